Source: an optimization exercise on an open RTL-to-GDS flow (aim: small area, a short achievable clock period and few clock cycles). Production flows keep margins and buffers that such runs may drop.
RTL that was checked went through simulation tests only; none was proved equivalent to the original.
The runs stand in the order in which they began. Some may have run side by side, so a run need not build on the results above it, and the first need not be the original design.
Some runs may be left out. An edit can pass the tests and still lose a function that they never use.
The RTL of run 3 was laid out without a check of its function.
Power and IR drop assume default switching activity.

`flow/run.sh`:
```
#!/bin/bash
# synth_recipe.tcl (not shown) runs the flow's synth.tcl, then flattens the netlist and writes it again
# the make line also repeats each setting of config.mk as NAME=value (left out here)
make -C /OpenROAD-flow-scripts/flow DESIGN_CONFIG=/design/flow/config.mk WORK_HOME=/design/flow/orfs CLKGATE_MAP_FILE= SYNTH_SCRIPT=/design/flow/synth_recipe.tcl finish
```
`flow/config.mk`:
```
export PLATFORM = sky130hd
export DESIGN_NAME = top_CPU
export DESIGN_NICKNAME = top_CPU
export VERILOG_FILES = /design/flow/design.v
export SDC_FILE = /design/flow/constraint.sdc
export NUM_CORES = 4
export LEC_CHECK = 0
export CAP_MARGIN = 20
export CORE_MARGIN = 2
export CORE_UTILIZATION = 30
export PLACE_DENSITY = 0.45
export SLEW_MARGIN = 20
```
`flow/constraint.sdc`:
```
create_clock -name core_clock -period 11.0 [get_ports {clk}]
set_input_delay 2.2000 -clock core_clock [delete_from_list [all_inputs] [get_ports {clk}]]
set_output_delay 2.2000 -clock core_clock [all_outputs]
set_load 0.01 [all_outputs]
```
`flow/design.v`:
```
`timescale 1ns / 1ps
module ALU(
    input [2:0] ALUOp,
    input [31:0] A,
    input [31:0] B,
    output reg [31:0] result,
    output zero,     
    output sign     
    );
    assign zero = (result == 0) ? 1 : 0;
    assign sign = result[31];
    always @(ALUOp or A or B) begin
        case(ALUOp)
            3'b000: result = A + B;
            3'b001: result = A - B;
            3'b010: result = B << A;
            3'b011: result = A | B;
            3'b100: result = A & B;
            3'b101: result = (A < B) ? 1 : 0;  
            3'b110: begin                      
                        if((A[31] == B[31]) && (A < B)) result = 1;
                        else if(A[31]==1 && B[31]==0) result = 1;
                        else result = 0;
                    end
            3'b111: result = A ^ B;
        endcase
    end
endmodule
`timescale 1ns / 1ps
module ImmediateExtend(
    input [15:0] original,
    input ExtSel,     
    output reg [31:0] extended
    );
    always @(*) begin
        extended[15:0] = original;     
        if(ExtSel == 0) begin    
            extended[31:16] = 0;
        end
        else begin    
            if(original[15] == 0) extended[31:16] = 0;
            else extended[31:16] = 16'hFFFF;
        end
    end
endmodule
`timescale 1ns / 1ps
module Mux2_32bits(
    input choice,
    input [31:0] in0,
    input [31:0] in1,
    output [31:0] out
    );
    assign out = (choice==0) ? in0 : in1;
endmodule
`timescale 1ns / 1ps
module Mux4_32bits(
    input [1:0] choice,
    input [31:0] in0,
    input [31:0] in1,
    input [31:0] in2,
    input [31:0] in3,
    output reg [31:0] out
    );
    always @(choice or in0 or in1 or in2 or in3) begin
        case(choice)
            2'b00: out = in0;
            2'b01: out = in1;
            2'b10: out = in2;
            2'b11: out = in3;
            default: out = 0;
        endcase
    end
endmodule
`timescale 1ns / 1ps
module Mux4_5bits(
    input [1:0] choice,
    input [4:0] in0, in1, in2, in3,
    output reg [4:0] out
    );
    always @(*) begin
        case(choice)
            0: out = in0;
            1: out = in1;
            2: out = in2;
            default: out = in3;
        endcase
    end
endmodule
`timescale 1ns / 1ps
module DFF_32bits(
    input clk,
    input Reset,
    input [31:0] in,
    output reg [31:0] out
    );
    always @(posedge clk ) begin
          out <= in;
    end
endmodule
`timescale 1ns / 1ps
module RegisterFile(
    input clk,
    input Reset,
    input WE,     
    input [4:0] ReadReg1,
    input [4:0] ReadReg2,
    input [4:0] WriteReg,
    input [31:0] WriteData,
    output [31:0] ReadData1,
    output [31:0] ReadData2
    );
    reg [31:0] file [1:31];
    integer i;
    assign ReadData1 = (ReadReg1 == 0) ? 0 : file[ReadReg1];
    assign ReadData2 = (ReadReg2 == 0) ? 0 : file[ReadReg2];
    always @(posedge clk or negedge Reset) begin
        if(Reset == 0) begin
            for(i = 1; i <= 31; i=i+1) begin
                file[i] <= 0;
            end
        end
        else if(WE == 1 && WriteReg != 0)
            file[WriteReg] <= WriteData;
    end
endmodule
`timescale 1ns / 1ps
module PC(
    input clk,
    input Reset,
    input PCWre,
    input [31:0] nextIAddr,
    output reg [31:0] currentIAddr
    );
    always @(posedge clk or negedge Reset) begin
        if(Reset == 0) currentIAddr <= 0;
        else begin
            if(PCWre == 1) currentIAddr <= nextIAddr;
            else currentIAddr <= currentIAddr;
        end
    end
endmodule
`timescale 1ns / 1ps
module IR(
    input clk,
    input IRWre,
    input [31:0] insIn,
    output reg [31:0] insOut
    );
    always @(posedge clk) begin
        if(IRWre==1) insOut <= insIn;
        else insOut <= insOut;
    end
endmodule
`timescale 1ns / 1ps
module ControlUnit(
    input clk, rst,
    input zero, sign,
    input [5:0] opcode,
    output reg PCWre, ALUSrcA, ALUSrcB, DBDataSrc, RegWre, WrRegDSrc, mWR, IRWre, ExtSel,
    output reg [1:0] PCSrc,
    output reg [1:0] RegDst,
    output reg [2:0] ALUOp,
    output reg halted
    );
    reg [2:0] state;
    wire op_branch = (opcode==6'b110100 || opcode==6'b110101 || opcode==6'b110110);
    wire op_mem    = (opcode==6'b110000 || opcode==6'b110001);
    wire op_jump   = (opcode==6'b111000 || opcode==6'b111001 || opcode==6'b111010);
    wire op_halt   = (opcode==6'b111111);
    wire op_alu    = (opcode==6'b000000 || opcode==6'b000001 || opcode==6'b000010 || opcode==6'b010000 || opcode==6'b010001 ||
                      opcode==6'b010010 || opcode==6'b010011 || opcode==6'b011000 || opcode==6'b100110 || opcode==6'b100111);
    always @(posedge clk or negedge rst) begin
        if(rst==0) begin
            state <= 3'b000;
            halted <= 0;
        end
        else begin
            case(state)
                3'b000: state <= 3'b001;
                3'b001: begin
                        if(op_branch) state <= 3'b101;
                        else if(op_mem) state <= 3'b010;
                        else if(op_jump) state <= 3'b000;
                        else if(op_halt) begin
                            state <= 3'b001;
                            halted <= 1;
                        end
                        else state <= 3'b110;
                    end
                3'b110: state <= 3'b111;
                3'b010: state <= 3'b011;
                3'b011: begin
                        if(opcode==6'b110001) state <= 3'b100;
                        else state <= 3'b000;
                    end
                default: state <= 3'b000;
            endcase
        end
    end
    always @(*) begin
        case(opcode)
            6'b000000: {ALUSrcA, ALUSrcB, DBDataSrc, WrRegDSrc, ExtSel, PCSrc, RegDst, ALUOp} = 12'b00010_00_10_000;  
            6'b000001: {ALUSrcA, ALUSrcB, DBDataSrc, WrRegDSrc, ExtSel, PCSrc, RegDst, ALUOp} = 12'b00010_00_10_001;  
            6'b000010: {ALUSrcA, ALUSrcB, DBDataSrc, WrRegDSrc, ExtSel, PCSrc, RegDst, ALUOp} = 12'b01011_00_01_000;  
            6'b010000: {ALUSrcA, ALUSrcB, DBDataSrc, WrRegDSrc, ExtSel, PCSrc, RegDst, ALUOp} = 12'b00010_00_10_100;  
            6'b010001: {ALUSrcA, ALUSrcB, DBDataSrc, WrRegDSrc, ExtSel, PCSrc, RegDst, ALUOp} = 12'b01010_00_01_100;  
            6'b010010: {ALUSrcA, ALUSrcB, DBDataSrc, WrRegDSrc, ExtSel, PCSrc, RegDst, ALUOp} = 12'b01010_00_01_011;  
            6'b010011: {ALUSrcA, ALUSrcB, DBDataSrc, WrRegDSrc, ExtSel, PCSrc, RegDst, ALUOp} = 12'b01010_00_01_111;  
            6'b011000: {ALUSrcA, ALUSrcB, DBDataSrc, WrRegDSrc, ExtSel, PCSrc, RegDst, ALUOp} = 12'b10010_00_10_010;  
            6'b100110: {ALUSrcA, ALUSrcB, DBDataSrc, WrRegDSrc, ExtSel, PCSrc, RegDst, ALUOp} = 12'b01011_00_01_110;  
            6'b100111: {ALUSrcA, ALUSrcB, DBDataSrc, WrRegDSrc, ExtSel, PCSrc, RegDst, ALUOp} = 12'b00010_00_10_110;  
            6'b110000: {ALUSrcA, ALUSrcB, DBDataSrc, WrRegDSrc, ExtSel, PCSrc, RegDst, ALUOp} = 12'b01011_00_00_000;  
            6'b110001: {ALUSrcA, ALUSrcB, DBDataSrc, WrRegDSrc, ExtSel, PCSrc, RegDst, ALUOp} = 12'b01111_00_01_000;  
            6'b110100: {ALUSrcA, ALUSrcB, DBDataSrc, WrRegDSrc, ExtSel, PCSrc, RegDst, ALUOp} = {5'b00011, (zero==1) ? 2'b01 : 2'b00, 5'b00_001};  
            6'b110101: {ALUSrcA, ALUSrcB, DBDataSrc, WrRegDSrc, ExtSel, PCSrc, RegDst, ALUOp} = {5'b00011, (zero==0) ? 2'b01 : 2'b00, 5'b00_001};  
            6'b110110: {ALUSrcA, ALUSrcB, DBDataSrc, WrRegDSrc, ExtSel, PCSrc, RegDst, ALUOp} = {5'b00011, (sign==1) ? 2'b01 : 2'b00, 5'b00_000};  
            6'b111000: {ALUSrcA, ALUSrcB, DBDataSrc, WrRegDSrc, ExtSel, PCSrc, RegDst, ALUOp} = 12'b00010_11_00_000;  
            6'b111001: {ALUSrcA, ALUSrcB, DBDataSrc, WrRegDSrc, ExtSel, PCSrc, RegDst, ALUOp} = 12'b00010_10_00_000;  
            6'b111010: {ALUSrcA, ALUSrcB, DBDataSrc, WrRegDSrc, ExtSel, PCSrc, RegDst, ALUOp} = 12'b00000_11_00_000;  
            default:   {ALUSrcA, ALUSrcB, DBDataSrc, WrRegDSrc, ExtSel, PCSrc, RegDst, ALUOp} = 12'b00010_00_00_000;  
        endcase
    end
    always @(*) begin
        IRWre = (state == 3'b000);
        mWR   = (state == 3'b011) && (opcode == 6'b110000);
        RegWre = (state == 3'b111 && op_alu)
              || (state == 3'b100)
              || (state == 3'b001 && opcode == 6'b111010);
        case(state)
            3'b111, 3'b101, 3'b100: PCWre = 1;
            3'b011: PCWre = (opcode==6'b110000);
            3'b001: PCWre = op_jump;
            default: PCWre = 0;
        endcase
    end
endmodule
`timescale 1ns / 1ps
module top_CPU(
    input clk,
    input Reset,
    output [31:0] imem_addr,
    input  [31:0] imem_data,
    output [31:0] dmem_addr,
    output [31:0] dmem_wdata,
    output dmem_we,
    input  [31:0] dmem_rdata,
    output halted
    );
    wire [31:0] currentIAddr, nextIAddr;
    wire [31:0] bincode;
    wire [31:0] ALU_inA, ALU_inB, ALU_result;
    wire [31:0] ReadData1, ReadData2;
    wire [5:0] opcode;
    wire [4:0] rs, rt, rd;
    wire ALU_zero, ALU_sign;
    wire [15:0] immediate;
    wire [31:0] extended;
    wire [31:0] ADR_out, BDR_out, ALUoutDR_out, DataBus_before, DataBus;
    assign opcode = bincode[31:26];
    assign rs = bincode[25:21];
    assign rt = bincode[20:16];
    assign rd = bincode[15:11];
    assign immediate = bincode[15:0];
    wire PCWre, ALUSrcA, ALUSrcB, DBDataSrc, RegWre, WrRegDSrc, mWR, IRWre, ExtSel;
    wire [1:0] PCSrc;
    wire [1:0] RegDst;
    wire [2:0] ALUOp;
    wire [4:0] WriteReg;
    wire [31:0] WriteData;
    assign imem_addr = currentIAddr;
    assign dmem_addr = ALUoutDR_out;
    assign dmem_wdata = BDR_out;
    assign dmem_we = mWR;
    ControlUnit ControlUnit(
        .clk(clk), .rst(Reset),
        .zero(ALU_zero), .sign(ALU_sign),
        .opcode(opcode),
        .PCWre(PCWre), .ALUSrcA(ALUSrcA), .ALUSrcB(ALUSrcB), .DBDataSrc(DBDataSrc), .RegWre(RegWre), .WrRegDSrc(WrRegDSrc), .mWR(mWR), .IRWre(IRWre), .ExtSel(ExtSel),
        .PCSrc(PCSrc),
        .RegDst(RegDst),
        .ALUOp(ALUOp),
        .halted(halted)
    );
    PC PC(
        .clk(clk), .Reset(Reset), .PCWre(PCWre), .nextIAddr(nextIAddr),
        .currentIAddr(currentIAddr)
    );
    RegisterFile RegisterFile(
        .clk(clk), .Reset(Reset), .WE(RegWre),
        .ReadReg1(rs), .ReadReg2(rt), .WriteReg(WriteReg), .WriteData(WriteData),
        .ReadData1(ReadData1), .ReadData2(ReadData2)
    );
    ALU ALU(
        .ALUOp(ALUOp), .A(ALU_inA), .B(ALU_inB),
        .result(ALU_result), .zero(ALU_zero), .sign(ALU_sign)
    );
    ImmediateExtend ImmediateExtend(
        .original(immediate), .ExtSel(ExtSel),
        .extended(extended)
    );
    IR IR(
        .clk(clk), .IRWre(IRWre), .insIn(imem_data),
        .insOut(bincode)
    );
    DFF_32bits ADR(
        .clk(clk), .Reset(Reset), .in(ReadData1),
        .out(ADR_out)
    );
    DFF_32bits BDR(
        .clk(clk), .Reset(Reset), .in(ReadData2),
        .out(BDR_out)
    );
    DFF_32bits ALUoutDR(
        .clk(clk), .Reset(Reset), .in(ALU_result),
        .out(ALUoutDR_out)
    );
    DFF_32bits DBDR(
        .clk(clk), .Reset(Reset), .in(DataBus_before),
        .out(DataBus)
    );
    Mux4_32bits Mux_nextIAddr(
        .choice(PCSrc), .in0(currentIAddr+4), .in1(currentIAddr+4+(extended<<2)), .in2(ReadData1), .in3({currentIAddr[31:28], bincode[25:0], 2'b00}),
        .out(nextIAddr)
    );
    Mux4_5bits Mux_WriteReg(
        .choice(RegDst), .in0(5'd31), .in1(rt), .in2(rd), .in3(5'd0),
        .out(WriteReg)
    );
    Mux2_32bits Mux_WriteData(
        .choice(WrRegDSrc), .in0(currentIAddr+4), .in1(DataBus),
        .out(WriteData)
    );
    Mux2_32bits Mux_ALU_inA(
        .choice(ALUSrcA), .in0(ADR_out), .in1({27'd0, immediate[10:6]}),
        .out(ALU_inA)
    );
    Mux2_32bits Mux_ALU_inB(
        .choice(ALUSrcB), .in0(BDR_out), .in1(extended),
        .out(ALU_inB)
    );
    Mux2_32bits Mux_DBDR(
        .choice(DBDataSrc), .in0(ALU_result), .in1(dmem_rdata),
        .out(DataBus_before)
    );
endmodule
```
==> results.rst, run 1 <==
.. list-table::
   :header-rows: 1

   * - Metric
     - Value
   * - Status
     - complete, no violations
   * - Post-layout total power
     - 17600 uW
   * - GPL Wtd Cong
     - 0.976
   * - Type of the worst setup path
     - flop to flop
   * - Top area cells in the synthesized netlist
     - sky130_fd_sc_hd__dfrtp_1 41%, sky130_fd_sc_hd__o21ai_0 8.9%, sky130_fd_sc_hd__nand2_1 7.8%
   * - H-tree lvl count
     - 4
   * - Final number of max-transition violations
     - 0
   * - Average routed wire per standard cell
     - 38.0 um
   * - Clock slew at the register clock pins of the worst setup and hold paths
     - 0.06 ns
   * - Master cell of the clock root buffer
     - sky130_fd_sc_hd__clkbuf_16
   * - Kind of capture point of the worst setup path
     - flop
   * - Final worst hold slack
     - 0.507 ns
   * - Global-route wire length before repair
     - 515 mm
   * - I/O pin count
     - 164
   * - Synth-to-Final Area Change
     - 16.6%
   * - Number of vias after detailed routing
     - 63719
   * - Final period util
     - 0.865
   * - CP max-delay cell
     - sky130_fd_sc_hd__edfxtp_1
   * - Commonest cells in the netlist
     - 1318 x sky130_fd_sc_hd__nand2_1, 1117 x sky130_fd_sc_hd__o21ai_0, 1028 x sky130_fd_sc_hd__dfrtp_1, 572 x sky130_fd_sc_hd__clkbuf_1, 333 x sky130_fd_sc_hd__a22oi_1
   * - Number of antenna violations at the first check in global routing
     - 27
   * - Max Cap Violations
     - 0
   * - Sequential area share after synthesis
     - 0.463
   * - Hold Violations, Final
     - 0
   * - Standby leakage power
     - 0.0303 uW
   * - Hold crit path type
     - flop to flop
   * - Count of synthesis-stage warnings from yosys
     - 10
   * - Total negative setup slack
     - 0 ns
   * - Total DRC errors in the routed layout
     - 0
   * - Most numerous cell in the Yosys netlist
     - sky130_fd_sc_hd__nand2_1
   * - Count of antenna-violating nets left after detailed routing
     - 0
   * - Data required time at the worst endpoint
     - 11.71 ns
   * - Non-filler instance count after layout
     - 10005
   * - FF+latch count, synth
     - 1188
   * - Worst vdd ir
     - 175 uV
   * - Maximum cell stage delay along the critical path
     - 0.86 ns
   * - Maximum frequency from static timing analysis
     - 0.105 GHz
   * - Worst slack at placement
     - 1.79 ns
   * - Async set or reset register ratio after synthesis
     - 0.865
   * - All-Layer GR Usage
     - 0.343
   * - Die Y
     - 463 um
   * - Unrepaired setup endpoints after global routing
     - no
   * - EDFF count, synth
     - 32
   * - Largest area contributor in the netlist
     - sky130_fd_sc_hd__dfrtp_1
   * - Port Buffers
     - 163
   * - Worst-Skew Late Latency
     - 0.84 ns
   * - Cell Chain, Critical Path
     - nor3b_2 > o21ai_4 > nand2_2 > a21oi_1 > inv_1 > ha_1 > nor2_1 > o221ai_1 > a211oi_1 > o21ai_0 > buf_4 > o21a_1 > a21oi_1 > a211oi_1 > or2_2 > a211oi_1 > o22ai_1 > nor4b_1 > and3_1 > o21a_1 > buf_4 > a221oi_1 > a221oi_1
   * - Worst Tran Pin Value
     - 1.35 ns
   * - Number of global-route vias before repair
     - 59791
   * - Number of buffers on the longest clock path
     - 3
   * - Detailed placement HPWL
     - 238 mm
   * - Arrival time reported for the critical path endpoint
     - 10.22 ns
   * - Worst-path fanout max
     - 35
   * - Die Width
     - 463 um
   * - # Post-CTS Setup Buffers
     - 0
   * - Critical Path Start Type
     - flop
   * - Number of sinks handled by clock tree synthesis
     - 1188
   * - Crit-path leading delay family
     - compound AO/OA/AOI/OAI gates
   * - Effective utilization at floorplan
     - 0.302
   * - Fin Clk Skew
     - 0.0336 ns
   * - Final worst path period need
     - 9.51 ns
   * - Total buffers and inverters traversed by the critical path
     - 3
   * - Iteration count of the initial detailed-routing pass
     - 11
   * - Cell count after placement
     - 9720
   * - Total CTS buffers
     - 144
   * - Share of cells above drive strength 1
     - 0.103
   * - Vias per std cell
     - 6.37
   * - CTS tree
     - done
   * - DRC violation total after the first TritonRoute iteration
     - 9798
   * - Maximum number of pins on one net before global-route repair
     - 159
   * - Remaining global-route overflow
     - 0
   * - Final net count
     - 7256
   * - Count of final setup violators
     - 0
   * - Netlist cell types
     - 108
   * - Count of hold-fix buffers inserted at cts
     - 0
   * - Floorplan die area
     - 0.214 mm^2
   * - Netlist area before placement
     - 0.0631 mm^2
   * - Count of standard-cell rows
     - 168
   * - Average footprint of a synthesized cell
     - 8.82 um^2
   * - Final wirelength
     - 380 mm
   * - Most numerous cell on the critical path
     - sky130_fd_sc_hd__a211oi_1
   * - Resized Gates After CTS
     - 0
   * - Relative slew margins
     - 0.100
   * - Power Dens Cells
     - 239 mW/mm^2
   * - Post-Syn Instances
     - 7155
   * - Final worst setup slack
     - 1.49 ns
   * - Most used DFF post-synth
     - sky130_fd_sc_hd__dfrtp_1
   * - Area share of the largest cell type after synthesis
     - 0.407
   * - Core area
     - 0.209 mm^2
[path summary, 6_finish.rpt]
path,from,end,slack [ns],cells past startpoint
worst max-delay path,IR.insOut[28],PC.currentIAddr[17],1.49,23
worst min-delay path,RegisterFile.file[1][6],RegisterFile.file[1][6],0.51,2
worst max register to register,IR.insOut[28],PC.currentIAddr[17],1.49,23
worst min register to register,RegisterFile.file[1][6],RegisterFile.file[1][6],0.51,2
max in group asynchronous,Reset,RegisterFile.file[2][0],7.09,3
min in group asynchronous,Reset,RegisterFile.file[28][11],1.39,1
[registers in the layout, indices dropped and copies added (netlist names)]
register,flops
DBDR.out,32
RegisterFile.file,992
ADR.out,32
PC.currentIAddr,32
ControlUnit.halted,1
ControlUnit.state,3
IR.insOut,32
ALUoutDR.out,32
BDR.out,32
[report_power, final]
group	internal (uW)	switching (uW)	total (uW)	leakage, uW
clock	3020	2110	5140	0.00245
sequential	4960	756	5720	0.0156
combinational	1940	4790	6730	0.0122
[logic make-up after synthesis]
logic type      synth area share
compound gates             0.283
xor+xnor                  0.0111
flops                      0.463
mux                       0.0178
simple gates               0.152
fa+ha+maj                 0.0259
buf+inv                   0.0468
[final cells by class]
cell class | count | area (um^2)
fillers | 21503 | 136000
flip-flops and latches | 1188 | 29200
repair buffers | 396 | 3450
diodes | 19 | 47.5
clock buffers | 201 | 4140
well taps | 2805 | 3510
clock inverters | 65 | 837
multi-input cells | 5203 | 31900
inverters | 128 | 480
[metal layers]
layer | wire length [um] | global-route usage
met2 | 160000 | 0.503
met5 | 322 | 0
met3 | 42800 | 0.109
met1 | 148000 | 0.435
met4 | 29500 | 0.218
[worst reg2reg max path: cells and delay by family, from the launching register on]
kind	cells	cell delay (ns)
flip-flops	1	0.86
AND/OR/NAND/NOR	6	2.52
adder cells (fa/ha/maj)	1	0.37
buffers and inverters	3	0.76
AO/OA/AOI/OAI	13	4.92
[metrics by stage]
| stage | utilization | cell area (um^2) |
|---|---|---|
| 5_1_grt | 0.351 | 73600 |
| 6_report | 0.352 | 73600 |
| 2_1_floorplan | - | 63100 |
| 3_3_place_gp | 0.327 | 68500 |
| 3_5_place_dp | 0.327 | 68500 |
| 4_1_cts | 0.351 | 73500 |
[placed cells by master, fill, tap and decap left out, types with 19 or more instances in the layout]
cell type	instances
sky130_fd_sc_hd__a211oi_1	49
sky130_fd_sc_hd__a21o_1	24
sky130_fd_sc_hd__a21oi_1	266
sky130_fd_sc_hd__a221oi_1	281
sky130_fd_sc_hd__a222oi_1	65
sky130_fd_sc_hd__a22o_1	258
sky130_fd_sc_hd__a22oi_1	333
sky130_fd_sc_hd__a31oi_1	22
sky130_fd_sc_hd__and3_1	35
sky130_fd_sc_hd__buf_4	227
sky130_fd_sc_hd__clkbuf_1	29
sky130_fd_sc_hd__clkbuf_16	148
sky130_fd_sc_hd__clkbuf_8	24
sky130_fd_sc_hd__clkdlybuf4s50_1	162
sky130_fd_sc_hd__clkinv_2	24
sky130_fd_sc_hd__dfrtp_1	1028
sky130_fd_sc_hd__dfxtp_1	128
sky130_fd_sc_hd__diode_2	19
sky130_fd_sc_hd__edfxtp_1	32
sky130_fd_sc_hd__ha_1	126
sky130_fd_sc_hd__inv_1	119
sky130_fd_sc_hd__mux2_2	41
sky130_fd_sc_hd__mux2i_1	38
sky130_fd_sc_hd__mux2i_2	24
sky130_fd_sc_hd__nand2_1	1289
sky130_fd_sc_hd__nand2_4	29
sky130_fd_sc_hd__nand2b_1	26
sky130_fd_sc_hd__nand3_1	128
sky130_fd_sc_hd__nand4_1	145
sky130_fd_sc_hd__nor2_1	205
sky130_fd_sc_hd__nor2_4	61
sky130_fd_sc_hd__nor2b_1	21
sky130_fd_sc_hd__nor3_1	112
sky130_fd_sc_hd__nor3_2	19
sky130_fd_sc_hd__nor4_1	21
sky130_fd_sc_hd__o211ai_1	27
sky130_fd_sc_hd__o21ai_0	1117
sky130_fd_sc_hd__xnor2_1	59
sky130_fd_sc_hd__xor2_1	21
Testbench counts, summed over its fixed seeds: cycles 123,739.
==> inputs of run 2 (changes only) <==
==> flow/design.v (replaced) <==
`timescale 1ns / 1ps
module top_CPU(
    input clk,
    input Reset,
    output [31:0] imem_addr,
    input  [31:0] imem_data,
    output [31:0] dmem_addr,
    output [31:0] dmem_wdata,
    output dmem_we,
    input  [31:0] dmem_rdata,
    output halted
    );
    reg  [29:0] pc;             
    reg  [31:0] ir;             
    reg  [29:0] pc_d;           
    reg         d_valid;
    reg  [31:0] e_a, e_b, e_s;  
    reg  [4:0]  e_sa;
    reg  [4:0]  e_rd;
    reg  [29:0] e_alt;          
    reg         e_wr, e_load, e_store, e_beq, e_bne, e_bltz, e_jr, e_halt, e_pred;
    reg         e_sub, e_sadd, e_sand, e_sor, e_sxor, e_ssll, e_sslt, e_spass;
    reg  [31:0] m_res, m_wdata;
    reg  [4:0]  m_rd;
    reg         m_wr, m_load, m_we;
    reg  [31:0] w_res;
    reg  [4:0]  w_rd;
    reg         w_wr;
    reg         halted_r;
    assign imem_addr  = {pc, 2'b00};
    assign dmem_addr  = m_res;
    assign dmem_wdata = m_wdata;
    assign dmem_we    = m_we;
    assign halted     = halted_r;
    reg [31:0] rf [1:31];
    reg [31:1] rf_v;
    wire [4:0] rs = ir[25:21];
    wire [4:0] rt = ir[20:16];
    wire [31:0] rf_rs = (rs != 0 && rf_v[rs]) ? rf[rs] : 32'd0;
    wire [31:0] rf_rt = (rt != 0 && rf_v[rt]) ? rf[rt] : 32'd0;
    always @(posedge clk)
        if (w_wr) rf[w_rd] <= w_res;
    always @(posedge clk or negedge Reset)
        if (!Reset) rf_v <= 0;
        else if (w_wr) rf_v[w_rd] <= 1'b1;
    wire [5:0] op = ir[31:26];
    wire op_add   = op == 6'b000000;
    wire op_sub   = op == 6'b000001;
    wire op_addiu = op == 6'b000010;
    wire op_and   = op == 6'b010000;
    wire op_andi  = op == 6'b010001;
    wire op_ori   = op == 6'b010010;
    wire op_xori  = op == 6'b010011;
    wire op_sll   = op == 6'b011000;
    wire op_slti  = op == 6'b100110;
    wire op_slt   = op == 6'b100111;
    wire op_sw    = op == 6'b110000;
    wire op_lw    = op == 6'b110001;
    wire op_beq   = op == 6'b110100;
    wire op_bne   = op == 6'b110101;
    wire op_bltz  = op == 6'b110110;
    wire op_j     = op == 6'b111000;
    wire op_jr    = op == 6'b111001;
    wire op_jal   = op == 6'b111010;
    wire op_halt  = op == 6'b111111;
    wire d_rtype  = op_add | op_sub | op_and | op_sll | op_slt;
    wire d_itype  = op_addiu | op_andi | op_ori | op_xori | op_slti | op_lw;
    wire d_branch = op_beq | op_bne | op_bltz;
    wire d_uses_rs = (d_rtype & ~op_sll) | d_itype | op_sw | d_branch | op_jr;
    wire d_uses_rt = d_rtype | op_sw | d_branch;
    wire [4:0] d_dst = d_rtype ? ir[15:11] : d_itype ? rt : op_jal ? 5'd31 : 5'd0;
    wire d_wr = d_dst != 5'd0;
    wire d_useimm = d_itype | op_sw | op_jal;
    wire d_zext = op_andi | op_ori | op_xori;
    wire [29:0] pc_d1 = pc_d + 30'd1;
    wire [31:0] d_imm = op_jal ? {pc_d1, 2'b00} :
                        {{16{ir[15] & ~d_zext}}, ir[15:0]};
    wire [29:0] d_btarget = pc_d1 + {{14{ir[15]}}, ir[15:0]};
    wire [29:0] d_jtarget = {pc_d[29:26], ir[25:0]};
    wire d_pred = d_branch & ir[15];             
    wire [31:0] e_bx  = e_sub ? ~e_b : e_b;
    wire [31:0] e_sum = e_a + e_bx + {31'd0, e_sub};
    wire e_lt = (e_a[31] ^ e_b[31]) ? e_a[31] : e_sum[31];
    wire [31:0] e_res = ({32{e_sadd}} & e_sum)
                      | ({32{e_sand}} & (e_a & e_b))
                      | ({32{e_sor}}  & (e_a | e_b))
                      | ({32{e_sxor}} & (e_a ^ e_b))
                      | ({32{e_ssll}} & (e_b << e_sa))
                      | ({32{e_spass}} & e_b)
                      | {31'd0, e_sslt & e_lt};
    wire e_eq = e_a == e_b;
    wire e_taken = (e_beq & e_eq) | (e_bne & ~e_eq) | (e_bltz & e_sum[31]);
    wire e_redir = e_jr | ((e_beq | e_bne | e_bltz) & (e_taken ^ e_pred));
    wire [29:0] e_target = e_jr ? e_a[31:2] : e_alt;
    wire e_kill = e_redir | e_halt;
    wire [31:0] m_val = m_load ? dmem_rdata : m_res;
    wire fe_rs = e_wr & (e_rd == rs);
    wire fm_rs = m_wr & (m_rd == rs);
    wire fw_rs = w_wr & (w_rd == rs);
    wire fe_rt = e_wr & (e_rd == rt);
    wire fm_rt = m_wr & (m_rd == rt);
    wire fw_rt = w_wr & (w_rd == rt);
    wire [31:0] rs_old = fm_rs ? m_val : fw_rs ? w_res : rf_rs;
    wire [31:0] rt_old = fm_rt ? m_val : fw_rt ? w_res : rf_rt;
    wire [31:0] rs_val = fe_rs ? e_res : rs_old;
    wire [31:0] rt_val = fe_rt ? e_res : rt_old;
    wire stall = d_valid & e_load & ((d_uses_rs & (e_rd == rs)) | (d_uses_rt & (e_rd == rt)));
    wire d_go = d_valid & ~stall & ~e_kill & ~halted_r;
    wire d_redir = d_go & (op_j | op_jal | d_pred);
    always @(posedge clk or negedge Reset) begin
        if (!Reset) begin
            pc <= 0;
            d_valid <= 0;
            e_wr <= 0; e_load <= 0; e_store <= 0; e_beq <= 0; e_bne <= 0;
            e_bltz <= 0; e_jr <= 0; e_halt <= 0;
            m_wr <= 0; m_load <= 0; m_we <= 0;
            w_wr <= 0;
            halted_r <= 0;
        end else begin
            if (e_redir) pc <= e_target;
            else if (!stall) pc <= d_redir ? (d_pred ? d_btarget : d_jtarget) : pc + 30'd1;
            if (e_kill | halted_r) d_valid <= 0;
            else if (!stall) d_valid <= ~d_redir;
            e_wr    <= d_go & d_wr;
            e_load  <= d_go & op_lw;
            e_store <= d_go & op_sw;
            e_beq   <= d_go & op_beq;
            e_bne   <= d_go & op_bne;
            e_bltz  <= d_go & op_bltz;
            e_jr    <= d_go & op_jr;
            e_halt  <= d_go & op_halt;
            m_wr   <= e_wr;
            m_load <= e_load;
            m_we   <= e_store;
            w_wr <= m_wr;
            if (e_halt) halted_r <= 1;
        end
    end
    always @(posedge clk) begin
        if (!stall) begin
            ir   <= imem_data;
            pc_d <= pc;
        end
        e_a   <= rs_val;
        e_b   <= d_useimm ? d_imm : rt_val;
        e_s   <= rt_val;
        e_sa  <= ir[10:6];
        e_rd  <= d_dst;
        e_pred <= d_pred;
        e_alt <= d_pred ? pc_d1 : d_btarget;
        e_sub  <= op_sub | op_slt | op_slti;
        e_sadd <= op_add | op_sub | op_addiu | op_lw | op_sw;
        e_sand <= op_and | op_andi;
        e_sor  <= op_ori;
        e_sxor <= op_xori;
        e_ssll <= op_sll;
        e_sslt <= op_slt | op_slti;
        e_spass <= op_jal;
        m_res   <= e_res;
        m_wdata <= e_s;
        m_rd    <= e_rd;
        w_res   <= m_val;
        w_rd    <= m_rd;
    end
endmodule
--- a/flow/config.mk
+++ b/flow/config.mk
@@ -5,6 +5,7 @@
 export SDC_FILE = /design/flow/constraint.sdc
 export NUM_CORES = 4
 export LEC_CHECK = 0
+export ABC_CLOCK_PERIOD_IN_PS = 3000
 export CAP_MARGIN = 20
 export CORE_MARGIN = 2
 export CORE_UTILIZATION = 30
==> results.rst, run 2 <==
.. list-table::
   :header-rows: 1

   * - Metric
     - Value
   * - Status
     - complete, no violations (unchanged)
   * - Maximum number of pins on one net before global-route repair
     - 80 (was 159)
   * - Number of sinks handled by clock tree synthesis
     - 1390 (was 1188)
   * - Hold crit path type
     - flop to flop (unchanged)
   * - Number of global-route vias before repair
     - 44588 (was 59791)
   * - Standby leakage power
     - 0.0278 uW (was 0.0303 uW)
   * - Most frequent cells in the layout
     - 1054 x sky130_fd_sc_hd__edfxtp_1, 624 x sky130_fd_sc_hd__mux4_2, 281 x sky130_fd_sc_hd__a21oi_1 (was 1289 x sky130_fd_sc_hd__nand2_1, 1117 x sky130_fd_sc_hd__o21ai_0, 1028 x sky130_fd_sc_hd__dfrtp_1)
   * - Design Area, Final
     - 0.0802 mm^2 (was 0.0736 mm^2)
   * - Relative slew margins
     - 0.220 (was 0.100)
   * - All-Layer GR Usage
     - 0.207 (was 0.343)
   * - Final worst hold slack
     - 0.321 ns (was 0.507 ns)
   * - Number of vias after detailed routing
     - 44517 (was 63719)
   * - Total DRC errors in the routed layout
     - 0 (unchanged)
   * - Clock slew at the register clock pins of the worst setup and hold paths
     - 0.06 ns (about the same)
   * - Share of power burned in combinational logic
     - 0.176 (was 0.383)
   * - Type of the worst setup path
     - flop to flop (unchanged)
   * - Final net count
     - 5043 (was 7256)
   * - Placed instance area
     - 0.0751 mm^2 (was 0.0685 mm^2)
   * - Count of hold-fix buffers inserted at cts
     - 0 (unchanged)
   * - Power Dens Cells
     - 177 mW/mm^2 (was 239 mW/mm^2)
   * - Data required time at the worst endpoint
     - 11.71 ns (about the same)
   * - Top area cells in the synthesized netlist
     - sky130_fd_sc_hd__edfxtp_1 45%, sky130_fd_sc_hd__mux4_2 20%, sky130_fd_sc_hd__dfxtp_1 7.5% (was sky130_fd_sc_hd__dfrtp_1 41%, sky130_fd_sc_hd__o21ai_0 8.9%, sky130_fd_sc_hd__nand2_1 7.8%)
   * - Critical Path Start Type
     - flop (unchanged)
   * - Number of buffers on the longest clock path
     - 3 (unchanged)
   * - Final number of max-transition violations
     - 0 (unchanged)
   * - Count of final setup violators
     - 0 (unchanged)
   * - Arrival time reported for the critical path endpoint
     - 6.31 ns (was 10.22 ns)
   * - Netlist area before placement
     - 0.0697 mm^2 (was 0.0631 mm^2)
   * - Master cell of the clock root buffer
     - sky130_fd_sc_hd__clkbuf_16 (unchanged)
   * - Launching element of the worst setup path
     - e_sub (was IR.insOut[28])
   * - Max Cap Violations
     - 0 (unchanged)
   * - Final period util
     - 0.509 (was 0.865)
   * - Count of antenna-violating nets left after detailed routing
     - 0 (unchanged)
   * - Floorplan die area
     - 0.236 mm^2 (was 0.214 mm^2)
   * - Largest area contributor in the netlist
     - sky130_fd_sc_hd__edfxtp_1 (was sky130_fd_sc_hd__dfrtp_1)
   * - # Post-CTS Setup Buffers
     - 0 (unchanged)
   * - Flip-flop count of the largest register after layout
     - 992 (unchanged)
   * - Maximum frequency from static timing analysis
     - 0.178 GHz (was 0.105 GHz)
   * - Total CTS buffers
     - 159 (was 144)
   * - Logic depth of the worst register-to-register path
     - 12 (was 23)
   * - Worst-Skew Late Latency
     - 0.83 ns (was 0.84 ns)
   * - Hold Violations, Final
     - 0 (unchanged)
   * - Number of antenna violations at the first check in global routing
     - 12 (was 27)
   * - Core area
     - 0.231 mm^2 (was 0.209 mm^2)
   * - Sequential fraction of design power
     - 0.454 (was 0.325)
   * - Average routed wire per standard cell
     - 30.9 um (was 38.0 um)
   * - Most numerous cell in the Yosys netlist
     - sky130_fd_sc_hd__edfxtp_1 (was sky130_fd_sc_hd__nand2_1)
   * - Worst-path fanout max
     - 32 (was 35)
   * - Resized Gates After CTS
     - 0 (unchanged)
   * - Final worst path period need
     - 5.60 ns (was 9.51 ns)
   * - GPL Wtd Cong
     - 0.899 (was 0.976)
   * - Iteration count of the initial detailed-routing pass
     - 5 (was 11)
   * - Biggest register
     - rf (was RegisterFile.file)
   * - FF+latch count, synth
     - 1390 (was 1188)
   * - Internal power contribution
     - 10100 uW (was 9920 uW)
   * - Average footprint of a synthesized cell
     - 14.8 um^2 (was 8.82 um^2)
   * - Total negative setup slack
     - 0 ns (unchanged)
   * - Count of synthesis-stage warnings from yosys
     - 1 (was 10)
   * - Final worst setup slack
     - 5.40 ns (was 1.49 ns)
   * - FILL cells
     - 21886 (was 21503)
   * - Kind of capture point of the worst setup path
     - flop (unchanged)
   * - Final wirelength
     - 247 mm (was 380 mm)
   * - Die Y
     - 486 um (was 463 um)
   * - CTS tree
     - done (unchanged)
   * - Sequential area share after synthesis
     - 0.556 (was 0.463)
   * - DRC violation total after the first TritonRoute iteration
     - 4391 (was 9798)
   * - Netlist cell types
     - 76 (was 108)
   * - Clock power share
     - 0.370 (was 0.292)
   * - Unrepaired setup endpoints after global routing
     - no (unchanged)
   * - Remaining global-route overflow
     - 0 (unchanged)
   * - I/O pin count
     - 164 (unchanged)
   * - Critical register-to-register path endpoint
     - pc[17] (was PC.currentIAddr[17])
   * - Commonest cells in the netlist
     - 1054 x sky130_fd_sc_hd__edfxtp_1, 624 x sky130_fd_sc_hd__mux4_2, 281 x sky130_fd_sc_hd__a21oi_1, 264 x sky130_fd_sc_hd__nor2_1, 261 x sky130_fd_sc_hd__dfxtp_1 (was 1318 x sky130_fd_sc_hd__nand2_1, 1117 x sky130_fd_sc_hd__o21ai_0, 1028 x sky130_fd_sc_hd__dfrtp_1, 572 x sky130_fd_sc_hd__clkbuf_1, 333 x sky130_fd_sc_hd__a22oi_1)
   * - Commonest non-fill, non-tap cell in the layout
     - sky130_fd_sc_hd__edfxtp_1 (was sky130_fd_sc_hd__nand2_1)
   * - Worst vdd ir
     - 124 uV (was 175 uV)
   * - Switching Fraction
     - 0.289 (was 0.436)
   * - FF-to-FF Start
     - e_sub (was IR.insOut[28])
   * - Cell count after placement
     - 7701 (was 9720)
   * - Area share of the largest cell type after synthesis
     - 0.454 (was 0.407)
   * - Global-route wire length before repair
     - 349 mm (was 515 mm)
   * - Worst slack at placement
     - 5.47 ns (was 1.79 ns)
   * - Async set or reset register ratio after synthesis
     - 0.0540 (was 0.865)
   * - Non-filler instance count after layout
     - 7993 (was 10005)
   * - Synth-to-Final Area Change
     - 15.1% (was 16.6%)
   * - Effective utilization at floorplan
     - 0.302 (about the same)
   * - Port Buffers
     - 161 (was 163)
   * - Worst Tran Pin Value
     - 1.17 ns (was 1.35 ns)
   * - Most used DFF post-synth
     - sky130_fd_sc_hd__edfxtp_1 (was sky130_fd_sc_hd__dfrtp_1)
   * - Destination of the critical timing path
     - pc[17] (was PC.currentIAddr[17])
   * - Detailed placement HPWL
     - 156 mm (was 238 mm)
   * - Die Width
     - 486 um (was 463 um)
   * - Post-Syn Instances
     - 4720 (was 7155)
   * - Vias per std cell
     - 5.57 (was 6.37)
   * - H-tree lvl count
     - 4 (unchanged)
   * - Count of standard-cell rows
     - 176 (was 168)
   * - EDFF count, synth
     - 1054 (was 32)
   * - Register-to-register setup slack
     - 5.40 ns (was 1.49 ns)
   * - Psw
     - 4100 uW (was 7660 uW)
   * - Fin Clk Skew
     - 0.0510 ns (was 0.0336 ns)
   * - Share of cells above drive strength 1
     - 0.223 (was 0.103)
==> run 2: cell count changes in the layout (fill, tap and decap cells not counted), sizes merged, moves of 253 or more <==
| cell | previous run | this run |
|---|---|---|
| mux4 | 0 | 624 |
| a22oi | 333 | 16 |
| o21ai | 1130 | 209 |
| dfrtp | 1028 | 75 |
| edfxtp | 32 | 1054 |
| a221oi | 285 | 32 |
| nand2 | 1322 | 252 |
==> run 2: worst max-delay path: stages (launching register included) <==
cell                       delay [ns]
sky130_fd_sc_hd__dfxtp_2         1.01
sky130_fd_sc_hd__xor2_1          0.17
sky130_fd_sc_hd__ha_1            0.42
sky130_fd_sc_hd__a21oi_1         0.44
sky130_fd_sc_hd__o211ai_1        0.18
sky130_fd_sc_hd__a21oi_1         0.37
sky130_fd_sc_hd__o221ai_1        0.23
sky130_fd_sc_hd__nor3_2          0.55
sky130_fd_sc_hd__mux2_4          0.53
sky130_fd_sc_hd__nor4_4          0.32
sky130_fd_sc_hd__buf_4           0.49
sky130_fd_sc_hd__mux2_2          0.39
sky130_fd_sc_hd__a221o_1         0.31
==> run 2: cell type report <==
cell class              instances  area, um^2  share of cell area
well taps                    3026        3790              0.0472
clock inverters                77         729             0.00909
inverters                     154         578             0.00721
flip-flops and latches       1390       38800               0.484
repair buffers                281        2540              0.0317
multi-input cells            2850       29400               0.366
diodes                          4        10.0            0.000125
clock buffers                 211        4370              0.0545
==> run 2: worst min-delay path by stage <==
| stage | cells after the start | to | slack [ns] | from |
|---|---|---|---|---|
| final | 0 | m_wdata[9] | 0.32 | e_s[9] |
| after global routing | 0 | m_wdata[9] | 0.32 | e_s[9] |
| after CTS | 0 | m_wdata[9] | 0.32 | e_s[9] |
| after detailed placement | 0 | m_wdata[31] | 0.31 | e_s[31] |
| after global placement | 0 | m_wdata[31] | 0.31 | e_s[31] |
| after floorplan | 0 | m_wdata[0] | 0.31 | e_s[0] |
==> run 2: layer usage <==
metal,vias to the layer above,routed length [um],GRT usage
met2,1579,118000,0.336
li1,19031,-,-
met5,-,54,0
met3,377,13800,0.0329
met4,8,9270,0.0755
met1,23522,106000,0.279
==> run 2: logic make-up after synthesis <==
group,count (synthesis),share of synthesized area
simple gates,808,0.0534
mux,886,0.240
compound gates,840,0.0766
xor+xnor,173,0.0217
fa+ha+maj,141,0.0255
flops,1390,0.556
other cells,1,0.0000538
buf+inv,481,0.0268
==> run 2: power by group through the flow <==
stage | combinational (uW) | sequential, uW | clock (uW)
after floorplan | 1630 | 6360 | 0
after global placement | 2470 | 6550 | 0
after detailed placement | 2490 | 6540 | 0
after CTS | 2500 | 6440 | 5380
after global routing | 2710 | 6490 | 5580
final | 2500 | 6440 | 5260
==> run 2: through the flow <==
stage	total power [uW]	utilization
floorplan	7990	-
global placement	9020	0.326
detailed placement	9030	0.326
CTS	14300	0.348
global route	14800	0.348
finish	14200	0.348
Testbench counts for the RTL of run 2, summed over its fixed seeds: cycles 38,743.
==> inputs of run 3 (changes only) <==
--- a/flow/design.v
+++ b/flow/design.v
@@ -26,6 +26,8 @@
     reg  [31:0] w_res;
     reg  [4:0]  w_rd;
     reg         w_wr;
+    reg  [31:1] w_en;           
+    reg         kill_q;         
     reg         halted_r;
     assign imem_addr  = {pc, 2'b00};
     assign dmem_addr  = m_res;
@@ -36,13 +38,23 @@
     reg [31:1] rf_v;
     wire [4:0] rs = ir[25:21];
     wire [4:0] rt = ir[20:16];
-    wire [31:0] rf_rs = (rs != 0 && rf_v[rs]) ? rf[rs] : 32'd0;
-    wire [31:0] rf_rt = (rt != 0 && rf_v[rt]) ? rf[rt] : 32'd0;
+    reg [31:0] rf_rs, rf_rt;
+    integer k;
+    always @(*) begin
+        rf_rs = 32'd0;
+        rf_rt = 32'd0;
+        for (k = 1; k < 32; k = k + 1) begin
+            rf_rs = rf_rs | ({32{rs == k && rf_v[k]}} & rf[k]);
+            rf_rt = rf_rt | ({32{rt == k && rf_v[k]}} & rf[k]);
+        end
+    end
+    integer n;
     always @(posedge clk)
-        if (w_wr) rf[w_rd] <= w_res;
+        for (n = 1; n < 32; n = n + 1)
+            if (w_en[n]) rf[n] <= w_res;
     always @(posedge clk or negedge Reset)
         if (!Reset) rf_v <= 0;
-        else if (w_wr) rf_v[w_rd] <= 1'b1;
+        else rf_v <= rf_v | w_en;
     wire [5:0] op = ir[31:26];
     wire op_add   = op == 6'b000000;
     wire op_sub   = op == 6'b000001;
@@ -75,12 +87,13 @@
     wire [29:0] pc_d1 = pc_d + 30'd1;
     wire [31:0] d_imm = op_jal ? {pc_d1, 2'b00} :
                         {{16{ir[15] & ~d_zext}}, ir[15:0]};
-    wire [29:0] d_btarget = pc_d1 + {{14{ir[15]}}, ir[15:0]};
+    wire [30:0] d_bsum = {pc_d, 1'b1} + {{14{ir[15]}}, ir[15:0], 1'b1};
+    wire [29:0] d_btarget = d_bsum[30:1];      
     wire [29:0] d_jtarget = {pc_d[29:26], ir[25:0]};
-    wire d_pred = d_branch & ir[15];             
-    wire [31:0] e_bx  = e_sub ? ~e_b : e_b;
-    wire [31:0] e_sum = e_a + e_bx + {31'd0, e_sub};
-    wire e_lt = (e_a[31] ^ e_b[31]) ? e_a[31] : e_sum[31];
+    wire d_pred = d_branch & ir[15];
+    wire d_sub = op_sub | op_slt | op_slti;             
+    wire [31:0] e_sum = e_a + e_b + {31'd0, e_sub};
+    wire e_lt = (e_a[31] ^ ~e_b[31]) ? e_a[31] : e_sum[31];
     wire [31:0] e_res = ({32{e_sadd}} & e_sum)
                       | ({32{e_sand}} & (e_a & e_b))
                       | ({32{e_sor}}  & (e_a | e_b))
@@ -89,23 +102,25 @@
                       | ({32{e_spass}} & e_b)
                       | {31'd0, e_sslt & e_lt};
     wire e_eq = e_a == e_b;
+    wire e_ok = ~kill_q & ~halted_r;            
     wire e_taken = (e_beq & e_eq) | (e_bne & ~e_eq) | (e_bltz & e_sum[31]);
-    wire e_redir = e_jr | ((e_beq | e_bne | e_bltz) & (e_taken ^ e_pred));
+    wire e_redir = e_ok & (e_jr | ((e_beq | e_bne | e_bltz) & (e_taken ^ e_pred)));
     wire [29:0] e_target = e_jr ? e_a[31:2] : e_alt;
-    wire e_kill = e_redir | e_halt;
+    wire e_wr_ok = e_wr & e_ok;
     wire [31:0] m_val = m_load ? dmem_rdata : m_res;
-    wire fe_rs = e_wr & (e_rd == rs);
+    wire fe_rs = e_wr_ok & (e_rd == rs);
     wire fm_rs = m_wr & (m_rd == rs);
     wire fw_rs = w_wr & (w_rd == rs);
-    wire fe_rt = e_wr & (e_rd == rt);
+    wire fe_rt = e_wr_ok & (e_rd == rt);
     wire fm_rt = m_wr & (m_rd == rt);
     wire fw_rt = w_wr & (w_rd == rt);
     wire [31:0] rs_old = fm_rs ? m_val : fw_rs ? w_res : rf_rs;
     wire [31:0] rt_old = fm_rt ? m_val : fw_rt ? w_res : rf_rt;
     wire [31:0] rs_val = fe_rs ? e_res : rs_old;
     wire [31:0] rt_val = fe_rt ? e_res : rt_old;
-    wire stall = d_valid & e_load & ((d_uses_rs & (e_rd == rs)) | (d_uses_rt & (e_rd == rt)));
-    wire d_go = d_valid & ~stall & ~e_kill & ~halted_r;
+    wire d_ok = d_valid & ~kill_q & ~halted_r;
+    wire stall = d_ok & e_ok & e_load & ((d_uses_rs & (e_rd == rs)) | (d_uses_rt & (e_rd == rt)));
+    wire d_go = d_ok & ~stall;
     wire d_redir = d_go & (op_j | op_jal | d_pred);
     always @(posedge clk or negedge Reset) begin
         if (!Reset) begin
@@ -115,12 +130,14 @@
             e_bltz <= 0; e_jr <= 0; e_halt <= 0;
             m_wr <= 0; m_load <= 0; m_we <= 0;
             w_wr <= 0;
+            w_en <= 0;
+            kill_q <= 0;
             halted_r <= 0;
         end else begin
             if (e_redir) pc <= e_target;
             else if (!stall) pc <= d_redir ? (d_pred ? d_btarget : d_jtarget) : pc + 30'd1;
-            if (e_kill | halted_r) d_valid <= 0;
-            else if (!stall) d_valid <= ~d_redir;
+            if (!stall) d_valid <= ~d_redir;
+            kill_q <= e_redir;
             e_wr    <= d_go & d_wr;
             e_load  <= d_go & op_lw;
             e_store <= d_go & op_sw;
@@ -129,11 +146,13 @@
             e_bltz  <= d_go & op_bltz;
             e_jr    <= d_go & op_jr;
             e_halt  <= d_go & op_halt;
-            m_wr   <= e_wr;
+            m_wr   <= e_wr_ok;
             m_load <= e_load;
-            m_we   <= e_store;
+            m_we   <= e_store & e_ok;
             w_wr <= m_wr;
-            if (e_halt) halted_r <= 1;
+            for (n = 1; n < 32; n = n + 1)
+                w_en[n] <= m_wr && (m_rd == n);
+            if (e_halt & e_ok) halted_r <= 1;
         end
     end
     always @(posedge clk) begin
@@ -142,13 +161,13 @@
             pc_d <= pc;
         end
         e_a   <= rs_val;
-        e_b   <= d_useimm ? d_imm : rt_val;
+        e_b   <= d_sub ? ~(d_useimm ? d_imm : rt_val) : (d_useimm ? d_imm : rt_val);
         e_s   <= rt_val;
         e_sa  <= ir[10:6];
         e_rd  <= d_dst;
         e_pred <= d_pred;
         e_alt <= d_pred ? pc_d1 : d_btarget;
-        e_sub  <= op_sub | op_slt | op_slti;
+        e_sub  <= d_sub;
         e_sadd <= op_add | op_sub | op_addiu | op_lw | op_sw;
         e_sand <= op_and | op_andi;
         e_sor  <= op_ori;
==> flow/flow/run.sh (new file) <==
#!/bin/bash
set -euo pipefail
MARGIN=$(cat flow/margin.txt)
bash standard.sh SETUP_SLACK_MARGIN=$MARGIN finish > standard.log 2>&1
==> flow/flow/margin.txt (new file) <==
7.2
==> flow/standard.sh (new file) <==
#!/bin/bash
# synth_recipe.tcl (not shown) runs the flow's synth.tcl, then flattens the netlist and writes it again
# the make line also repeats each setting of config.mk as NAME=value (left out here)
make -C /OpenROAD-flow-scripts/flow DESIGN_CONFIG=/design/flow/config.mk WORK_HOME=/design/flow/orfs CLKGATE_MAP_FILE= SYNTH_SCRIPT=/design/flow/synth_recipe.tcl "${@:-finish}"
--- a/flow/config.mk
+++ b/flow/config.mk
@@ -5,7 +5,6 @@
 export SDC_FILE = /design/flow/constraint.sdc
 export NUM_CORES = 4
 export LEC_CHECK = 0
-export ABC_CLOCK_PERIOD_IN_PS = 3000
 export CAP_MARGIN = 20
 export CORE_MARGIN = 2
 export CORE_UTILIZATION = 30
removed: flow/run.sh
==> results.rst, run 3 <==
.. list-table::
   :header-rows: 1

   * - Metric
     - Value
   * - Most numerous cell in the Yosys netlist
     - sky130_fd_sc_hd__edfxtp_1 (unchanged)
   * - Total DRC errors in the routed layout
     - 0 (unchanged)
   * - Core area
     - 0.222 mm^2 (was 0.231 mm^2)
   * - Number of buffers on the longest clock path
     - 3 (unchanged)
   * - Cell Chain, Critical Path
     - inv_2 > ha_4 > inv_2 > or3_4 > o2111ai_4 > nand3_4 > a21oi_4 > o31ai_4 > nand2b_1 > a21oi_2 > o21a_2 > fa_2 > nor2b_2 > o31ai_1 > nor3b_2 > o21ai_4 > buf_12 > buf_4 > buf_8 > a211oi_4 > a311oi_1 (was xor2_1 > ha_1 > a21oi_1 > o211ai_1 > a21oi_1 > o221ai_1 > nor3_2 > mux2_4 > nor4_4 > buf_4 > mux2_2 > a221o_1)
   * - Maximum number of pins on one net before global-route repair
     - 64 (was 80)
   * - Total CTS buffers
     - 159 (unchanged)
   * - Largest area contributor in the netlist
     - sky130_fd_sc_hd__edfxtp_1 (unchanged)
   * - DRC violation total after the first TritonRoute iteration
     - 12427 (was 4391)
   * - Most used DFF post-synth
     - sky130_fd_sc_hd__edfxtp_1 (unchanged)
   * - Launching element of the worst setup path
     - e_a[4] (was e_sub)
   * - Maximum cell stage delay along the critical path
     - 0.60 ns (was 1.01 ns)
   * - Commonest cells in the netlist
     - 1054 x sky130_fd_sc_hd__edfxtp_1, 631 x sky130_fd_sc_hd__a22oi_1, 499 x sky130_fd_sc_hd__nand3_1, 355 x sky130_fd_sc_hd__nand2_1, 295 x sky130_fd_sc_hd__clkbuf_1 (was 1054 x sky130_fd_sc_hd__edfxtp_1, 624 x sky130_fd_sc_hd__mux4_2, 281 x sky130_fd_sc_hd__a21oi_1, 264 x sky130_fd_sc_hd__nor2_1, 261 x sky130_fd_sc_hd__dfxtp_1)
   * - Count of antenna-violating nets left after detailed routing
     - 0 (unchanged)
   * - Critical register-to-register path endpoint
     - pc[17] (unchanged)
   * - Worst vdd ir
     - 139 uV (was 124 uV)
   * - Relative slew margins
     - 0.111 (was 0.220)
   * - Share of power burned in combinational logic
     - 0.174 (was 0.176)
   * - Type of the worst setup path
     - flop to flop (unchanged)
   * - Average footprint of a synthesized cell
     - 11.7 um^2 (was 14.8 um^2)
   * - Count of synthesis-stage warnings from yosys
     - 2 (was 1)
   * - Biggest register
     - rf (unchanged)
   * - Power Dens Cells
     - 181 mW/mm^2 (was 177 mW/mm^2)
   * - Sequential area share after synthesis
     - 0.590 (was 0.556)
   * - Register-to-register setup slack
     - 6.49 ns (was 5.40 ns)
   * - Area occupied by multi-input gates
     - 0.0263 mm^2 (was 0.0294 mm^2)
   * - CTS tree
     - done (unchanged)
   * - Commonest non-fill, non-tap cell in the layout
     - sky130_fd_sc_hd__edfxtp_1 (unchanged)
   * - Share of cells above drive strength 1
     - 0.184 (was 0.223)
   * - Number of vias after detailed routing
     - 60281 (was 44517)
   * - Hold path startpoint
     - e_s[1] (was e_s[9])
   * - Data required time at the worst endpoint
     - 11.68 ns (was 11.71 ns)
   * - Most frequent cells in the layout
     - 1054 x sky130_fd_sc_hd__edfxtp_1, 630 x sky130_fd_sc_hd__a22oi_1, 495 x sky130_fd_sc_hd__nand3_1 (was 1054 x sky130_fd_sc_hd__edfxtp_1, 624 x sky130_fd_sc_hd__mux4_2, 281 x sky130_fd_sc_hd__a21oi_1)
   * - Clock slew at the register clock pins of the worst setup and hold paths
     - 0.06 ns (about the same)
   * - Count of final setup violators
     - 0 (unchanged)
   * - Die Width
     - 475 um (was 486 um)
   * - Final number of max-transition violations
     - 0 (unchanged)
   * - FILL cells
     - 21804 (was 21886)
   * - Hold crit path type
     - flop to flop (unchanged)
   * - Worst-path fanout max
     - 4 (was 32)
   * - Met3 global-route usage
     - 0.105 (was 0.0329)
   * - Worst-Skew Late Latency
     - 0.84 ns (was 0.83 ns)
   * - Number of antenna violations at the first check in global routing
     - 32 (was 12)
   * - Area share of the largest cell type after synthesis
     - 0.475 (was 0.454)
   * - Final wirelength
     - 386 mm (was 247 mm)
   * - Max Cap Violations
     - 0 (unchanged)
   * - Worst Tran Pin Value
     - 1.33 ns (was 1.17 ns)
   * - GPL Wtd Cong
     - 0.984 (was 0.899)
   * - Cell count after placement
     - 8605 (was 7701)
   * - Detailed placement HPWL
     - 229 mm (was 156 mm)
   * - Switching Fraction
     - 0.306 (was 0.289)
   * - Sequential fraction of design power
     - 0.446 (was 0.454)
   * - Non-filler instance count after layout
     - 9047 (was 7993)
   * - Iteration count of the initial detailed-routing pass
     - 7 (was 5)
   * - Final worst setup slack
     - 6.49 ns (was 5.40 ns)
   * - Die Y
     - 475 um (was 486 um)
   * - Worst slack at placement
     - 5.46 ns (was 5.47 ns)
   * - Global-route wire length before repair
     - 506 mm (was 349 mm)
   * - Utilization of the core after routing
     - 0.361 (was 0.348)
   * - Top area cells in the synthesized netlist
     - sky130_fd_sc_hd__edfxtp_1 47%, sky130_fd_sc_hd__dfxtp_1 7.5%, sky130_fd_sc_hd__a22oi_1 7.1% (was sky130_fd_sc_hd__edfxtp_1 45%, sky130_fd_sc_hd__mux4_2 20%, sky130_fd_sc_hd__dfxtp_1 7.5%)
   * - Final worst path period need
     - 4.51 ns (was 5.60 ns)
   * - Global Route met1 Usage
     - 0.414 (was 0.279)
   * - Unrepaired setup endpoints after global routing
     - yes (was no)
   * - FF+latch count, synth
     - 1412 (was 1390)
   * - Kind of capture point of the worst setup path
     - flop (unchanged)
   * - Flip-flop count of the largest register after layout
     - 992 (unchanged)
   * - Fin Clk Skew
     - 0.0387 ns (was 0.0510 ns)
   * - Final net count
     - 6085 (was 5043)
   * - Met2 usage
     - 0.486 (was 0.336)
   * - Master cell of the clock root buffer
     - sky130_fd_sc_hd__clkbuf_16 (unchanged)
   * - Internal power contribution
     - 10000 uW (was 10100 uW)
   * - Number of sinks handled by clock tree synthesis
     - 1412 (was 1390)
   * - Netlist area before placement
     - 0.0667 mm^2 (was 0.0697 mm^2)
   * - Async set or reset register ratio after synthesis
     - 0.0758 (was 0.0540)
   * - Critical Path Start Type
     - flop (unchanged)
   * - Psw
     - 4420 uW (was 4100 uW)
   * - Hold Violations, Final
     - 0 (unchanged)
   * - Number of global-route vias before repair
     - 55379 (was 44588)
   * - Maximum frequency from static timing analysis
     - 0.222 GHz (was 0.178 GHz)
   * - Synth-to-Final Area Change
     - 20.0% (was 15.1%)
   * - Worst hold path endpoint
     - m_wdata[1] (was m_wdata[9])
   * - EDFF count, synth
     - 1054 (unchanged)
   * - Effective utilization at floorplan
     - 0.301 (was 0.302)
   * - H-tree lvl count
     - 4 (unchanged)
   * - Area used by sequential logic in the layout
     - 0.0395 mm^2 (was 0.0388 mm^2)
   * - Count of standard-cell rows
     - 173 (was 176)
   * - Floorplan die area
     - 0.226 mm^2 (was 0.236 mm^2)
   * - Status
     - complete, no violations (unchanged)
   * - I/O pin count
     - 164 (unchanged)
   * - Vias per std cell
     - 6.66 (was 5.57)
   * - Remaining global-route overflow
     - 0 (unchanged)
   * - CP max-delay cell
     - sky130_fd_sc_hd__fa_2 (was sky130_fd_sc_hd__dfxtp_2)
   * - Clock power share
     - 0.380 (was 0.370)
   * - Post-Syn Instances
     - 5722 (was 4720)
   * - Busiest layer in global routing
     - met2 (unchanged)
   * - Port Buffers
     - 161 (unchanged)
   * - Logic depth of the worst register-to-register path
     - 21 (was 12)
   * - Arrival time reported for the critical path endpoint
     - 5.19 ns (was 6.31 ns)
   * - All-Layer GR Usage
     - 0.330 (was 0.207)
   * - Standby leakage power
     - 0.0287 uW (was 0.0278 uW)
   * - Total negative setup slack
     - 0 ns (unchanged)
   * - Netlist cell types
     - 95 (was 76)
   * - Most numerous cell on the critical path
     - sky130_fd_sc_hd__inv_2 (was sky130_fd_sc_hd__a21oi_1)
   * - Depth of the worst hold-timing path
     - 0 (unchanged)
   * - Average routed wire per standard cell
     - 42.6 um (was 30.9 um)
   * - Final period util
     - 0.410 (was 0.509)
   * - FF-to-FF Start
     - e_a[4] (was e_sub)
[run 3: cell count changes after synthesis, sizes merged, moves of 138 or more]
cell | before | now
nand3 | 60 | 499
and3 | 41 | 191
nand4 | 23 | 163
mux4 | 624 | 29
mux2i | 220 | 82
a22oi | 16 | 631
[run 3: power by group through the flow]
stage	combinational, uW	clock, uW	sequential (uW)
2_1_floorplan	1120	0	6390
3_3_place_gp	2160	0	6580
3_5_place_dp	2150	0	6580
4_1_cts	2370	5520	6430
5_1_grt	2610	5720	6450
6_report	2520	5500	6440
[run 3: worst max path at each step]
stage | slack, ns | to | cells after the start
6_report | 6.49 | pc[17] | 21
5_1_grt | 6.45 | pc[29] | 22
4_1_cts | 6.56 | pc[28] | 22
3_5_place_dp | 5.46 | pc[29] | 21
3_3_place_gp | 5.47 | pc[29] | 21
2_1_floorplan | 7.10 | pc[21] | 22
[run 3: cell families (layout without fill, tap and decap cells)]
group / after synthesis / after routing / synth area share
buf+inv: 592 / 922 / 0.0380
compound gates: 1494 / 1494 / 0.162
xor+xnor: 129 / 129 / 0.0169
other cells: 1 / 20 / 0.0000562
flops: 1412 / 1412 / 0.590
fa+ha+maj: 99 / 99 / 0.0190
mux: 165 / 165 / 0.0312
simple gates: 1830 / 1831 / 0.143
[run 3: worst max-delay path: cells and delay by family (launching register included)]
kind	cells	cell delay [ns]
adder cells (fa/ha/maj)	2	0.86
AO/OA/AOI/OAI	9	1.57
flip-flops	1	0.36
AND/OR/NAND/NOR	5	0.98
buffers and inverters	5	0.55
[run 3: what timing repair did]
action,4_1_cts,5_1_grt
gates resized for setup,458,124
pin swaps,37,42
hold buffers,0,0
setup endpoints to repair,281,149
gates cloned,4,1
buffers inserted,85,39
[run 3: routing by layer]
metal / routed length, um / vias up
met5: 171 / -
met4: 31300 / 24
met3: 52100 / 1443
met2: 163000 / 5733
met1: 139000 / 30233
li1: - / 22848
[run 3: per-stage QoR]
stage | power [uW] | hold slack, ns | instance area, um^2
detailed placement | 8730 | 0.312 | 71900
CTS | 14300 | 0.326 | 79100
finish | 14500 | 0.325 | 80000
global placement | 8750 | 0.310 | 71900
floorplan | 7520 | 0.310 | 66800
global route | 14800 | 0.330 | 80000
[run 3: area by class of cell]
cell class,count,area share
Antenna cell,18,0.000563
Clock buffer,204,0.0547
Clock inverter,91,0.0113
Inverter,121,0.00582
Multi-Input combinational cell,3720,0.329
Sequential cell,1412,0.494
Tap cell,2975,0.0465
Timing Repair Buffer,506,0.0578
==> inputs of run 4 (changes only) <==
--- a/flow/design.v
+++ b/flow/design.v
@@ -12,21 +12,21 @@
     );
     reg  [29:0] pc;             
     reg  [31:0] ir;             
-    reg  [29:0] pc_d;           
     reg         d_valid;
-    reg  [31:0] e_a, e_b, e_s;  
+    reg  [31:0] e_a, e_b;       
+    reg  [31:0] e_s;            
     reg  [4:0]  e_sa;
     reg  [4:0]  e_rd;
-    reg  [29:0] e_alt;          
     reg         e_wr, e_load, e_store, e_beq, e_bne, e_bltz, e_jr, e_halt, e_pred;
     reg         e_sub, e_sadd, e_sand, e_sor, e_sxor, e_ssll, e_sslt, e_spass;
     reg  [31:0] m_res, m_wdata;
     reg  [4:0]  m_rd;
     reg         m_wr, m_load, m_we;
+    reg         m_bltz, m_pred;     
+    wire [29:0] m_alt = m_wdata[31:2];
     reg  [31:0] w_res;
     reg  [4:0]  w_rd;
     reg         w_wr;
-    reg  [31:1] w_en;           
     reg         kill_q;         
     reg         halted_r;
     assign imem_addr  = {pc, 2'b00};
@@ -51,10 +51,10 @@
     integer n;
     always @(posedge clk)
         for (n = 1; n < 32; n = n + 1)
-            if (w_en[n]) rf[n] <= w_res;
+            if (w_wr && w_rd == n) rf[n] <= w_res;
     always @(posedge clk or negedge Reset)
         if (!Reset) rf_v <= 0;
-        else rf_v <= rf_v | w_en;
+        else if (w_wr) rf_v[w_rd] <= 1'b1;
     wire [5:0] op = ir[31:26];
     wire op_add   = op == 6'b000000;
     wire op_sub   = op == 6'b000001;
@@ -84,13 +84,13 @@
     wire d_wr = d_dst != 5'd0;
     wire d_useimm = d_itype | op_sw | op_jal;
     wire d_zext = op_andi | op_ori | op_xori;
-    wire [29:0] pc_d1 = pc_d + 30'd1;
-    wire [31:0] d_imm = op_jal ? {pc_d1, 2'b00} :
+    wire [29:0] pc_d1 = pc;
+    wire [29:0] d_link = {pc[29:26] + {3'd0, ir[25:0] == 26'd0}, ir[25:0]};
+    wire [31:0] d_imm = op_jal ? {d_link, 2'b00} :
                         {{16{ir[15] & ~d_zext}}, ir[15:0]};
-    wire [30:0] d_bsum = {pc_d, 1'b1} + {{14{ir[15]}}, ir[15:0], 1'b1};
-    wire [29:0] d_btarget = d_bsum[30:1];      
-    wire [29:0] d_jtarget = {pc_d[29:26], ir[25:0]};
-    wire d_pred = d_branch & ir[15];
+    wire [29:0] d_btarget = pc_d1 + {{14{ir[15]}}, ir[15:0]};
+    wire d_same = rs == rt;
+    wire d_pred = (op_beq & (ir[15] | d_same)) | (op_bne & ~d_same) | (op_bltz & ir[15]);
     wire d_sub = op_sub | op_slt | op_slti;             
     wire [31:0] e_sum = e_a + e_b + {31'd0, e_sub};
     wire e_lt = (e_a[31] ^ ~e_b[31]) ? e_a[31] : e_sum[31];
@@ -102,10 +102,11 @@
                       | ({32{e_spass}} & e_b)
                       | {31'd0, e_sslt & e_lt};
     wire e_eq = e_a == e_b;
-    wire e_ok = ~kill_q & ~halted_r;            
-    wire e_taken = (e_beq & e_eq) | (e_bne & ~e_eq) | (e_bltz & e_sum[31]);
-    wire e_redir = e_ok & (e_jr | ((e_beq | e_bne | e_bltz) & (e_taken ^ e_pred)));
-    wire [29:0] e_target = e_jr ? e_a[31:2] : e_alt;
+    wire m_redir = m_bltz & (m_res[31] ^ m_pred);
+    wire e_ok = ~kill_q & ~halted_r & ~m_redir;    
+    wire e_taken = (e_beq & e_eq) | (e_bne & ~e_eq);
+    wire e_redir = e_ok & (e_jr | ((e_beq | e_bne) & (e_taken ^ e_pred)));
+    wire [29:0] e_target = e_jr ? e_a[31:2] : e_s[31:2];
     wire e_wr_ok = e_wr & e_ok;
     wire [31:0] m_val = m_load ? dmem_rdata : m_res;
     wire fe_rs = e_wr_ok & (e_rd == rs);
@@ -121,54 +122,56 @@
     wire d_ok = d_valid & ~kill_q & ~halted_r;
     wire stall = d_ok & e_ok & e_load & ((d_uses_rs & (e_rd == rs)) | (d_uses_rt & (e_rd == rt)));
     wire d_go = d_ok & ~stall;
-    wire d_redir = d_go & (op_j | op_jal | d_pred);
+    wire d_redir = d_go & d_pred;
+    wire d_jr = d_go & op_jr & ~fe_rs & ~(fm_rs & m_load);
+    wire [5:0] f_op = imem_data[31:26];
+    wire f_jump = (f_op == 6'b111000) | (f_op == 6'b111010);
+    wire [29:0] pc_p1 = pc + 30'd1;
+    wire [29:0] f_jtarget = {pc[29:26], imem_data[25:0]};
     always @(posedge clk or negedge Reset) begin
         if (!Reset) begin
             pc <= 0;
             d_valid <= 0;
             e_wr <= 0; e_load <= 0; e_store <= 0; e_beq <= 0; e_bne <= 0;
             e_bltz <= 0; e_jr <= 0; e_halt <= 0;
-            m_wr <= 0; m_load <= 0; m_we <= 0;
+            m_wr <= 0; m_load <= 0; m_we <= 0; m_bltz <= 0;
             w_wr <= 0;
-            w_en <= 0;
             kill_q <= 0;
             halted_r <= 0;
         end else begin
-            if (e_redir) pc <= e_target;
-            else if (!stall) pc <= d_redir ? (d_pred ? d_btarget : d_jtarget) : pc + 30'd1;
-            if (!stall) d_valid <= ~d_redir;
-            kill_q <= e_redir;
+            if (m_redir) pc <= m_alt;
+            else if (e_redir) pc <= e_target;
+            else if (!stall) pc <= d_jr ? rs_old[31:2] : d_redir ? d_btarget : f_jump ? f_jtarget : pc_p1;
+            if (!stall) d_valid <= ~(d_redir | d_jr);
+            kill_q <= e_redir | m_redir;
             e_wr    <= d_go & d_wr;
             e_load  <= d_go & op_lw;
             e_store <= d_go & op_sw;
             e_beq   <= d_go & op_beq;
             e_bne   <= d_go & op_bne;
             e_bltz  <= d_go & op_bltz;
-            e_jr    <= d_go & op_jr;
+            e_jr    <= d_go & op_jr & ~d_jr;
             e_halt  <= d_go & op_halt;
             m_wr   <= e_wr_ok;
             m_load <= e_load;
             m_we   <= e_store & e_ok;
+            m_bltz <= e_bltz & e_ok;
             w_wr <= m_wr;
-            for (n = 1; n < 32; n = n + 1)
-                w_en[n] <= m_wr && (m_rd == n);
             if (e_halt & e_ok) halted_r <= 1;
         end
     end
     always @(posedge clk) begin
         if (!stall) begin
-            ir   <= imem_data;
-            pc_d <= pc;
+            ir   <= (f_op == 6'b111010) ? {imem_data[31:26], pc_p1[25:0]} : imem_data;
         end
         e_a   <= rs_val;
         e_b   <= d_sub ? ~(d_useimm ? d_imm : rt_val) : (d_useimm ? d_imm : rt_val);
-        e_s   <= rt_val;
+        e_s   <= (fe_rt & ~d_branch) ? e_res : d_branch ? {d_pred ? pc_d1 : d_btarget, 2'b00} : rt_old;
         e_sa  <= ir[10:6];
         e_rd  <= d_dst;
         e_pred <= d_pred;
-        e_alt <= d_pred ? pc_d1 : d_btarget;
         e_sub  <= d_sub;
-        e_sadd <= op_add | op_sub | op_addiu | op_lw | op_sw;
+        e_sadd <= op_add | op_sub | op_addiu | op_lw | op_sw | op_bltz;
         e_sand <= op_and | op_andi;
         e_sor  <= op_ori;
         e_sxor <= op_xori;
@@ -178,6 +181,7 @@
         m_res   <= e_res;
         m_wdata <= e_s;
         m_rd    <= e_rd;
+        m_pred  <= e_pred;
         w_res   <= m_val;
         w_rd    <= m_rd;
     end
==> flow/flow/run.sh (replaced) <==
#!/bin/bash
# The standard layout (standard.sh, which runs the standard synthesis script) with these
# changes to how the layout is made; the SDC and clock period are unchanged:
#  - adders are left to abc as plain gates (ADDER_MAP_FILE empty) instead of fa/ha cells
#  - port buffers are buf_4 cells (buffer_ports otherwise picks delay cells)
#  - CTS: no dummy loads, clkbuf_16 buffers, sink clusters of up to 30 within 60 um
# The make output goes to standard.log; each ORFS step logs to orfs/logs/.
set -euo pipefail
bash standard.sh \
  SETUP_SLACK_MARGIN=7.5 \
  ADDER_MAP_FILE= \
  "BUFFER_PORTS_ARGS=-buffer_cell sky130_fd_sc_hd__buf_4" \
  "CTS_ARGS=-sink_clustering_enable -repair_clock_nets -dont_use_dummy_load -buf_list sky130_fd_sc_hd__clkbuf_16 -sink_clustering_size 30 -sink_clustering_max_diameter 60" \
  finish > standard.log 2>&1
--- a/flow/config.mk
+++ b/flow/config.mk
@@ -7,6 +7,6 @@
 export LEC_CHECK = 0
 export CAP_MARGIN = 20
 export CORE_MARGIN = 2
-export CORE_UTILIZATION = 30
-export PLACE_DENSITY = 0.45
+export CORE_UTILIZATION = 40
+export PLACE_DENSITY = 0.5
 export SLEW_MARGIN = 20
removed: flow/flow/margin.txt
==> results.rst, run 4 <==
.. list-table::
   :header-rows: 1

   * - Metric
     - Value
   * - Status
     - complete, no violations (unchanged)
   * - Most used DFF post-synth
     - sky130_fd_sc_hd__edfxtp_1 (unchanged)
   * - Power Dens Cells
     - 157 mW/mm^2 (was 181 mW/mm^2)
   * - Max Cap Violations
     - 0 (unchanged)
   * - Busiest layer in global routing
     - met2 (unchanged)
   * - Hold crit path type
     - flop to flop (unchanged)
   * - Top area cells in the synthesized netlist
     - sky130_fd_sc_hd__edfxtp_1 49%, sky130_fd_sc_hd__a22oi_1 8.5%, sky130_fd_sc_hd__dfxtp_1 7.1% (was sky130_fd_sc_hd__edfxtp_1 47%, sky130_fd_sc_hd__dfxtp_1 7.5%, sky130_fd_sc_hd__a22oi_1 7.1%)
   * - Commonest non-fill, non-tap cell in the layout
     - sky130_fd_sc_hd__edfxtp_1 (unchanged)
   * - FF-to-FF Start
     - ir[22] (was e_a[4])
   * - Utilization of the core after routing
     - 0.493 (was 0.361)
   * - Count of standard-cell rows
     - 145 (was 173)
   * - Share of cells above drive strength 1
     - 0.265 (was 0.184)
   * - Biggest register
     - rf (unchanged)
   * - Die Width
     - 401 um (was 475 um)
   * - Met3 global-route usage
     - 0.161 (was 0.105)
   * - Vias per std cell
     - 7.52 (was 6.66)
   * - I/O pin count
     - 164 (unchanged)
   * - DRC violation total after the first TritonRoute iteration
     - 12755 (was 12427)
   * - Effective utilization at floorplan
     - 0.403 (was 0.301)
   * - Worst-path fanout max
     - 17 (was 4)
   * - Number of sinks handled by clock tree synthesis
     - 1323 (was 1412)
   * - Maximum frequency from static timing analysis
     - 0.271 GHz (was 0.222 GHz)
   * - Count of antenna-violating nets left after detailed routing
     - 0 (unchanged)
   * - Area share of the largest cell type after synthesis
     - 0.488 (was 0.475)
   * - Logic depth of the worst register-to-register path
     - 15 (was 21)
   * - EDFF count, synth
     - 1024 (was 1054)
   * - Sequential area share after synthesis
     - 0.590 (about the same)
   * - Relative slew margins
     - 0.216 (was 0.111)
   * - Average footprint of a synthesized cell
     - 11.7 um^2 (about the same)
   * - Dominant combinational cell family by area after synthesis
     - compound AO/OA/AOI/OAI gates (unchanged)
   * - Number of antenna violations at the first check in global routing
     - 24 (was 32)
   * - Critical register-to-register path endpoint
     - pc[12] (was pc[17])
   * - Final worst path period need
     - 3.69 ns (was 4.51 ns)
   * - Commonest cells in the netlist
     - 1024 x sky130_fd_sc_hd__edfxtp_1, 714 x sky130_fd_sc_hd__a22oi_1, 411 x sky130_fd_sc_hd__nand2_1, 342 x sky130_fd_sc_hd__clkbuf_1, 294 x sky130_fd_sc_hd__nor2_1 (was 1054 x sky130_fd_sc_hd__edfxtp_1, 631 x sky130_fd_sc_hd__a22oi_1, 499 x sky130_fd_sc_hd__nand3_1, 355 x sky130_fd_sc_hd__nand2_1, 295 x sky130_fd_sc_hd__clkbuf_1)
   * - Final net count
     - 5787 (was 6085)
   * - Largest area contributor in the netlist
     - sky130_fd_sc_hd__edfxtp_1 (unchanged)
   * - Worst-Skew Late Latency
     - 0.85 ns (was 0.84 ns)
   * - Count of final setup violators
     - 0 (unchanged)
   * - Die Y
     - 401 um (was 475 um)
   * - Area used by sequential logic in the layout
     - 0.0373 mm^2 (was 0.0395 mm^2)
   * - Simple logic cell fraction of the synthesized area
     - 0.105 (was 0.143)
   * - Hold Violations, Final
     - 0 (unchanged)
   * - FF+latch count, synth
     - 1323 (was 1412)
   * - Async set or reset register ratio after synthesis
     - 0.0582 (was 0.0758)
   * - Most numerous cell in the Yosys netlist
     - sky130_fd_sc_hd__edfxtp_1 (unchanged)
   * - Type of the worst setup path
     - flop to flop (unchanged)
   * - Global Route met1 Usage
     - 0.504 (was 0.414)
   * - Average routed wire per standard cell
     - 45.7 um (was 42.6 um)
   * - Post-synthesis mux area share
     - 0.0325 (was 0.0312)
   * - Total negative setup slack
     - 0 ns (unchanged)
   * - XOR/XNOR Fraction of Synth Area
     - 0.0313 (was 0.0169)
   * - Global-route wire length before repair
     - 465 mm (was 506 mm)
   * - Unrepaired setup endpoints after global routing
     - yes (unchanged)
   * - Destination of the critical timing path
     - pc[12] (was pc[17])
   * - Critical Path Start Type
     - flop (unchanged)
   * - Netlist cell types
     - 100 (was 95)
   * - Post-synthesis adder-cell area fraction
     - 0.00399 (was 0.0190)
   * - Remaining global-route overflow
     - 0 (unchanged)
   * - H-tree lvl count
     - 3 (was 4)
   * - Synth-to-Final Area Change
     - 22.2% (was 20.0%)
   * - Count of synthesis-stage warnings from yosys
     - 2 (unchanged)
   * - Non-filler instance count after layout
     - 7795 (was 9047)
   * - Final number of max-transition violations
     - 0 (unchanged)
   * - Iteration count of the initial detailed-routing pass
     - 13 (was 7)
   * - GPL Wtd Cong
     - 0.979 (was 0.984)
   * - Met2 usage
     - 0.618 (was 0.486)
   * - Number of vias after detailed routing
     - 58587 (was 60281)
   * - Post-layout total power
     - 12100 uW (was 14500 uW)
   * - CTS tree
     - done (unchanged)
   * - Clock slew at the register clock pins of the worst setup and hold paths
     - 0.06 ns (about the same)
   * - Launching element of the worst setup path
     - ir[22] (was e_a[4])
   * - Flip-flop count of the largest register after layout
     - 992 (unchanged)
   * - Area occupied by multi-input gates
     - 0.0265 mm^2 (was 0.0263 mm^2)
   * - Arrival time reported for the critical path endpoint
     - 4.32 ns (was 5.19 ns)
   * - Register-to-register setup slack
     - 7.31 ns (was 6.49 ns)
   * - Maximum number of pins on one net before global-route repair
     - 62 (was 64)
   * - Port Buffers
     - 161 (unchanged)
   * - All-Layer GR Usage
     - 0.422 (was 0.330)
   * - Total DRC errors in the routed layout
     - 0 (unchanged)
   * - Data required time at the worst endpoint
     - 11.63 ns (was 11.68 ns)
   * - Floorplan die area
     - 0.161 mm^2 (was 0.226 mm^2)
   * - FILL cells
     - 13713 (was 21804)
   * - Master cell of the clock root buffer
     - sky130_fd_sc_hd__clkbuf_16 (unchanged)
   * - Final period util
     - 0.335 (was 0.410)
   * - Core area
     - 0.156 mm^2 (was 0.222 mm^2)
   * - Post-Syn Instances
     - 5397 (was 5722)
   * - Synth Area in Compound Gates
     - 0.201 (was 0.162)
   * - Netlist area before placement
     - 0.0630 mm^2 (was 0.0667 mm^2)
   * - Worst Tran Pin Value
     - 1.17 ns (was 1.33 ns)
   * - Number of buffers on the longest clock path
     - 3 (unchanged)
   * - Total CTS buffers
     - 118 (was 159)
   * - Fin Clk Skew
     - 0.127 ns (was 0.0387 ns)
   * - Worst vdd ir
     - 147 uV (was 139 uV)
   * - Kind of capture point of the worst setup path
     - flop (unchanged)
   * - Standby leakage power
     - 0.0270 uW (was 0.0287 uW)
   * - Most frequent cells in the layout
     - 1024 x sky130_fd_sc_hd__edfxtp_1, 695 x sky130_fd_sc_hd__a22oi_1, 503 x sky130_fd_sc_hd__buf_4 (was 1054 x sky130_fd_sc_hd__edfxtp_1, 630 x sky130_fd_sc_hd__a22oi_1, 495 x sky130_fd_sc_hd__nand3_1)
   * - Cell count after placement
     - 7310 (was 8605)
   * - Final wirelength
     - 357 mm (was 386 mm)
   * - Number of global-route vias before repair
     - 53252 (was 55379)
   * - Detailed placement HPWL
     - 212 mm (was 229 mm)
-- run 4: timing repair --
item,4_1_cts,5_1_grt
buffers inserted,209,122
resized for setup,606,327
hold buffers,0,0
pin swaps,89,153
setup endpoints to repair,222,137
gates cloned,7,9
-- run 4: logic make-up after synthesis --
family | Yosys count
AND/OR/NAND/NOR | 1361
other | 1
flip-flops | 1323
adder cells (fa/ha/maj) | 25
AO/OA/AOI/OAI | 1745
XOR/XNOR | 214
buffers and inverters | 561
multiplexers | 167
-- run 4: where the power goes --
group	switching (uW)	internal [uW]
combinational	1440	951
sequential	370	5640
clock	1820	1860
total	3630	8460
-- run 4: worst min path at each step --
stage	startpoint	slack, ns	to	cells after the start
2_1_floorplan	e_s[0]	0.31	m_wdata[0]	0
3_3_place_gp	e_s[0]	0.32	m_wdata[0]	0
3_5_place_dp	e_s[1]	0.31	m_wdata[1]	0
4_1_cts	e_s[25]	0.29	m_wdata[25]	0
5_1_grt	e_s[25]	0.31	m_wdata[25]	0
6_report	e_s[25]	0.31	m_wdata[25]	0
-- run 4: metal layers --
layer,wire length (um),vias to the layer above
li1,-,21807
met1,120000,28498
met2,148000,6299
met3,52300,1969
met4,35900,14
met5,268,-
-- run 4: metrics by stage --
stage          cell area [um^2]  setup WS, ns  hold WS [ns]
6_report                  77000          7.31         0.310
2_1_floorplan             63000          7.50         0.310
3_5_place_dp              66600          5.98         0.314
4_1_cts                   74000          7.37         0.291
3_3_place_gp              66600          5.91         0.316
5_1_grt                   76900          7.34         0.310
-- run 4: area by class of cell --
| cell class | count | share of cell area |
|---|---|---|
| timing repair buffer | 716 | 0.0967 |
| tap | 2058 | 0.0335 |
| multi-input combinational | 3515 | 0.344 |
| sequential | 1323 | 0.485 |
| antenna | 18 | 0.000585 |
| clock buffer | 118 | 0.0384 |
| inverter | 47 | 0.00236 |
-- run 4: critical path, stage by stage, from the launching register on --
cell                        delay (ns)
sky130_fd_sc_hd__edfxtp_1         0.38
sky130_fd_sc_hd__buf_6            0.15
sky130_fd_sc_hd__buf_4            0.15
sky130_fd_sc_hd__nor2b_2          0.19
sky130_fd_sc_hd__and3_2           0.25
sky130_fd_sc_hd__buf_12           0.17
sky130_fd_sc_hd__buf_12           0.21
sky130_fd_sc_hd__a221oi_2         0.31
sky130_fd_sc_hd__nand3_2          0.16
sky130_fd_sc_hd__nor4_4           0.57
sky130_fd_sc_hd__a211oi_2         0.14
sky130_fd_sc_hd__a21oi_1          0.15
sky130_fd_sc_hd__buf_4            0.24
sky130_fd_sc_hd__o21ai_2          0.07
sky130_fd_sc_hd__a211oi_2         0.25
sky130_fd_sc_hd__a2111oi_2        0.06
Testbench counts for the RTL of run 4, summed over its fixed seeds: cycles 37,059.
==> inputs of run 5 (changes only) <==
--- a/flow/config.mk
+++ b/flow/config.mk
@@ -7,6 +7,6 @@
 export LEC_CHECK = 0
 export CAP_MARGIN = 20
 export CORE_MARGIN = 2
-export CORE_UTILIZATION = 40
-export PLACE_DENSITY = 0.5
+export CORE_UTILIZATION = 50
+export PLACE_DENSITY = 0.6
 export SLEW_MARGIN = 20
==> results.rst, run 5 <==
.. list-table::
   :header-rows: 1

   * - Metric
     - Value
   * - Status
     - complete, no violations (unchanged)
   * - Total CTS buffers
     - 105 (was 118)
   * - Post-Syn Instances
     - 5397 (unchanged)
   * - Final number of max-transition violations
     - 0 (unchanged)
   * - CTS tree
     - done (unchanged)
   * - Final worst path period need
     - 3.73 ns (was 3.69 ns)
   * - Die Y
     - 359 um (was 401 um)
   * - Total negative setup slack
     - 0 ns (unchanged)
   * - Data required time at the worst endpoint
     - 11.65 ns (was 11.63 ns)
   * - Worst slack at placement
     - 6.20 ns (was 5.98 ns)
   * - All-Layer GR Usage
     - 0.499 (was 0.422)
   * - CP max-delay cell
     - sky130_fd_sc_hd__a211oi_2 (was sky130_fd_sc_hd__nor4_4)
   * - Most used DFF post-synth
     - sky130_fd_sc_hd__edfxtp_1 (unchanged)
   * - Max Cap Violations
     - 0 (unchanged)
   * - Count of antenna-violating nets left after detailed routing
     - 0 (unchanged)
   * - Average routed wire per standard cell
     - 46.2 um (was 45.7 um)
   * - Async set or reset register ratio after synthesis
     - 0.0582 (unchanged)
   * - H-tree lvl count
     - 3 (unchanged)
   * - Type of the worst setup path
     - flop to flop (unchanged)
   * - Kind of capture point of the worst setup path
     - flop (unchanged)
   * - Vias per std cell
     - 8.07 (was 7.52)
   * - Worst-path fanout max
     - 5 (was 17)
   * - Cell Chain, Critical Path
     - buf_6 > buf_4 > nor3b_4 > and3_4 > buf_4 > buf_4 > a22oi_1 > nand2_1 > nor4_1 > a211oi_2 > a21oi_2 > o221ai_1 > mux2i_1 > o31ai_1 (was buf_6 > buf_4 > nor2b_2 > and3_2 > buf_12 > buf_12 > a221oi_2 > nand3_2 > nor4_4 > a211oi_2 > a21oi_1 > buf_4 > o21ai_2 > a211oi_2 > a2111oi_2)
   * - Maximum cell stage delay along the critical path
     - 0.81 ns (was 0.57 ns)
   * - GPL Wtd Cong
     - 1.02 (was 0.979)
   * - Netlist cell types
     - 100 (unchanged)
   * - Hold Violations, Final
     - 0 (unchanged)
   * - Number of global-route vias before repair
     - 52798 (was 53252)
   * - Number of vias after detailed routing
     - 58909 (was 58587)
   * - Final worst hold slack
     - 0.327 ns (was 0.310 ns)
   * - EDFF count, synth
     - 1024 (unchanged)
   * - Flip-flop count of the largest register after layout
     - 992 (unchanged)
   * - Maximum number of pins on one net before global-route repair
     - 62 (unchanged)
   * - Total DRC errors in the routed layout
     - 0 (unchanged)
   * - Count of final setup violators
     - 0 (unchanged)
   * - Core area
     - 0.125 mm^2 (was 0.156 mm^2)
   * - Logic depth of the worst register-to-register path
     - 14 (was 15)
   * - Clock slew at the register clock pins of the worst setup and hold paths
     - 0.06 ns (about the same)
   * - Most numerous cell on the critical path
     - sky130_fd_sc_hd__buf_4
   * - Share of cells above drive strength 1
     - 0.245 (was 0.265)
   * - Number of antenna violations at the first check in global routing
     - 21 (was 24)
   * - Final wirelength
     - 337 mm (was 357 mm)
   * - Effective utilization at floorplan
     - 0.503 (was 0.403)
   * - Relative slew margins
     - 0.202 (was 0.216)
   * - Global-route wire length before repair
     - 444 mm (was 465 mm)
   * - Worst-Skew Late Latency
     - 0.81 ns (was 0.85 ns)
   * - Biggest register
     - rf (unchanged)
   * - FILL cells
     - 10016 (was 13713)
   * - Commonest non-fill, non-tap cell in the layout
     - sky130_fd_sc_hd__edfxtp_1 (unchanged)
   * - Sequential area share after synthesis
     - 0.590 (unchanged)
   * - Netlist area before placement
     - 0.0630 mm^2 (unchanged)
   * - Average footprint of a synthesized cell
     - 11.7 um^2 (unchanged)
   * - Number of buffers on the longest clock path
     - 3 (unchanged)
   * - Hold crit path type
     - flop to flop (unchanged)
   * - Worst vdd ir
     - 128 uV (was 147 uV)
   * - Maximum frequency from static timing analysis
     - 0.268 GHz (was 0.271 GHz)
   * - Depth of the worst hold-timing path
     - 0 (unchanged)
   * - Number of sinks handled by clock tree synthesis
     - 1323 (unchanged)
   * - Area share of the largest cell type after synthesis
     - 0.488 (unchanged)
   * - Commonest cells in the netlist
     - 1024 x sky130_fd_sc_hd__edfxtp_1, 714 x sky130_fd_sc_hd__a22oi_1, 411 x sky130_fd_sc_hd__nand2_1, 342 x sky130_fd_sc_hd__clkbuf_1, 294 x sky130_fd_sc_hd__nor2_1 (unchanged)
   * - Iteration count of the initial detailed-routing pass
     - 14 (was 13)
   * - Remaining global-route overflow
     - 0 (unchanged)
   * - Master cell of the clock root buffer
     - sky130_fd_sc_hd__clkbuf_16 (unchanged)
   * - Arrival time reported for the critical path endpoint
     - 4.38 ns (was 4.32 ns)
   * - FF+latch count, synth
     - 1323 (unchanged)
   * - Final worst setup slack
     - 7.27 ns (was 7.31 ns)
   * - Final net count
     - 5701 (was 5787)
   * - Die Width
     - 359 um (was 401 um)
   * - Count of standard-cell rows
     - 130 (was 145)
   * - Synth-to-Final Area Change
     - 19.3% (was 22.2%)
   * - Most frequent cells in the layout
     - 1024 x sky130_fd_sc_hd__edfxtp_1, 707 x sky130_fd_sc_hd__a22oi_1, 472 x sky130_fd_sc_hd__buf_4 (was 1024 x sky130_fd_sc_hd__edfxtp_1, 695 x sky130_fd_sc_hd__a22oi_1, 503 x sky130_fd_sc_hd__buf_4)
   * - Top area cells in the synthesized netlist
     - sky130_fd_sc_hd__edfxtp_1 49%, sky130_fd_sc_hd__a22oi_1 8.5%, sky130_fd_sc_hd__dfxtp_1 7.1% (unchanged)
   * - Count of synthesis-stage warnings from yosys
     - 2 (unchanged)
   * - Final period util
     - 0.339 (was 0.335)
   * - Fin Clk Skew
     - 0.141 ns (was 0.127 ns)
   * - Utilization of the core after routing
     - 0.600 (was 0.493)
   * - Detailed placement HPWL
     - 188 mm (was 212 mm)
   * - Power Dens Cells
     - 157 mW/mm^2 (about the same)
   * - I/O pin count
     - 164 (unchanged)
   * - Port Buffers
     - 161 (unchanged)
   * - Unrepaired setup endpoints after global routing
     - yes (unchanged)
   * - DRC violation total after the first TritonRoute iteration
     - 14949 (was 12755)
   * - Standby leakage power
     - 0.0264 uW (was 0.0270 uW)
   * - Floorplan die area
     - 0.129 mm^2 (was 0.161 mm^2)
   * - Most numerous cell in the Yosys netlist
     - sky130_fd_sc_hd__edfxtp_1 (unchanged)
   * - Largest area contributor in the netlist
     - sky130_fd_sc_hd__edfxtp_1 (unchanged)
   * - Critical Path Start Type
     - flop (unchanged)
   * - Worst Tran Pin Value
     - 1.20 ns (was 1.17 ns)
==> run 5: critical path, delay by kind of cell (launching register included) <==
family / cells / cell delay, ns
multiplexers: 1 / 0.10
AO/OA/AOI/OAI: 5 / 1.53
buffers and inverters: 4 / 0.81
AND/OR/NAND/NOR: 4 / 0.66
flip-flops: 1 / 0.53
==> run 5: final cells by class <==
cell class              instances  area (um^2)  area share
clock buffers                 105         2630      0.0350
inverters                      47          181     0.00242
multi-input cells            3518        26300       0.350
repair buffers                640         6580      0.0876
flip-flops and latches       1323        37300       0.497
well taps                    1650         2060      0.0275
diodes                         15         37.5    0.000500
==> run 5: metrics by stage <==
stage                     cell area (um^2)  power [uW]  instances
after global placement               65800        7950       6864
after CTS                            72400       11500       7166
after floorplan                      63000        7130       5398
after detailed placement             65800        7950       6864
final                                75100       11800       7298
after global routing                 75100       12000       7285
==> run 5: worst paths after layout <==
check | startpoint | end | slack, ns
min in group asynchronous | Reset | rf_v[19] | 1.37
hold reg to reg | e_s[1] | m_wdata[1] | 0.33
hold / removal | e_s[1] | m_wdata[1] | 0.33
setup / recovery | ir[21] | pc[21] | 7.27
max in group asynchronous | Reset | pc[0] | 8.26
setup reg to reg | ir[21] | pc[21] | 7.27
==> run 5: report_power, final <==
group          internal, uW  switching [uW]  total, uW
Sequential             5640             419       6060
Clock                  1670            1730       3400
Combinational           948            1400       2350
==> run 5: timing repair <==
action | CTS | global route
gates resized for setup | 522 | 300
pin swaps | 63 | 128
setup buffers | 187 | 107
gates cloned | 10 | 10
endpoints found under the setup margin | 216 | 119
hold buffers | 0 | 0
==> run 5: routing by layer <==
layer	global-route usage	vias up	wire length, um
li1	-	21689	-
met1	0.587	27948	106000
met2	0.696	6940	133000
met3	0.232	2313	58700
met4	0.405	19	38300
met5	0.00925	-	295
==> run 5: cell families (layout without fill, tap and decap cells) <==
| kind of cell | after synthesis | after routing | share of synthesized area |
|---|---|---|---|
| AO/OA/AOI/OAI | 1745 | 1745 | 0.201 |
| XOR/XNOR | 214 | 214 | 0.0313 |
| adder cells (fa/ha/maj) | 25 | 25 | 0.00399 |
| buffers and inverters | 561 | 792 | 0.0362 |
| flip-flops | 1323 | 1323 | 0.590 |
| multiplexers | 167 | 167 | 0.0325 |
| other | 1 | 17 | 0.0000596 |
| AND/OR/NAND/NOR | 1361 | 1365 | 0.105 |
==> inputs of run 6 (changes only) <==
--- a/flow/design.v
+++ b/flow/design.v
@@ -24,9 +24,6 @@
     reg         m_wr, m_load, m_we;
     reg         m_bltz, m_pred;     
     wire [29:0] m_alt = m_wdata[31:2];
-    reg  [31:0] w_res;
-    reg  [4:0]  w_rd;
-    reg         w_wr;
     reg         kill_q;         
     reg         halted_r;
     assign imem_addr  = {pc, 2'b00};
@@ -34,6 +31,7 @@
     assign dmem_wdata = m_wdata;
     assign dmem_we    = m_we;
     assign halted     = halted_r;
+    wire [31:0] m_val = m_load ? dmem_rdata : m_res;
     reg [31:0] rf [1:31];
     reg [31:1] rf_v;
     wire [4:0] rs = ir[25:21];
@@ -51,10 +49,10 @@
     integer n;
     always @(posedge clk)
         for (n = 1; n < 32; n = n + 1)
-            if (w_wr && w_rd == n) rf[n] <= w_res;
+            if (m_wr && m_rd == n) rf[n] <= m_val;
     always @(posedge clk or negedge Reset)
         if (!Reset) rf_v <= 0;
-        else if (w_wr) rf_v[w_rd] <= 1'b1;
+        else if (m_wr) rf_v[m_rd] <= 1'b1;
     wire [5:0] op = ir[31:26];
     wire op_add   = op == 6'b000000;
     wire op_sub   = op == 6'b000001;
@@ -108,15 +106,12 @@
     wire e_redir = e_ok & (e_jr | ((e_beq | e_bne) & (e_taken ^ e_pred)));
     wire [29:0] e_target = e_jr ? e_a[31:2] : e_s[31:2];
     wire e_wr_ok = e_wr & e_ok;
-    wire [31:0] m_val = m_load ? dmem_rdata : m_res;
     wire fe_rs = e_wr_ok & (e_rd == rs);
     wire fm_rs = m_wr & (m_rd == rs);
-    wire fw_rs = w_wr & (w_rd == rs);
     wire fe_rt = e_wr_ok & (e_rd == rt);
     wire fm_rt = m_wr & (m_rd == rt);
-    wire fw_rt = w_wr & (w_rd == rt);
-    wire [31:0] rs_old = fm_rs ? m_val : fw_rs ? w_res : rf_rs;
-    wire [31:0] rt_old = fm_rt ? m_val : fw_rt ? w_res : rf_rt;
+    wire [31:0] rs_old = fm_rs ? m_val : rf_rs;
+    wire [31:0] rt_old = fm_rt ? m_val : rf_rt;
     wire [31:0] rs_val = fe_rs ? e_res : rs_old;
     wire [31:0] rt_val = fe_rt ? e_res : rt_old;
     wire d_ok = d_valid & ~kill_q & ~halted_r;
@@ -135,7 +130,6 @@
             e_wr <= 0; e_load <= 0; e_store <= 0; e_beq <= 0; e_bne <= 0;
             e_bltz <= 0; e_jr <= 0; e_halt <= 0;
             m_wr <= 0; m_load <= 0; m_we <= 0; m_bltz <= 0;
-            w_wr <= 0;
             kill_q <= 0;
             halted_r <= 0;
         end else begin
@@ -156,7 +150,6 @@
             m_load <= e_load;
             m_we   <= e_store & e_ok;
             m_bltz <= e_bltz & e_ok;
-            w_wr <= m_wr;
             if (e_halt & e_ok) halted_r <= 1;
         end
     end
@@ -182,7 +175,5 @@
         m_wdata <= e_s;
         m_rd    <= e_rd;
         m_pred  <= e_pred;
-        w_res   <= m_val;
-        w_rd    <= m_rd;
     end
 endmodule
--- a/flow/config.mk
+++ b/flow/config.mk
@@ -7,6 +7,6 @@
 export LEC_CHECK = 0
 export CAP_MARGIN = 20
 export CORE_MARGIN = 2
-export CORE_UTILIZATION = 50
-export PLACE_DENSITY = 0.6
+export CORE_UTILIZATION = 40
+export PLACE_DENSITY = 0.5
 export SLEW_MARGIN = 20
==> results.rst, run 6 <==
.. list-table::
   :header-rows: 1

   * - Metric
     - Value
   * - All-Layer GR Usage
     - 0.443 (was 0.499)
   * - Synth-to-Final Area Change
     - 19.3% (about the same)
   * - Number of antenna violations at the first check in global routing
     - 20 (was 21)
   * - Most frequent cells in the layout
     - 1024 x sky130_fd_sc_hd__edfxtp_1, 740 x sky130_fd_sc_hd__a22oi_1, 421 x sky130_fd_sc_hd__buf_4 (was 1024 x sky130_fd_sc_hd__edfxtp_1, 707 x sky130_fd_sc_hd__a22oi_1, 472 x sky130_fd_sc_hd__buf_4)
   * - Dominant combinational cell family by area after synthesis
     - compound AO/OA/AOI/OAI gates (unchanged)
   * - Critical register-to-register path endpoint
     - e_b[10] (was pc[21])
   * - Netlist area before placement
     - 0.0627 mm^2 (was 0.0630 mm^2)
   * - Status
     - complete, no violations (unchanged)
   * - Async set or reset register ratio after synthesis
     - 0.0591 (was 0.0582)
   * - Effective utilization at floorplan
     - 0.402 (was 0.503)
   * - Floorplan die area
     - 0.160 mm^2 (was 0.129 mm^2)
   * - Post-Syn Instances
     - 5397 (unchanged)
   * - Count of synthesis-stage warnings from yosys
     - 2 (unchanged)
   * - Die Y
     - 400 um (was 359 um)
   * - FF-to-FF Start
     - ir[18] (was ir[21])
   * - DRC violation total after the first TritonRoute iteration
     - 11575 (was 14949)
   * - Data required time at the worst endpoint
     - 11.63 ns (was 11.65 ns)
   * - Non-filler instance count after layout
     - 7713 (was 7298)
   * - Worst vdd ir
     - 147 uV (was 128 uV)
   * - Cell count after placement
     - 7328 (was 6864)
   * - H-tree lvl count
     - 4 (was 3)
   * - Count of antenna-violating nets left after detailed routing
     - 0 (unchanged)
   * - Commonest non-fill, non-tap cell in the layout
     - sky130_fd_sc_hd__edfxtp_1 (unchanged)
   * - Power Dens Cells
     - 165 mW/mm^2 (was 157 mW/mm^2)
   * - FILL cells
     - 13932 (was 10016)
   * - Global-route wire length before repair
     - 476 mm (was 444 mm)
   * - Final wirelength
     - 368 mm (was 337 mm)
   * - Maximum number of pins on one net before global-route repair
     - 44 (was 62)
   * - Type of the worst setup path
     - flop to flop (unchanged)
   * - Top area cells in the synthesized netlist
     - sky130_fd_sc_hd__edfxtp_1 49%, sky130_fd_sc_hd__a22oi_1 8.9%, sky130_fd_sc_hd__dfxtp_1 5.9% (was sky130_fd_sc_hd__edfxtp_1 49%, sky130_fd_sc_hd__a22oi_1 8.5%, sky130_fd_sc_hd__dfxtp_1 7.1%)
   * - Max Cap Violations
     - 0 (unchanged)
   * - Master cell of the clock root buffer
     - sky130_fd_sc_hd__clkbuf_16 (unchanged)
   * - Area share of the largest cell type after synthesis
     - 0.491 (was 0.488)
   * - Placed instance area
     - 0.0663 mm^2 (was 0.0658 mm^2)
   * - Detailed placement HPWL
     - 211 mm (was 188 mm)
   * - GPL Wtd Cong
     - 1.03 (was 1.02)
   * - Total CTS buffers
     - 132 (was 105)
   * - Biggest register
     - rf (unchanged)
   * - Kind of capture point of the worst setup path
     - flop (unchanged)
   * - Flip-flop count of the largest register after layout
     - 992 (unchanged)
   * - I/O pin count
     - 164 (unchanged)
   * - Final worst path period need
     - 3.65 ns (was 3.73 ns)
   * - Final period util
     - 0.332 (was 0.339)
   * - Count of standard-cell rows
     - 145 (was 130)
   * - Utilization of the core after routing
     - 0.480 (was 0.600)
   * - Post-synthesis adder-cell area fraction
     - 0.00276 (was 0.00399)
   * - Number of global-route vias before repair
     - 53223 (was 52798)
   * - Number of buffers on the longest clock path
     - 3 (unchanged)
   * - Port Buffers
     - 161 (unchanged)
   * - Design Area, Final
     - 0.0748 mm^2 (was 0.0751 mm^2)
   * - Relative slew margins
     - 0.162 (was 0.202)
   * - Clock slew at the register clock pins of the worst setup and hold paths
     - 0.05 ns (was 0.06 ns)
   * - Remaining global-route overflow
     - 0 (unchanged)
   * - EDFF count, synth
     - 1024 (unchanged)
   * - Worst-Skew Late Latency
     - 0.81 ns (about the same)
   * - CTS tree
     - done (unchanged)
   * - Hold crit path type
     - flop to flop (unchanged)
   * - Standby leakage power
     - 0.0264 uW (about the same)
   * - Iteration count of the initial detailed-routing pass
     - 13 (was 14)
   * - Core area
     - 0.156 mm^2 (was 0.125 mm^2)
   * - Commonest cells in the netlist
     - 1024 x sky130_fd_sc_hd__edfxtp_1, 742 x sky130_fd_sc_hd__a22oi_1, 388 x sky130_fd_sc_hd__nand2_1, 307 x sky130_fd_sc_hd__nor2_1, 267 x sky130_fd_sc_hd__clkbuf_1 (was 1024 x sky130_fd_sc_hd__edfxtp_1, 714 x sky130_fd_sc_hd__a22oi_1, 411 x sky130_fd_sc_hd__nand2_1, 342 x sky130_fd_sc_hd__clkbuf_1, 294 x sky130_fd_sc_hd__nor2_1)
   * - Register-to-register setup slack
     - 7.35 ns (was 7.27 ns)
   * - Final net count
     - 5709 (was 5701)
   * - Total negative setup slack
     - 0 ns (unchanged)
   * - XOR/XNOR Fraction of Synth Area
     - 0.0299 (was 0.0313)
   * - Number of vias after detailed routing
     - 58435 (was 58909)
   * - Arrival time reported for the critical path endpoint
     - 4.28 ns (was 4.38 ns)
   * - Synth Area in Compound Gates
     - 0.194 (was 0.201)
   * - Worst-path fanout max
     - 19 (was 5)
   * - Worst Tran Pin Value
     - 1.26 ns (was 1.20 ns)
   * - Hold Violations, Final
     - 0 (unchanged)
   * - Share of cells above drive strength 1
     - 0.235 (was 0.245)
   * - FF+latch count, synth
     - 1285 (was 1323)
   * - Die Width
     - 400 um (was 359 um)
   * - Unrepaired setup endpoints after global routing
     - yes (unchanged)
   * - Critical Path Start Type
     - flop (unchanged)
   * - Netlist cell types
     - 110 (was 100)
   * - Largest area contributor in the netlist
     - sky130_fd_sc_hd__edfxtp_1 (unchanged)
   * - Count of final setup violators
     - 0 (unchanged)
   * - Launching element of the worst setup path
     - ir[18] (was ir[21])
   * - Logic depth of the worst register-to-register path
     - 12 (was 14)
   * - Most numerous cell in the Yosys netlist
     - sky130_fd_sc_hd__edfxtp_1 (unchanged)
   * - Vias per std cell
     - 7.58 (was 8.07)
   * - Maximum frequency from static timing analysis
     - 0.274 GHz (was 0.268 GHz)
   * - Post-synthesis mux area share
     - 0.0350 (was 0.0325)
   * - Average routed wire per standard cell
     - 47.7 um (was 46.2 um)
   * - Fin Clk Skew
     - 0.0849 ns (was 0.141 ns)
   * - Most used DFF post-synth
     - sky130_fd_sc_hd__edfxtp_1 (unchanged)
   * - Number of sinks handled by clock tree synthesis
     - 1285 (was 1323)
   * - Destination of the critical timing path
     - e_b[10] (was pc[21])
   * - Final number of max-transition violations
     - 0 (unchanged)
   * - Total DRC errors in the routed layout
     - 0 (unchanged)
   * - Average footprint of a synthesized cell
     - 11.6 um^2 (was 11.7 um^2)
   * - Simple logic cell fraction of the synthesized area
     - 0.122 (was 0.105)
   * - Sequential area share after synthesis
     - 0.580 (was 0.590)
## run 6: changes by cell type after synthesis, sizes merged, moves of 27 or more
| cell | delta |
|---|---|
| mux2i | -34 |
| clkbuf | -72 |
| mux2 | +27 |
| buf | +39 |
| dfxtp | -37 |
| nand3 | +39 |
| a22oi | +28 |
| a22o | -53 |
| and2 | +40 |
| a221oi | -47 |
| o21ai | -34 |
## run 6: final cells by class
type                       count  area [um^2]  area share
antenna                       14         35.0    0.000468
clock buffer                 132         3300      0.0442
inverter                      45          179     0.00239
multi-input combinational   3591        26300       0.352
sequential                  1285        36500       0.488
tap                         2058         2570      0.0344
timing repair buffer         588         5850      0.0782
## run 6: how the worst min path moves through the flow
stage	to	startpoint	slack (ns)	cells past startpoint
6_report	m_wdata[0]	e_s[0]	0.32	0
3_3_place_gp	m_wdata[0]	e_s[0]	0.31	0
2_1_floorplan	m_wdata[0]	e_s[0]	0.31	0
5_1_grt	m_wdata[0]	e_s[0]	0.33	0
3_5_place_dp	m_wdata[0]	e_s[0]	0.32	0
4_1_cts	m_wdata[0]	e_s[0]	0.33	0
## run 6: worst max-delay path: stages (launching register included)
cell	delay, ns
sky130_fd_sc_hd__edfxtp_1	0.42
sky130_fd_sc_hd__buf_12	0.18
sky130_fd_sc_hd__and3b_1	0.41
sky130_fd_sc_hd__and2_4	0.48
sky130_fd_sc_hd__buf_6	0.44
sky130_fd_sc_hd__a22oi_1	0.13
sky130_fd_sc_hd__nand3_1	0.12
sky130_fd_sc_hd__and4b_1	0.23
sky130_fd_sc_hd__a31oi_4	0.36
sky130_fd_sc_hd__nor2_1	0.07
sky130_fd_sc_hd__a21oi_1	0.32
sky130_fd_sc_hd__o21ai_0	0.18
sky130_fd_sc_hd__xnor2_1	0.17
## run 6: timing repair
| action | 4_1_cts | 5_1_grt |
|---|---|---|
| pin swaps | 42 | 61 |
| setup buffers | 160 | 64 |
| hold buffers | 0 | 0 |
| gates resized for setup | 486 | 238 |
| gates cloned | 7 | 8 |
| endpoints found under the setup margin | 233 | 140 |
## run 6: cells by family after synthesis
| family | count (synthesis) |
|---|---|
| and+or+nand+nor | 1514 |
| muxes | 168 |
| other | 1 |
| xor gates and xnor gates | 209 |
| buffers and inverters | 526 |
| adders and majority gates | 17 |
| AOI/OAI and AO/OA | 1677 |
| DFF | 1285 |
## run 6: per-stage QoR
step	hold slack [ns]	setup WS, ns	power (uW)
floorplan	0.310	7.09	7080
global placement	0.314	5.67	7990
detailed placement	0.315	5.73	7980
CTS	0.326	7.36	12100
global route	0.326	7.35	12600
finish	0.324	7.35	12300
## run 6: routing by layer
metal	track usage	share of wire	up-vias
li1	-	-	21779
met1	0.528	0.33	28729
met2	0.650	0.42	6080
met3	0.156	0.15	1832
met4	0.354	0.11	15
met5	0.00212	0.00053	-
## run 6: report_power, final
group | total (uW) | internal [uW] | switching [uW]
Clock | 3940 | 2100 | 1840
Sequential | 5750 | 5490 | 266
Combinational | 2650 | 985 | 1660
Total | 12300 | 8570 | 3770
Testbench counts for the RTL of run 6, summed over its fixed seeds: cycles 37,059.
==> inputs of run 7 (changes only) <==
--- a/flow/config.mk
+++ b/flow/config.mk
@@ -7,6 +7,6 @@
 export LEC_CHECK = 0
 export CAP_MARGIN = 20
 export CORE_MARGIN = 2
-export CORE_UTILIZATION = 40
-export PLACE_DENSITY = 0.5
+export CORE_UTILIZATION = 50
+export PLACE_DENSITY = 0.6
 export SLEW_MARGIN = 20
==> results.rst, run 7 <==
.. list-table::
   :header-rows: 1

   * - Metric
     - Value
   * - Netlist cell types
     - 110 (unchanged)
   * - Synth-to-Final Area Change
     - 15.6% (was 19.3%)
   * - Number of global-route vias before repair
     - 52954 (was 53223)
   * - Worst vdd ir
     - 143 uV (was 147 uV)
   * - Effective utilization at floorplan
     - 0.505 (was 0.402)
   * - Critical Path Start Type
     - flop (unchanged)
   * - Final number of max-transition violations
     - 0 (unchanged)
   * - Worst Tran Pin Value
     - 1.22 ns (was 1.26 ns)
   * - Commonest non-fill, non-tap cell in the layout
     - sky130_fd_sc_hd__edfxtp_1 (unchanged)
   * - Most used DFF post-synth
     - sky130_fd_sc_hd__edfxtp_1 (unchanged)
   * - Arrival time reported for the critical path endpoint
     - 4.34 ns (was 4.28 ns)
   * - Total CTS buffers
     - 114 (was 132)
   * - Sequential area share after synthesis
     - 0.580 (unchanged)
   * - Vias per std cell
     - 8.16 (was 7.58)
   * - Number of sinks handled by clock tree synthesis
     - 1285 (unchanged)
   * - Maximum cell stage delay along the critical path
     - 0.39 ns (was 0.48 ns)
   * - Total buffers and inverters traversed by the critical path
     - 2 (unchanged)
   * - Type of the worst setup path
     - flop to flop (unchanged)
   * - Master cell of the clock root buffer
     - sky130_fd_sc_hd__clkbuf_16 (unchanged)
   * - Port Buffers
     - 161 (unchanged)
   * - Commonest cells in the netlist
     - 1024 x sky130_fd_sc_hd__edfxtp_1, 742 x sky130_fd_sc_hd__a22oi_1, 388 x sky130_fd_sc_hd__nand2_1, 307 x sky130_fd_sc_hd__nor2_1, 267 x sky130_fd_sc_hd__clkbuf_1 (unchanged)
   * - Flip-flop count of the largest register after layout
     - 992 (unchanged)
   * - Unrepaired setup endpoints after global routing
     - yes (unchanged)
   * - Average footprint of a synthesized cell
     - 11.6 um^2 (unchanged)
   * - Worst-path fanout max
     - 35 (was 19)
   * - Count of standard-cell rows
     - 129 (was 145)
   * - Area share of the largest cell type after synthesis
     - 0.491 (unchanged)
   * - Clock slew at the register clock pins of the worst setup and hold paths
     - 0.06 ns (was 0.05 ns)
   * - Data required time at the worst endpoint
     - 11.61 ns (was 11.63 ns)
   * - Top area cells in the synthesized netlist
     - sky130_fd_sc_hd__edfxtp_1 49%, sky130_fd_sc_hd__a22oi_1 8.9%, sky130_fd_sc_hd__dfxtp_1 5.9% (unchanged)
   * - Async set or reset register ratio after synthesis
     - 0.0591 (unchanged)
   * - Count of synthesis-stage warnings from yosys
     - 2 (unchanged)
   * - Count of antenna-violating nets left after detailed routing
     - 0 (unchanged)
   * - Number of antenna violations at the first check in global routing
     - 11 (was 20)
   * - Average routed wire per standard cell
     - 47.7 um (about the same)
   * - FF+latch count, synth
     - 1285 (unchanged)
   * - Remaining global-route overflow
     - 0 (unchanged)
   * - Largest area contributor in the netlist
     - sky130_fd_sc_hd__edfxtp_1 (unchanged)
   * - Fin Clk Skew
     - 0.129 ns (was 0.0849 ns)
   * - Count of final setup violators
     - 0 (unchanged)
   * - FILL cells
     - 10200 (was 13932)
   * - DRC violation total after the first TritonRoute iteration
     - 12215 (was 11575)
   * - I/O pin count
     - 164 (unchanged)
   * - Netlist area before placement
     - 0.0627 mm^2 (unchanged)
   * - Standby leakage power
     - 0.0254 uW (was 0.0264 uW)
   * - Post-Syn Instances
     - 5397 (unchanged)
   * - CP max-delay cell
     - sky130_fd_sc_hd__nor3_2 (was sky130_fd_sc_hd__and2_4)
   * - GPL Wtd Cong
     - 1.06 (was 1.03)
   * - Count of hold-fix buffers inserted at cts
     - 0 (unchanged)
   * - Final worst path period need
     - 3.73 ns (was 3.65 ns)
   * - Final wirelength
     - 343 mm (was 368 mm)
   * - Cell Chain, Critical Path
     - buf_6 > and3b_1 > and2_2 > buf_6 > a22o_1 > a221oi_1 > nand4_1 > nor3_2 > a21oi_1 > o21ai_0 > a21oi_1 > o31a_1 (was buf_12 > and3b_1 > and2_4 > buf_6 > a22oi_1 > nand3_1 > and4b_1 > a31oi_4 > nor2_1 > a21oi_1 > o21ai_0 > xnor2_1)
   * - Crit-path leading delay family
     - compound AO/OA/AOI/OAI gates (was simple AND/OR/NAND/NOR gates)
   * - Status
     - complete, no violations (unchanged)
   * - Most numerous cell in the Yosys netlist
     - sky130_fd_sc_hd__edfxtp_1 (unchanged)
   * - Number of vias after detailed routing
     - 58533 (was 58435)
   * - Total negative setup slack
     - 0 ns (unchanged)
   * - Die Width
     - 358 um (was 400 um)
   * - Detailed placement HPWL
     - 196 mm (was 211 mm)
   * - Final net count
     - 5596 (was 5709)
   * - Maximum number of pins on one net before global-route repair
     - 49 (was 44)
   * - Utilization of the core after routing
     - 0.584 (was 0.480)
   * - Floorplan die area
     - 0.128 mm^2 (was 0.160 mm^2)
   * - EDFF count, synth
     - 1024 (unchanged)
   * - Power Dens Cells
     - 164 mW/mm^2 (was 165 mW/mm^2)
   * - Share of cells above drive strength 1
     - 0.218 (was 0.235)
   * - All-Layer GR Usage
     - 0.517 (was 0.443)
   * - H-tree lvl count
     - 3 (was 4)
   * - Core area
     - 0.124 mm^2 (was 0.156 mm^2)
   * - Die Y
     - 358 um (was 400 um)
   * - Kind of capture point of the worst setup path
     - flop (unchanged)
   * - CTS tree
     - done (unchanged)
   * - Post-layout total power
     - 11900 uW (was 12300 uW)
   * - Hold crit path type
     - flop to flop (unchanged)
   * - Final period util
     - 0.339 (was 0.332)
   * - Biggest register
     - rf (unchanged)
   * - Worst-Skew Late Latency
     - 0.81 ns (about the same)
   * - Hold Violations, Final
     - 0 (unchanged)
   * - Maximum frequency from static timing analysis
     - 0.268 GHz (was 0.274 GHz)
   * - Relative slew margins
     - 0.189 (was 0.162)
   * - Most frequent cells in the layout
     - 1024 x sky130_fd_sc_hd__edfxtp_1, 739 x sky130_fd_sc_hd__a22oi_1, 384 x sky130_fd_sc_hd__nand2_1 (was 1024 x sky130_fd_sc_hd__edfxtp_1, 740 x sky130_fd_sc_hd__a22oi_1, 421 x sky130_fd_sc_hd__buf_4)
   * - Max Cap Violations
     - 0 (unchanged)
   * - Global-route wire length before repair
     - 450 mm (was 476 mm)
   * - Number of buffers on the longest clock path
     - 3 (unchanged)
   * - Total DRC errors in the routed layout
     - 0 (unchanged)
   * - Iteration count of the initial detailed-routing pass
     - 14 (was 13)
==> run 7: layout make-up <==
class,instances,area [um^2],share of cell area
flip-flops and latches,1285,36500,0.504
multi-input cells,3591,26200,0.362
repair buffers,493,4610,0.0637
clock buffers,114,2850,0.0394
well taps,1637,2050,0.0283
inverters,45,181,0.00250
diodes,12,30.0,0.000415
==> run 7: power by group <==
group	leakage [uW]	switching, uW	total [uW]	internal [uW]
logic	0.0120	1610	2570	961
clock network	0.00140	1740	3540	1800
registers	0.0120	298	5780	5490
total	0.0254	3650	11900	8250
==> run 7: kinds of logic (layout without fill, tap and decap cells) <==
group	after synthesis	in the layout	share of synthesized area
other cells	1	14	0.0000598
simple gates	1514	1518	0.122
flops	1285	1285	0.580
buf+inv	526	652	0.0359
mux	168	168	0.0350
xor+xnor	209	209	0.0299
fa+ha+maj	17	17	0.00276
compound gates	1677	1677	0.194
==> run 7: metrics by stage <==
stage	cell area, um^2	hold WS [ns]	std cells	setup WS (ns)
floorplan	62800	0.310	5398	7.09
global placement	65600	0.314	6892	5.94
detailed placement	65600	0.322	6893	6.26
CTS	70900	0.309	7114	7.40
global route	72400	0.306	7165	7.36
finish	72400	0.317	7177	7.27
==> run 7: worst reg2reg max path: stages, from the launching register on <==
cell and delay, ns:
sky130_fd_sc_hd__edfxtp_1 0.37, sky130_fd_sc_hd__buf_6 0.32, sky130_fd_sc_hd__and3b_1 0.32, sky130_fd_sc_hd__and2_2 0.22, sky130_fd_sc_hd__buf_6 0.21, sky130_fd_sc_hd__a22o_1 0.56
sky130_fd_sc_hd__a221oi_1 0.29, sky130_fd_sc_hd__nand4_1 0.15, sky130_fd_sc_hd__nor3_2 0.39, sky130_fd_sc_hd__a21oi_1 0.33, sky130_fd_sc_hd__o21ai_0 0.28, sky130_fd_sc_hd__a21oi_1 0.10
sky130_fd_sc_hd__o31a_1 0.11
==> run 7: path summary, 6_finish.rpt <==
| kind | start | slack, ns | cells past startpoint | endpoint |
|---|---|---|---|---|
| max reg2reg | ir[23] | 7.27 | 12 | pc[29] |
| min | e_s[19] | 0.32 | 0 | m_wdata[19] |
| min reg2reg | e_s[19] | 0.32 | 0 | m_wdata[19] |
| max | ir[23] | 7.27 | 12 | pc[29] |
| min in group asynchronous | Reset | 1.44 | 1 | m_wr |
| max in group asynchronous | Reset | 8.27 | 2 | pc[17] |
==> run 7: repair_timing <==
action                     CTS  global route
buffers inserted           104            44
pin swaps                   23            57
gates resized for setup    398           235
gates cloned                 3             7
setup endpoints to repair  222           146
==> run 7: per-layer routing <==
metal / vias up / global-route usage / wire (um) / part of all wire
met1: 28137 / 0.613 / 110000 / 0.32
met4: 22 / 0.408 / 37300 / 0.11
met5: - / 0.0219 / 498 / 0.0015
met2: 6708 / 0.724 / 137000 / 0.40
li1: 21551 / - / - / -
met3: 2115 / 0.234 / 58300 / 0.17

what the ideal ports hide:
How much do the figures lean on ideal ports? The routed layouts below were timed once more, with nothing changed but the port constraints. Step 1 sets driving cells, clkbuf_16 on the clock port and buf_2 on the other inputs (assumed; they add their load-dependent delay and slew). Step 2 times the ports against the registers' clock, not the clock port: input delays grow and output delays shrink by t, the midpoint of the rising clock arrivals with the driver on. Slacks: ideal ports / drivers / drivers and shift; pairs: ideal ports / drivers.
run	shift t [ns]	setup WS [ns]	worst hold slack (ns)	cell pins on the clock port's net
run 1	0.910	1.489 / 1.489 / 1.489	0.507 / 0.507 / 0.507	1
run 2	0.889	5.396 / 5.396 / 5.396	0.321 / 0.321 / 0.321	1
run 3	0.915	6.490 / 6.490 / 6.490	0.325 / 0.325 / 0.325	1
run 4	0.861	7.313 / 7.290 / 6.652	0.310 / 0.310 / 0.310	1
run 5	0.822	7.266 / 7.266 / 6.832	0.327 / 0.327 / 0.327	1
run 6	0.857	7.353 / 7.300 / 6.636	0.324 / 0.324 / 0.324	1
run 7	0.817	7.269 / 7.269 / 6.491	0.317 / 0.317 / 0.317	1
After both steps every run listed still meets setup and hold. For run 7, which loses most, drivers alone change the setup slack by 0.000 ns; drivers and shift together by -0.778 ns.
